What follows belongs to an exercise in optimizing a design on an open flow for a short achievable clock period and few clock cycles; a production flow would make more cautious choices. At most, simulation tests tie the RTL to the original design; equivalence was not proved. Order is by start time. A run may have started before the one above it ended, and the first run may already hold edits. The series may have gaps, and a smaller design here may also do less where the tests do not look. Only the layout flow was run in run 2; the RTL was not checked for function there. Power and IR drop assume default switching activity.

**flow/run.sh**
```bash
#!/bin/bash
# synth_recipe.tcl (not shown) runs the flow's synth.tcl, then flattens the netlist and writes it again
# the make line also repeats each setting of config.mk as NAME=value (left out here)
make -C /OpenROAD-flow-scripts/flow DESIGN_CONFIG=/design/flow/config.mk WORK_HOME=/design/flow/orfs CLKGATE_MAP_FILE= SYNTH_SCRIPT=/design/flow/synth_recipe.tcl finish
```
**flow/design.v**
```verilog
`timescale 1ns / 1ps
module alu8(input [7:0] a, input [7:0] b, input [2:0] sel,
                    output [7:0] f, output ovf, output take_branch);
    reg [1:0] t_branch;
    reg oflow;
    reg [7:0] out;
    always @(*) begin
        out = 8'd0;
        oflow = 1'b0;
        t_branch = 2'b00;
        case (sel) 
            3'd0: begin      
                out = a + b;
                if ((a[7] == b[7]) && (a[7] != out[7])) begin
                    oflow = 1;
                end else begin
                    oflow = 0;
                end
            end
            3'd1: out = ~b;      
            3'd2: out = a & b;   
            3'd3: out = a | b;   
            3'd4: out = {a[7], a[7], a[6], a[5], a[4], a[3], a[2], a[1]};    
            3'd5: out = {a[6], a[5], a[4], a[3], a[2], a[1], a[0], 1'b0};    
            3'd6: begin              
                out = 8'd0;
                if (a == b) begin
                    t_branch = 2'b01;
                end else begin
                    t_branch = 2'b00;
                end
            end
            3'd7: begin              
                out = 8'd0;
                if (a != b) begin
                    t_branch = 2'b10;
                end else begin
                    t_branch = 2'b00;
                end
            end
        endcase
    end
    assign ovf = oflow & ~sel[2] & ~sel[1] & ~sel[0];
    assign take_branch = (t_branch[0] & sel[2] & sel[1] & ~sel[0]) |
                         (t_branch[1] & sel[2] & sel[1] &  sel[0]);
    assign f = out;
endmodule
`timescale 1ns / 1ps
module reg_file(input clk, input rst, input wr_en, 
    input [1:0] wr_addr, input [8:0] wr_data,
    input [1:0] rd0_addr, input [1:0] rd1_addr, 
    output [8:0] rd0_data, output [8:0] rd1_data);
    reg [8:0] reg0;
    reg [8:0] reg1;
    reg [8:0] reg2;
    reg [8:0] reg3;
    assign rd0_data = (rd0_addr[1] == 0) ? (rd0_addr[0] == 0 ? reg0 : reg1) : 
                                           (rd0_addr[0] == 0 ? reg2 : reg3);
    assign rd1_data = (rd1_addr[1] == 0) ? (rd1_addr[0] == 0 ? reg0 : reg1) :
                                           (rd1_addr[0] == 0 ? reg2 : reg3);
    always @(posedge rst, posedge clk) begin
        if (rst) begin
            reg0 <= 9'd0;
            reg1 <= 9'd0;
            reg2 <= 9'd0;
            reg3 <= 9'd0;
        end else if (wr_en) begin
            case (wr_addr)
                2'd0: reg0 <= wr_data;
                2'd1: reg1 <= wr_data;
                2'd2: reg2 <= wr_data;
                2'd3: reg3 <= wr_data;
            endcase
        end
    end
endmodule
`timescale 1ns / 1ps
module alu_regfile(input clk, input rst, input wr_en, 
                   input [1:0] wr_addr, input [8:0] wr_data,
                   input [1:0] rd0_addr, input [1:0] rd1_addr, 
                   input [7:0] instr_i, input [2:0] alu_op, 
                   input alu_s0, input alu_s1,
                   output [7:0] f, output ovf, output take_branch,
                   output [7:0] alu_in0, output [7:0] alu_in1,
		           output [8:0] ReadData1, output [8:0] ReadData2
    );
    wire [8:0] rd0_data;
    wire [8:0] rd1_data;
    reg [7:0] in0;
    reg [7:0] in1;
    assign alu_in0 = in0;
    assign alu_in1 = in1;
    assign ReadData1 = rd0_data;
    assign ReadData2 = rd1_data;
    reg_file regFile (.clk(clk), .rst(rst), .wr_en(wr_en), .wr_addr(wr_addr), .wr_data(wr_data), 
            .rd0_addr(rd0_addr), .rd1_addr(rd1_addr), .rd0_data(rd0_data), .rd1_data(rd1_data));
    always @(*) begin
        case (alu_s0) 
            0: in0 = rd0_data[7:0];
            1: in0 = 8'd0;
        endcase
        case (alu_s1)
            0: in1 = rd1_data[7:0];
            1: in1 = instr_i;
        endcase
    end
    alu8 alu (.a(alu_in0), .b(alu_in1), .sel(alu_op), .f(f), .ovf(ovf), .take_branch(take_branch));
endmodule
`timescale 1ns / 1ps
module data_memory(input clk, input rst, input we,
    input [7:0] a, input [8:0] d, output [8:0] spo);
    reg [8:0] mem [255:0];
    assign spo = mem[a];
    genvar i;
    generate
        for (i=0; i<256; i=i+1) begin : word
            always @(posedge rst, posedge clk) begin
                if (rst) begin
                    mem[i] <= 9'd0;
                end else if (we && (a == i)) begin
                    mem[i] <= d;
                end
            end
        end
    endgenerate
endmodule
`timescale 1ns / 1ps
module instr_decoder(input [15:0] instruction, output RegWrite, output RegDst, 
                     output [7:0] instr_i, output ALUSrc1, output ALUSrc2, output [2:0] ALUOp, 
                     output MemWrite, output [3:0] opcode, output MemToReg, 
                     output [1:0] rs_addr, output [1:0] rt_addr, output [1:0] rd_addr
    );
    reg [22:0] settings; 
    assign RegDst = settings[22];
    assign RegWrite = settings[21];
    assign instr_i = settings[20:13];
    assign ALUSrc1 = settings[12];
    assign ALUSrc2 = settings[11];
    assign ALUOp = settings[10:8];
    assign MemWrite = settings[7];
    assign MemToReg = settings[6];
    assign rs_addr = settings[5:4];
    assign rt_addr = settings[3:2];
    assign rd_addr = settings[1:0];
    assign opcode = instruction [15:12];
    always @(*) begin
        settings = 23'd0;
        case (instruction[15:12])
            4'b0000: begin
                settings[22:21] = 2'b01;
                settings[20:13] = instruction[7:0];
                settings[12:6] = 7'b01_000_01;
                settings[5:0] = {instruction[11:8], 2'b00};
            end
            4'b0001: begin
                settings[22:21] = 2'b00;
                settings[20:13] = instruction[7:0];
                settings[12:6] = 7'b01_000_10;
                settings[5:0] = {instruction[11:8], 2'b00};
            end
            4'b0010: begin
                settings[22:21] = 2'b11;
                settings[20:13] = 8'b0;
                settings[12:6] = 7'b00_000_00;
                settings[5:0] = instruction[11:6];
            end
            4'b0011: begin
                settings[22:21] = 2'b01;
                settings[20:13] = instruction[7:0];
                settings[12:6] = 7'b01_000_00;
                settings[5:0] = {instruction[11:8], 2'b00};
            end
            4'b0100: begin
                settings[22:21] = 2'b11;
                settings[20:13] = 8'b0;
                settings[12:6] = 7'b10_001_00;
                settings[5:0] = instruction[11:6];
            end
            4'b0101: begin
                settings[22:21] = 2'b11;
                settings[20:13] = 8'b0;
                settings[12:6] = 7'b00_010_00;
                settings[5:0] = instruction[11:6];
            end
            4'b0110: begin
                settings[22:21] = 2'b01;
                settings[20:13] = instruction[7:0];
                settings[12:6] = 7'b01_010_00;
                settings[5:0] = {instruction[11:8], 2'b00};
            end
            4'b0111: begin
                settings[22:21] = 2'b11;
                settings[20:13] = 8'b0;
                settings[12:6] = 7'b00_011_00;
                settings[5:0] = instruction[11:6];
            end
            4'b1000: begin
                settings[22:21] = 2'b01;
                settings[20:13] = instruction[7:0];
                settings[12:6] = 7'b01_011_00;
                settings[5:0] = {instruction[11:8], 2'b00};
            end
            4'b1001: begin
                settings[22:21] = 2'b01;
                settings[20:13] = instruction[7:0];
                settings[12:6] = 7'b01_100_00;
                settings[5:0] = {instruction[11:8], 2'b00};
            end
            4'b1010: begin
                settings[22:21] = 2'b01;
                settings[20:13] = instruction[7:0];
                settings[12:6] = 7'b01_101_00;
                settings[5:0] = {instruction[11:8], 2'b00};
            end
            4'b1011: begin
                settings[22:21] = 2'b00;
                settings[20:13] = instruction[7:0];
                settings[12:6] = 7'b00_110_00;
                settings[5:0] = {instruction[11:8], 2'b00};
            end
            4'b1100: begin
                settings[22:21] = 2'b00;
                settings[20:13] = instruction[7:0];
                settings[12:6] = 7'b00_111_00;
                settings[5:0] = {instruction[11:8], 2'b00};
            end
            4'b1101: begin
                settings[22:21] = 2'b01;
                settings[20:13] = 8'b0;
                settings[12:6] = 7'b10_010_00;
                settings[5:0] = instruction[11:6];
            end
        endcase
    end
endmodule
`timescale 1ns / 1ps
module programcounter(input clk, input rst, input [7:0] immediate, 
	     	      input take_branch, output [7:0] pc
	);
	reg [7:0] pcount; 
	assign pc = pcount;
	always @(posedge clk, posedge rst) begin
		if (rst) begin
			pcount <= 8'b0;
		end
		else if (take_branch) begin
			pcount <= pcount + immediate;
		end
		else begin
			pcount <= pcount + 1;
		end
	end
endmodule
`timescale 1ns / 1ps
module top (
		input wire clk,
		input wire rst,
		output wire [7:0] imem_addr,
		input wire [15:0] imem_data,
		output reg 	  tr_rf_we,
		output reg [1:0]  tr_rf_addr,
		output reg [8:0]  tr_rf_data,
		output reg 	  tr_dm_we,
		output reg [7:0]  tr_dm_addr,
		output reg [8:0]  tr_dm_data
	);
	wire [7:0] ALU_in1, ALU_in2;
	wire [7:0] ALU_out;
	wire [2:0] ALU_op;
	wire 	   ALU_ovf;
	wire 	   ALU_tb;
	wire [15:0] instruction;
	wire [3:0] opcode;
	wire [1:0] rs_addr;
	wire [1:0] rt_addr;
	wire [1:0] rd_addr;
	wire [7:0] immediate;
	wire RegDst;
	wire RegWrite;
	wire ALUSrc1;
	wire ALUSrc2;
	wire MemWrite;
	wire MemToReg;
	wire [1:0] rf_waddr;
	wire [8:0] rf_wdata;
	wire [8:0] rf_rdata1;
	wire [8:0] rf_rdata2;
	wire [8:0] data_mem_out;
	wire [7:0] pc;
	alu_regfile ALU_RegFile (
		.clk(clk), .rst(rst), .wr_en(RegWrite),
		.wr_addr(rf_waddr), .wr_data(rf_wdata), 
		.rd0_addr(rs_addr), .rd1_addr(rt_addr), .instr_i(immediate),
		.alu_op(ALU_op), .alu_s0(ALUSrc1), .alu_s1(ALUSrc2),
		.f(ALU_out), .ovf(ALU_ovf), .take_branch(ALU_tb),
		.alu_in0(ALU_in1), .alu_in1(ALU_in2), 
		.ReadData1(rf_rdata1), .ReadData2(rf_rdata2)
	);
	data_memory DataMem (
		.clk(clk), .rst(rst), .we(MemWrite),
		.a(ALU_out), .d(rf_rdata2), .spo(data_mem_out)
	);
	assign imem_addr = pc;
	assign instruction = imem_data;
	instr_decoder InstrDec (
		.instruction(instruction), .RegWrite(RegWrite), .RegDst(RegDst),
		.instr_i(immediate), 
		.ALUSrc1(ALUSrc1), .ALUSrc2(ALUSrc2), .ALUOp(ALU_op),
		.MemWrite(MemWrite), .opcode(opcode), .MemToReg(MemToReg),
		.rs_addr(rs_addr), .rt_addr(rt_addr), .rd_addr(rd_addr)
	);
	programcounter PCount (
		.clk(clk), .rst(rst),
		.immediate(immediate), .take_branch(ALU_tb), .pc(pc)
	);
	reg [8:0] WriteData;
	reg [1:0] WriteAddr;
	assign rf_wdata = WriteData;
	assign rf_waddr = WriteAddr;
	always @(*) begin
		case (MemToReg)
			1'b0: WriteData = {ALU_ovf, ALU_out};
			1'b1: WriteData = data_mem_out;
		endcase
	end
	always @(*) begin
		case (RegDst)
			1'b0: WriteAddr = rt_addr;
			1'b1: WriteAddr = rd_addr;
		endcase
	end
	always @(posedge clk, posedge rst) begin
		if (rst) begin
			tr_rf_we <= 1'b0;
			tr_rf_addr <= 2'd0;
			tr_rf_data <= 9'd0;
			tr_dm_we <= 1'b0;
			tr_dm_addr <= 8'd0;
			tr_dm_data <= 9'd0;
		end else begin
			tr_rf_we <= RegWrite;
			tr_rf_addr <= WriteAddr;
			tr_rf_data <= WriteData;
			tr_dm_we <= MemWrite;
			tr_dm_addr <= ALU_out;
			tr_dm_data <= rf_rdata2;
		end
	end
endmodule
```
**flow/constraint.sdc**
```tcl
create_clock -name core_clock -period 13.0 [get_ports {clk}]
set_input_delay 2.6000 -clock core_clock [delete_from_list [all_inputs] [get_ports {clk}]]
set_output_delay 2.6000 -clock core_clock [all_outputs]
set_load 0.01 [all_outputs]
```
**flow/config.mk**
```make
export PLATFORM = sky130hd
export DESIGN_NAME = top
export DESIGN_NICKNAME = top
export VERILOG_FILES = /design/flow/design.v
export SDC_FILE = /design/flow/constraint.sdc
export NUM_CORES = 4
export LEC_CHECK = 0
export CAP_MARGIN = 40
export CORE_MARGIN = 2
export CORE_UTILIZATION = 25
export SLEW_MARGIN = 20
```
==> results of run 1 <==
## state kept, by name (all words and copies together), names as in the netlist
name,cells
DataMem.mem,2304
ALU_RegFile.regFile.reg0,9
ALU_RegFile.regFile.reg1,9
ALU_RegFile.regFile.reg2,9
ALU_RegFile.regFile.reg3,9
tr_dm_data,9
tr_rf_data,9
PCount.pcount,8
tr_dm_addr,8
tr_rf_addr,2
tr_dm_we,1
tr_rf_we,1
## kinds of logic (layout without fill, tap and decap cells)
family	count (synthesis)	count (layout)
flops	2378	2378
xor+xnor	8	8
mux	159	159
compound gates	3952	3952
buf+inv	1051	2258
simple gates	4173	4173
other cells	0	326
fa+ha+maj	25	25
## critical path: cells and delay by family
family / cells / cell delay (ns)
AO/OA/AOI/OAI: 11 / 3.70
adder cells (fa/ha/maj): 1 / 0.34
buffers and inverters: 12 / 3.32
AND/OR/NAND/NOR: 7 / 2.45
## through the flow
step,total power [mW],cells,instance area (µm²),hold slack [ns],worst slack (ns)
5_1_grt,27.1,18700,139000,0.494,1.38
3_5_place_dp,17.7,18100,128000,0.463,0.826
6_report,27.6,19000,140000,0.473,1.38
2_1_floorplan,10.6,11700,108000,0.441,-22.65
4_1_cts,26.7,18600,138000,0.477,1.80
3_3_place_gp,17.5,17900,126000,0.453,0.104
## final cells by class
type / count / area (µm²) / area share (%)
clock buffers: 443 / 9030 / 6.47
multi-input cells: 8317 / 45600 / 32.6
clock inverters: 101 / 1240 / 0.888
diodes: 326 / 816 / 0.585
flip-flops and latches: 2378 / 59500 / 42.6
repair buffers: 1651 / 16000 / 11.5
inverters: 63 / 260 / 0.186
well taps: 5687 / 7120 / 5.10
## worst max path at each step
stage | startpoint | endpoint | slack, ns | cells past startpoint
2_1_floorplan | rst | ALU_RegFile.regFile.reg0[0] | -22.65 | 1
3_5_place_dp | imem_data[14] | ALU_RegFile.regFile.reg3[1] | 0.83 | 30
4_1_cts | imem_data[14] | ALU_RegFile.regFile.reg3[1] | 1.80 | 30
3_3_place_gp | imem_data[14] | ALU_RegFile.regFile.reg0[7] | 0.10 | 27
5_1_grt | imem_data[14] | ALU_RegFile.regFile.reg3[1] | 1.38 | 30
6_report | imem_data[14] | ALU_RegFile.regFile.reg3[1] | 1.38 | 31
## report_power, final
part	switching [mW]	internal (mW)	total [mW]
Combinational	8.50	1.81	10.3
Clock	3.98	5.17	9.15
Sequential	0.390	7.73	8.12
## metal layers
| layer | vias to the layer above | part of all wire (%) |
|---|---|---|
| met4 | 86 | 11 |
| li1 | 44200 | - |
| met2 | 11800 | 39 |
| met1 | 63000 | 37 |
| met3 | 3541 | 13 |
| met5 | - | 0.055 |
## cell usage in the layout, fill, tap and decap left out, types with 70 or more instances in the layout
master     synthesis  layout
buf_4             31    1290
nand2_2            3     130
nand2_1         3004    2867
o22ai_1           81      79
nand4_1          162     162
a22o_1           147     147
nor3_1           161     138
clkbuf_16          0     319
nand3_1          325     324
o21ai_0         2435    2423
buf_12             0     207
a21oi_1          203     195
mux2i_1          114     110
nor4_1            83      70
nor2_1           220     145
a31oi_1           81      75
a22oi_1          374     371
a32oi_1          117     116
diode_2            0     326
dfrtp_1         2378    2378
==> impl_results.md, run 1 <==
- Gr ovfl total: 0
- Arr. time, crit path: 12.53 ns
- Util after Layout: 32.6%
- Crit-path max FO: 38
- First-pass GRT wire length: 1450000 µm
- Clock slew at reported path FFs: 0.06 ns
- TritonCTS clock tree: done
- Count leader, synth: nand2_1
- P_leak: 58.8 nW
- Via/cell ratio: 6.46
- R2r endpoint: ALU_RegFile.regFile.reg3[1]
- R2R cell count: 27
- Root Buffer: clkbuf_16
- Outcome: finished clean
- Main combinational cell family by area after synthesis: compound AO/OA/AOI/OAI gates
- Final nets: 12800
- GP Congestion: 1.14
- Commonest cells post-synth: 3004 x nand2_1, 2435 x o21ai_0, 2378 x dfrtp_1
- Max Clk Rate: 86.0 MHz
- Yosys top cell area share: 55.3%
- IO Pins: 56
- Initial antenna violation count: 335
- Drt pass-1 iters: 8
- Ys Warns: 8
- Max Cap Viol: 0
- Synth Area in Compound Gates: 22.3%
- CP required: 13.90 ns
- CP peak stage delay: 0.84 ns
- Count of final hold-check violations: 0
- Drt wl/cell: 63.0 µm
- Synth area leaders: dfrtp_1 55%, o21ai_0 11%, nand2_1 10%
- WL final: 1200000 µm
- Routed vias: 123000
- Syn avg cell area: 9.16 µm²
- Post-Synth Simple-Gate Area: 16.5%
- Crit-path most repeated cell: buf_4
- P&R area growth vs syn: 29.7%
- Synth Cell Area: 108000 µm²
- Met2 usage: 70.5%
- Synth unique cells: 117
- #FFs+latches synth: 2378
- Met1 GRT Util: 63.8%
- Cell taking the most area after synthesis: dfrtp_1
- Ys flop type: dfrtp_1
- Crit path capture type: flop
- PortBufs: 55
- Full die area: 436000 µm²
- Clk sinks: 2378
- Hold buffers post-CTS: 0
- Share of layout cells above drive strength 1: 19.5%
- Skew final: 0.0845 ns
- Min-Delay Endpoint: DataMem.mem[119][4]
- Row cnt: 240
- Initial Util: 25.1%
- CTS buffer count: 312
- Max-Slew Margin vs Limit: 9.79%
- CTS Buffer Depth: 4
- Syn Nets: 11800
- PD cells: 198 nW/µm²
- Crit Reg-Reg Startpoint: ALU_RegFile.regFile.reg0[2]
- Actual slew at the worst max-slew pin: 1.35 ns
- Min cycle time layout: 11.62 ns
- CP max-delay cell: nor4_1
- Hold Crit Depth: 2
- Syn Inst Count: 11700
- Xor/xnor share of the synthesized area: 0.0651%
- Worst skew pair latency: 1.12 ns
- Register-to-register setup slack: 3.96 ns
- GRT Util Overall: 53.7%
- Tcrit/Tclk final: 89.4%
- Asr flop ratio synth: 100%
- DIE WIDTH: 660 µm
- HP Class: flop to flop
- Mux cell area share after synthesis: 1.57%
- Hold wc startpoint: DataMem.mem[119][4]
- Pin count of the biggest net entering global routing: 163
- Setup TNS: 0 ns
- Met3 GRT Util: 24.6%
- Sequential area share after synthesis: 55.3%
- DP HPWL: 913000 µm
- Routed Antenna Nets: 0
- Die height: 660 µm
- Core area: 428000 µm²
- Critical path class: primary input to flop
- Resized Gates After CTS: 0
- Setup bufs post-CTS: 0
- EDFF count, synth: 0
- Initial DRC count: 22100
- Final Max Tran Viols: 0
- Startpoint types: primary input
- Final setup viols: 0
- Synth Area in Adders: 0.305%
- Fillers: 44900
- Vias in the first global route: 106000
- Maximum VDD drop: 0.167 mV
- Unrepaired setup endpoints after global routing: no
- Gr busiest metal: met2
- Residual DRC count: 0
- H-tree lvl count: 5
Testbench counts, summed over its fixed seeds: cycles 57,457.
==> run 2, diff against run 1 <==
==> flow/design.v (replaced) <==
`timescale 1ns / 1ps
module top (
		input wire clk,
		input wire rst,
		output wire [7:0] imem_addr,
		input wire [15:0] imem_data,
		output reg 	  tr_rf_we,
		output reg [1:0]  tr_rf_addr,
		output reg [8:0]  tr_rf_data,
		output reg 	  tr_dm_we,
		output reg [7:0]  tr_dm_addr,
		output reg [8:0]  tr_dm_data
	);
	reg [7:0] pc;
	assign imem_addr = pc;
	wire [3:0] f_op   = imem_data[15:12];
	wire       f_br   = (f_op == 4'hB) | (f_op == 4'hC);
	wire       f_pred = f_br & imem_data[7];
	wire [7:0] f_pc1  = pc + 8'd1;
	wire [7:0] f_tgt  = pc + imem_data[7:0];
	reg        x_v;
	reg [15:0] x_ir;
	reg        x_pred;
	reg [7:0]  x_alt;
	wire [3:0] op  = x_ir[15:12];
	wire [1:0] rs  = x_ir[11:10];
	wire [1:0] rt  = x_ir[9:8];
	wire [1:0] rd  = x_ir[7:6];
	wire [7:0] imm = x_ir[7:0];
	reg [8:0] r0, r1, r2, r3;
	reg [8:0] rs_v, rt_v;
	always @(*) begin
		case (rs)
			2'd0: rs_v = r0;
			2'd1: rs_v = r1;
			2'd2: rs_v = r2;
			default: rs_v = r3;
		endcase
		case (rt)
			2'd0: rt_v = r0;
			2'd1: rt_v = r1;
			2'd2: rt_v = r2;
			default: rt_v = r3;
		endcase
	end
	wire [7:0] a = rs_v[7:0];
	wire [7:0] b = rt_v[7:0];
	wire [7:0] maddr = a + imm;
	reg  [8:0] mem [0:255];
	wire [8:0] l1 [0:63];
	wire [8:0] l2 [0:15];
	wire [8:0] l3 [0:3];
	genvar g;
	generate
		for (g = 0; g < 64; g = g + 1) begin : rd1
			assign l1[g] = maddr[1] ? (maddr[0] ? mem[4*g+3] : mem[4*g+2])
			                        : (maddr[0] ? mem[4*g+1] : mem[4*g]);
		end
		for (g = 0; g < 16; g = g + 1) begin : rd2
			assign l2[g] = maddr[3] ? (maddr[2] ? l1[4*g+3] : l1[4*g+2])
			                        : (maddr[2] ? l1[4*g+1] : l1[4*g]);
		end
		for (g = 0; g < 4; g = g + 1) begin : rd3
			assign l3[g] = maddr[5] ? (maddr[4] ? l2[4*g+3] : l2[4*g+2])
			                        : (maddr[4] ? l2[4*g+1] : l2[4*g]);
		end
	endgenerate
	wire [8:0] mrd = maddr[7] ? (maddr[6] ? l3[3] : l3[2])
	                          : (maddr[6] ? l3[1] : l3[0]);
	wire mwe = x_v & (op == 4'h1);
	generate
		for (g = 0; g < 256; g = g + 1) begin : word
			always @(posedge clk, posedge rst) begin
				if (rst)
					mem[g] <= 9'd0;
				else if (mwe && (maddr == g))
					mem[g] <= rt_v;
			end
		end
	endgenerate
	wire [7:0] addb = (op == 4'h2) ? b : imm;
	wire [7:0] sum  = a + addb;
	wire       ovf  = (a[7] == addb[7]) && (a[7] != sum[7]);
	reg [8:0] wdata;
	reg       wen;
	reg       use_rd;
	always @(*) begin
		wdata = 9'd0;
		wen = 1'b1;
		use_rd = 1'b0;
		case (op)
			4'h0: wdata = mrd;
			4'h1: wen = 1'b0;
			4'h2: begin wdata = {ovf, sum}; use_rd = 1'b1; end
			4'h3: wdata = {ovf, sum};
			4'h4: begin wdata = {1'b0, ~b}; use_rd = 1'b1; end
			4'h5: begin wdata = {1'b0, a & b}; use_rd = 1'b1; end
			4'h6: wdata = {1'b0, a & imm};
			4'h7: begin wdata = {1'b0, a | b}; use_rd = 1'b1; end
			4'h8: wdata = {1'b0, a | imm};
			4'h9: wdata = {1'b0, a[7], a[7:1]};
			4'hA: wdata = {1'b0, a[6:0], 1'b0};
			4'hD: wdata = 9'd0;
			default: wen = 1'b0;
		endcase
	end
	wire [1:0] waddr = use_rd ? rd : rt;
	wire       rwe   = x_v & wen;
	wire eq    = (a == b);
	wire x_br  = (op == 4'hB) | (op == 4'hC);
	wire taken = (op == 4'hB) ? eq : ~eq;
	wire x_mis = x_v & x_br & (taken ^ x_pred);
	always @(posedge clk, posedge rst) begin
		if (rst) begin
			pc <= 8'd0;
			x_v <= 1'b0;
			r0 <= 9'd0;
			r1 <= 9'd0;
			r2 <= 9'd0;
			r3 <= 9'd0;
			tr_rf_we <= 1'b0;
			tr_dm_we <= 1'b0;
		end else begin
			if (x_mis) begin
				pc <= x_alt;
				x_v <= 1'b0;
			end else begin
				pc <= f_pred ? f_tgt : f_pc1;
				x_v <= 1'b1;
			end
			if (rwe) begin
				case (waddr)
					2'd0: r0 <= wdata;
					2'd1: r1 <= wdata;
					2'd2: r2 <= wdata;
					default: r3 <= wdata;
				endcase
			end
			tr_rf_we <= rwe;
			tr_dm_we <= mwe;
		end
	end
	always @(posedge clk) begin
		x_ir <= imem_data;
		x_pred <= f_pred;
		x_alt <= f_pred ? f_pc1 : f_tgt;
		tr_rf_addr <= waddr;
		tr_rf_data <= wdata;
		tr_dm_addr <= maddr;
		tr_dm_data <= rt_v;
	end
endmodule
==> run 2 against run 1 <==
Net effect:
- still clean
- critical path depth shrank 18
- largest cell class unchanged
- sequential share of layout area rose by 7.2 points
- worst setup slack better by 4.8 ns
- power shrank 20%
- global-route usage shrank 40 points
- first-iteration DRC count down 71%
- die area down 2.1%
- register-to-register slack improved by 2.2 ns
- critical path type is now flop to flop
- routed wire length decreased by 75%
- cell count decreased by 21%
- worst hold slack worse by 0.012 ns
==> impl_results.md, run 2 <==
- IO Pins: 56 (unchanged)
- Pin count of the biggest net entering global routing: 170 (was 163)
- Final setup viols: 0 (unchanged)
- CP required: 13.78 ns (was 13.90 ns)
- Setup bufs post-CTS: 0 (unchanged)
- Full die area: 426000 µm² (was 436000 µm²)
- Final nets: 9257 (was 12800)
- Initial antenna violation count: 12 (was 335)
- Register-to-register setup slack: 6.14 ns (was 3.96 ns)
- Unrepaired setup endpoints after global routing: no (unchanged)
- Synth unique cells: 65 (was 117)
- Clock slew at reported path FFs: 0.07 ns (was 0.06 ns)
- Cell taking the most area after synthesis: dfrtp_1 (unchanged)
- Number of cells on the critical path: 13 (was 31)
- Ys Warns: 2 (was 8)
- CP bufs+invs: 4 (was 12)
- Drt pass-1 iters: 6 (was 8)
- PortBufs: 55 (unchanged)
- Synth area leaders: dfrtp_1 56%, mux4_2 15%, o21ai_0 10% (was dfrtp_1 55%, o21ai_0 11%, nand2_1 10%)
- PD cells: 183 nW/µm² (was 198 nW/µm²)
- Commonest cells post-synth: 2651 x nand2_1, 2351 x dfrtp_1, 2184 x o21ai_0 (was 3004 x nand2_1, 2435 x o21ai_0, 2378 x dfrtp_1)
- Outcome: finished clean (unchanged)
- Hold Crit Depth: 1 (was 2)
- Worst skew pair latency: 0.91 ns (was 1.12 ns)
- Placed Area: 112000 µm² (was 128000 µm²)
- #FFs+latches synth: 2404 (was 2378)
- Drt wl/cell: 19.9 µm (was 63.0 µm)
- DP HPWL: 181000 µm (was 913000 µm)
- Cells after DPL: 14500 (was 18100)
- Routed vias: 71300 (was 123000)
- Hold Slack: 0.461 ns (was 0.473 ns)
- Maximum VDD drop: 0.262 mV (was 0.167 mV)
- Syn Inst Count: 9525 (was 11700)
- Biggest regs: mem (2304), x_ir (16)
- Die height: 653 µm (was 660 µm)
- Final Max Tran Viols: 0 (unchanged)
- Final worst slack: 6.14 ns (was 1.38 ns)
- Setup TNS: 0 ns (unchanged)
- Clk sinks: 2404 (was 2378)
- HP Class: flop to flop (unchanged)
- Sequential area share after synthesis: 56.9% (was 55.3%)
- First-pass GRT wire length: 461000 µm (was 1450000 µm)
- Vias in the first global route: 69800 (was 106000)
- Count leader, synth: nand2_1 (unchanged)
- Arr. time, crit path: 7.63 ns (was 12.53 ns)
- Min cycle time layout: 6.86 ns (was 11.62 ns)
- CP cell instances: mux4_2 -> ha_4 -> inv_1 -> fa_4 -> buf_4 -> buf_4 -> mux4_2 -> and2_1 -> a2111oi_0 -> buf_4 -> o31ai_1 -> nand3_1 -> o31ai_1
- Most common cell after layout, fill and taps aside: nand2_1 (unchanged)
- Dpl ws: 6.30 ns (was 0.826 ns)
- Count of final hold-check violations: 0 (unchanged)
- Critical path class: flop to flop (was primary input to flop)
- Hold buffers post-CTS: 0 (unchanged)
- DIE WIDTH: 653 µm (was 660 µm)
- Initial Util: 25.1% (about the same)
- Ys flop type: dfrtp_1 (unchanged)
- Commonest non-fill, non-tap cells in the layout: 2650 x nand2_1, 2351 x dfrtp_1, 2183 x o21ai_0 (was 2867 x nand2_1, 2423 x o21ai_0, 2378 x dfrtp_1)
- Yosys top cell area share: 55.9% (was 55.3%)
- Skew final: 0.0444 ns (was 0.0845 ns)
- Top reg by flops: mem (was DataMem.mem)
- WL final: 298000 µm (was 1200000 µm)
- Max-Slew Margin vs Limit: 21.9% (was 9.79%)
- Overall Power: 22.0 mW (was 27.6 mW)
- CTS buffer count: 240 (was 312)
- CTS Buffer Depth: 3 (was 4)
- P&R area growth vs syn: 14.1% (was 29.7%)
- Routed Antenna Nets: 0 (unchanged)
- Initial DRC count: 6418 (was 22100)
- CP max-delay cell: fa_4 (was nor4_1)
- Max reg flops: 2304 (unchanged)
- Syn Nets: 9569 (was 11800)
- Crit path capture type: flop (unchanged)
- Tcrit/Tclk final: 52.7% (was 89.4%)
- Max Clk Rate: 146 MHz (was 86.0 MHz)
- R2R cell count: 13 (was 27)
- Startpoint types: flop (was primary input)
- TritonCTS clock tree: done (unchanged)
- Cell Count, Final, Fillers Out: 14900 (was 19000)
- Residual DRC count: 0 (unchanged)
- Fin area: 120000 µm² (was 140000 µm²)
- Gr ovfl total: 0 (unchanged)
- Row cnt: 238 (was 240)
- CP peak stage delay: 1.17 ns (was 0.84 ns)
- Via/cell ratio: 4.77 (was 6.46)
- Synth Cell Area: 105000 µm² (was 108000 µm²)
- H-tree lvl count: 4 (was 5)
- Root Buffer: clkbuf_16 (unchanged)
- Share of layout cells above drive strength 1: 13.9% (was 19.5%)
- Core area: 420000 µm² (was 428000 µm²)
- P_leak: 50.1 nW (was 58.8 nW)
- Actual slew at the worst max-slew pin: 1.17 ns (was 1.35 ns)
- Crit-path max FO: 54 (was 38)
- Max Cap Viol: 0 (unchanged)
- Worst path top cell family by delay: buffers and inverters (was compound AO/OA/AOI/OAI gates)
- Syn avg cell area: 11.1 µm² (was 9.16 µm²)
- Fillers: 43100 (was 44900)
- Resized Gates After CTS: 0 (unchanged)
- GP Congestion: 0.809 (was 1.14)
- Crit-path most repeated cell: buf_4 (unchanged)
- Asr flop ratio synth: 97.8% (was 100%)
- EDFF count, synth: 0 (unchanged)
- Util after Layout: 28.6% (was 32.6%)
- GRT Util Overall: 13.9% (was 53.7%)
## run 2: logic make-up (layout without fill, tap and decap cells)
logic type / Yosys count / after routing / share of synthesized area [%]
adder cells (fa/ha/maj): 28 / 28 / 0.349
other: 0 / 3 / 0
XOR/XNOR: 33 / 33 / 0.289
multiplexers: 829 / 829 / 16.1
flip-flops: 2404 / 2404 / 56.9
AO/OA/AOI/OAI: 2596 / 2596 / 12.9
buffers and inverters: 796 / 684 / 2.95
AND/OR/NAND/NOR: 2839 / 2839 / 10.5
## run 2: layout make-up
type	instances	area [µm²]	area share [%]
Sequential cell	2404	59900	49.9
Multi-Input combinational cell	6325	42700	35.5
Clock buffer	375	7150	5.96
Tap cell	5520	6910	5.75
Timing Repair Buffer	209	2400	2.00
Clock inverter	67	933	0.777
Inverter	33	135	0.112
Antenna cell	3	7.51	0.00625
## run 2: layer usage
layer	track usage [%]	part of all wire, %	routed length (µm)
met3	2.56	6.4	19000
met4	4.03	2.8	8410
met1	20.1	46	137000
met2	21.1	45	133000
met5	0	0	0
## run 2: where the power goes
group,internal [mW],total [mW],switching (mW)
Combinational,2.00,6.83,4.83
Sequential,7.81,8.00,0.196
Clock,4.08,7.13,3.06
## run 2: worst register-to-register path, cell delays in order, from the launching register on
cell and delay, ns:
dfxtp_1 0.69, mux4_2 0.46, ha_4 0.18, inv_1 0.06, fa_4 1.17, buf_4 0.68
buf_4 0.81, mux4_2 0.45, and2_1 0.14, a2111oi_0 0.07, buf_4 0.22, o31ai_1 0.75
nand3_1 0.64, o31ai_1 0.43
## run 2: path summary, 6_finish.rpt
| kind | from | endpoint |
|---|---|---|
| setup / recovery | x_ir[10] | r3[6] |
| max in group asynchronous | rst | mem[38][6] |
| hold reg to reg | x_alt[2] | pc[2] |
| setup reg to reg | x_ir[10] | r3[6] |
| min in group asynchronous | rst | pc[5] |
| hold / removal | x_alt[2] | pc[2] |
==> run 3, diff against run 2 <==
==> flow/design.v (replaced) <==
`timescale 1ns / 1ps
module top (
		input wire clk,
		input wire rst,
		output wire [7:0] imem_addr,
		input wire [15:0] imem_data,
		output reg 	  tr_rf_we,
		output reg [1:0]  tr_rf_addr,
		output reg [8:0]  tr_rf_data,
		output reg 	  tr_dm_we,
		output reg [7:0]  tr_dm_addr,
		output reg [8:0]  tr_dm_data
	);
	reg [8:0] r0, r1, r2, r3;
	reg [7:0] pc;
	assign imem_addr = pc;
	wire [3:0] f_op  = imem_data[15:12];
	wire [1:0] f_rs  = imem_data[11:10];
	wire [1:0] f_rt  = imem_data[9:8];
	wire [1:0] f_rd  = imem_data[7:6];
	wire [7:0] f_imm = imem_data[7:0];
	wire f_ld    = (f_op == 4'h0);
	wire f_st    = (f_op == 4'h1);
	wire f_rrr   = (f_op == 4'h2) | (f_op == 4'h4) | (f_op == 4'h5) | (f_op == 4'h7);
	wire f_wr    = ~f_st & (f_op != 4'hB) & (f_op != 4'hC) & (f_op != 4'hE) & (f_op != 4'hF);
	wire f_pred  = (f_op == 4'hC) | ((f_op == 4'hB) & f_imm[7]);
	wire [7:0] f_pc1 = pc + 8'd1;
	wire [7:0] f_tgt = pc + f_imm;
	reg        x_v;
	reg [15:0] x_ir;
	reg        x_pred;
	reg [7:0]  x_alt;
	reg [7:0]  x_addr;
	reg        x_ld, x_st, x_wr;
	reg [1:0]  x_dst;
	wire [3:0] op  = x_ir[15:12];
	wire [1:0] rs  = x_ir[11:10];
	wire [1:0] rt  = x_ir[9:8];
	wire [7:0] imm = x_ir[7:0];
	reg [8:0] rs_v, rt_v;
	always @(*) begin
		case (rs)
			2'd0: rs_v = r0;
			2'd1: rs_v = r1;
			2'd2: rs_v = r2;
			default: rs_v = r3;
		endcase
		case (rt)
			2'd0: rt_v = r0;
			2'd1: rt_v = r1;
			2'd2: rt_v = r2;
			default: rt_v = r3;
		endcase
	end
	wire [7:0] a = rs_v[7:0];
	wire [7:0] b = rt_v[7:0];
	wire [7:0] addb = (op == 4'h2) ? b : imm;
	wire [7:0] sum  = a + addb;
	wire       ovf  = (a[7] == addb[7]) && (a[7] != sum[7]);
	reg [8:0] alu_res;
	always @(*) begin
		case (op)
			4'h2, 4'h3: alu_res = {ovf, sum};
			4'h4: alu_res = {1'b0, ~b};
			4'h5: alu_res = {1'b0, a & b};
			4'h6: alu_res = {1'b0, a & imm};
			4'h7: alu_res = {1'b0, a | b};
			4'h8: alu_res = {1'b0, a | imm};
			4'h9: alu_res = {1'b0, a[7], a[7:1]};
			4'hA: alu_res = {1'b0, a[6:0], 1'b0};
			default: alu_res = 9'd0;
		endcase
	end
	reg        mem_clr;
	reg  [8:0] mem [0:255];
	wire [8:0] l1 [0:63];
	wire [8:0] l2 [0:15];
	wire [8:0] l3 [0:3];
	genvar g;
	generate
		for (g = 0; g < 64; g = g + 1) begin : rd1
			assign l1[g] = x_addr[1] ? (x_addr[0] ? mem[4*g+3] : mem[4*g+2])
			                         : (x_addr[0] ? mem[4*g+1] : mem[4*g]);
		end
		for (g = 0; g < 16; g = g + 1) begin : rd2
			assign l2[g] = x_addr[3] ? (x_addr[2] ? l1[4*g+3] : l1[4*g+2])
			                         : (x_addr[2] ? l1[4*g+1] : l1[4*g]);
		end
		for (g = 0; g < 4; g = g + 1) begin : rd3
			assign l3[g] = x_addr[5] ? (x_addr[4] ? l2[4*g+3] : l2[4*g+2])
			                         : (x_addr[4] ? l2[4*g+1] : l2[4*g]);
		end
	endgenerate
	wire [8:0] mrd = x_addr[7] ? (x_addr[6] ? l3[3] : l3[2])
	                           : (x_addr[6] ? l3[1] : l3[0]);
	wire mwe = x_v & x_st;
	generate
		for (g = 0; g < 256; g = g + 1) begin : word
			always @(posedge clk) begin
				if (mem_clr)
					mem[g] <= 9'd0;
				else if (mwe && (x_addr == g))
					mem[g] <= rt_v;
			end
		end
	endgenerate
	always @(posedge clk, posedge rst) begin
		if (rst)
			mem_clr <= 1'b1;
		else
			mem_clr <= 1'b0;
	end
	wire [8:0] wdata = x_ld ? mrd : alu_res;
	wire       rwe   = x_v & x_wr;
	wire eq    = (a == b);
	wire x_br  = (op == 4'hB) | (op == 4'hC);
	wire taken = (op == 4'hB) ? eq : ~eq;
	wire x_mis = x_v & x_br & (taken ^ x_pred);
	reg [8:0] f_base_rf;
	always @(*) begin
		case (f_rs)
			2'd0: f_base_rf = r0;
			2'd1: f_base_rf = r1;
			2'd2: f_base_rf = r2;
			default: f_base_rf = r3;
		endcase
	end
	wire       f_fwd   = x_v & x_wr & (x_dst == f_rs);
	wire [7:0] f_base  = f_fwd ? alu_res[7:0] : f_base_rf[7:0];
	wire [7:0] f_addr  = f_base + f_imm;
	wire       f_stall = f_fwd & x_ld & (f_ld | f_st);
	always @(posedge clk, posedge rst) begin
		if (rst) begin
			pc <= 8'd0;
			x_v <= 1'b0;
			r0 <= 9'd0;
			r1 <= 9'd0;
			r2 <= 9'd0;
			r3 <= 9'd0;
			tr_rf_we <= 1'b0;
			tr_dm_we <= 1'b0;
		end else begin
			if (x_mis) begin
				pc <= x_alt;
				x_v <= 1'b0;
			end else if (f_stall) begin
				x_v <= 1'b0;
			end else begin
				pc <= f_pred ? f_tgt : f_pc1;
				x_v <= 1'b1;
			end
			if (rwe) begin
				case (x_dst)
					2'd0: r0 <= wdata;
					2'd1: r1 <= wdata;
					2'd2: r2 <= wdata;
					default: r3 <= wdata;
				endcase
			end
			tr_rf_we <= rwe;
			tr_dm_we <= mwe;
		end
	end
	always @(posedge clk) begin
		x_ir <= imem_data;
		x_pred <= f_pred;
		x_alt <= f_pred ? f_pc1 : f_tgt;
		x_addr <= f_addr;
		x_ld <= f_ld;
		x_st <= f_st;
		x_wr <= f_wr;
		x_dst <= f_rrr ? f_rd : f_rt;
		tr_rf_addr <= x_dst;
		tr_rf_data <= wdata;
		tr_dm_addr <= x_addr;
		tr_dm_data <= rt_v;
	end
endmodule
==> flow/flow/run.sh (new file) <==
#!/bin/bash
# The standard layout, with timing repair aimed at a setup slack of
# SETUP_SLACK_MARGIN ns instead of 0, so that repair keeps improving paths
# well below the 13 ns clock period.
set -euo pipefail
bash standard.sh SETUP_SLACK_MARGIN=8.5 finish > standard.log 2>&1
==> flow/standard.sh (new file) <==
#!/bin/bash
# synth_recipe.tcl (not shown) runs the flow's synth.tcl, then flattens the netlist and writes it again
# the make line also repeats each setting of config.mk as NAME=value (left out here)
make -C /OpenROAD-flow-scripts/flow DESIGN_CONFIG=/design/flow/config.mk WORK_HOME=/design/flow/orfs CLKGATE_MAP_FILE= SYNTH_SCRIPT=/design/flow/synth_recipe.tcl "${@:-finish}"
--- a/flow/config.mk
+++ b/flow/config.mk
@@ -7,5 +7,6 @@
 export LEC_CHECK = 0
+export ABC_CLOCK_PERIOD_IN_PS = 4000
 export CAP_MARGIN = 40
 export CORE_MARGIN = 2
-export CORE_UTILIZATION = 25
+export CORE_UTILIZATION = 40
 export SLEW_MARGIN = 20
removed: flow/run.sh
==> run 3 against run 2 <==
Net effect:
- synthesized cell count increased by 28%
- fmax increased by 47%
- routed wire length increased by 40%
- synthesized area decreased by 0.53%
- cell count increased by 4.5%
- power decreased by 7.1%
- count of clock-buffer cells in the layout decreased by 13
- sequential power decreased by 3.5%
- largest cell class is now multi-input gates
==> impl_results.md, run 3 <==
- Synth area leaders: dfxtp_1 45%, mux4_2 14%, nand2_1 13% (was dfrtp_1 56%, mux4_2 15%, o21ai_0 10%)
- Clock slew at reported path FFs: 0.06 ns (was 0.07 ns)
- Setup TNS: 0 ns (unchanged)
- TritonCTS clock tree: done (unchanged)
- Top reg by flops: mem (unchanged)
- DIE WIDTH: 516 µm (was 653 µm)
- Crit-path most repeated cell: buf_4 (unchanged)
- Syn Nets: 12300 (was 9569)
- CTS Buffer Depth: 3 (unchanged)
- Most common cell after layout, fill and taps aside: nand2_1 (unchanged)
- Skew final: 0.0512 ns (was 0.0444 ns)
- Final worst slack: 8.34 ns (was 6.14 ns)
- Initial Util: 40.3% (was 25.1%)
- Main combinational cell family by area after synthesis: simple AND/OR/NAND/NOR gates (was multiplexers)
- Actual slew at the worst max-slew pin: 1.33 ns (was 1.17 ns)
- Ys Warns: 2 (unchanged)
- Gr ovfl total: 0 (unchanged)
- CP max-delay cell: dfxtp_4 (was fa_4)
- Via/cell ratio: 5.95 (was 4.77)
- Startpoint types: flop (unchanged)
- Maximum VDD drop: 0.201 mV (was 0.262 mV)
- WL final: 415000 µm (was 298000 µm)
- DP HPWL: 250000 µm (was 181000 µm)
- CP required: 13.83 ns (was 13.78 ns)
- Worst skew pair latency: 0.90 ns (was 0.91 ns)
- Cell taking the most area after synthesis: dfxtp_1 (was dfrtp_1)
- Final setup viols: 0 (unchanged)
- Root Buffer: clkbuf_16 (unchanged)
- CP peak stage delay: 0.73 ns (was 1.17 ns)
- Xor/xnor share of the synthesized area: 0.309% (was 0.289%)
- Routed vias: 92900 (was 71300)
- Critical path class: flop to flop (unchanged)
- CTS buffer count: 241 (was 240)
- Dpl ws: 6.78 ns (was 6.30 ns)
- Initial antenna violation count: 24 (was 12)
- Crit-path max FO: 24 (was 54)
- Synth Area in Compound Gates: 13.1% (was 12.9%)
- Min cycle time layout: 4.66 ns (was 6.86 ns)
- Post-Synth Simple-Gate Area: 19.9% (was 10.5%)
- Drt wl/cell: 26.6 µm (was 19.9 µm)
- Commonest non-fill, non-tap cells in the layout: 3659 x nand2_1, 2360 x dfxtp_1, 2247 x a21oi_1 (was 2650 x nand2_1, 2351 x dfrtp_1, 2183 x o21ai_0)
- Clk sinks: 2418 (was 2404)
- Hold buffers post-CTS: 0 (unchanged)
- Sequential area share after synthesis: 46.5% (was 56.9%)
- Syn avg cell area: 8.56 µm² (was 11.1 µm²)
- Util after Layout: 45.2% (was 28.6%)
- GRT Util Overall: 30.1% (was 13.9%)
- Commonest cells post-synth: 3671 x nand2_1, 2370 x dfxtp_1, 2250 x a21oi_1 (was 2651 x nand2_1, 2351 x dfrtp_1, 2184 x o21ai_0)
- H-tree lvl count: 4 (unchanged)
- Row cnt: 187 (was 238)
- Area of the multi-input gates: 52500 µm² (was 42700 µm²)
- Core area: 260000 µm² (was 420000 µm²)
- Max Clk Rate: 215 MHz (was 146 MHz)
- Share of layout cells above drive strength 1: 12.8% (was 13.9%)
- Vias in the first global route: 86800 (was 69800)
- Die height: 516 µm (was 653 µm)
- Arr. time, crit path: 5.49 ns (was 7.63 ns)
- First-pass GRT wire length: 595000 µm (was 461000 µm)
- Ys flop type: dfxtp_1 (was dfrtp_1)
- Outcome: finished clean (unchanged)
- Tcrit/Tclk final: 35.8% (was 52.7%)
- HP Class: flop to flop (unchanged)
- Max reg flops: 2304 (unchanged)
- Mux cell area share after synthesis: 16.0% (was 16.1%)
- Worst setup startpoint: x_addr[3] (was x_ir[10])
- Hold Slack: 0.441 ns (was 0.461 ns)
- Final nets: 11900 (was 9257)
- Crit path capture type: flop (unchanged)
- Synth unique cells: 87 (was 65)
- Final Max Tran Viols: 0 (unchanged)
- Biggest regs: mem (2304), x_ir (16) (unchanged)
- Full die area: 266000 µm² (was 426000 µm²)
- Sequential cell area: 48700 µm² (was 59900 µm²)
- Count leader, synth: nand2_1 (unchanged)
- Initial DRC count: 12300 (was 6418)
- Unrepaired setup endpoints after global routing: yes (was no)
- CP cell instances: buf_4 -> buf_6 -> and2_1 -> buf_4 -> nand2_2 -> buf_4 -> nor2_1 -> nand2_1 -> a21oi_1 (was mux4_2 -> ha_4 -> inv_1 -> fa_4 -> buf_4 -> buf_4 -> mux4_2 -> and2_1 -> a2111oi_0 -> buf_4 -> o31ai_1 -> nand3_1 -> o31ai_1)
- #FFs+latches synth: 2418 (was 2404)
- EDFF count, synth: 0 (unchanged)
- Synth Cell Area: 105000 µm² (about the same)
- Synth Area in Adders: 0.320% (was 0.349%)
- GP Congestion: 0.964 (was 0.809)
- PD cells: 174 nW/µm² (was 183 nW/µm²)
- P&R area growth vs syn: 12.1% (was 14.1%)
- Residual DRC count: 0 (unchanged)
- P_leak: 38.5 nW (was 50.1 nW)
- Max Cap Viol: 0 (unchanged)
- Register-to-register setup slack: 8.34 ns (was 6.14 ns)
- Drt pass-1 iters: 7 (was 6)
- Syn Inst Count: 12200 (was 9525)
- PortBufs: 55 (unchanged)
- Fillers: 24700 (was 43100)
- R2R cell count: 9 (was 13)
- Pin count of the biggest net entering global routing: 239 (was 170)
- Asr flop ratio synth: 1.99% (was 97.8%)
- Critical path endpoint: mem[205][1] (was r3[6])
- Routed Antenna Nets: 0 (unchanged)
- IO Pins: 56 (unchanged)
- Max-Slew Margin vs Limit: 11.3% (was 21.9%)
- Count of final hold-check violations: 0 (unchanged)
- R2r endpoint: mem[205][1] (was r3[6])
- Yosys top cell area share: 45.3% (was 55.9%)
- Crit Reg-Reg Startpoint: x_addr[3] (was x_ir[10])
[run 3: where the power goes]
part,switching [mW],internal (mW),total [mW]
logic,3.89,1.54,5.43
clock network,3.09,4.16,7.25
registers,0.188,7.53,7.72
total,7.17,13.2,20.4
[run 3: repair_timing]
action                                  4_1_cts  5_1_grt
cloned                                        4        5
hold endpoints to repair                      0        0
pin swaps                                     0        4
setup buffers                                15       11
resized for setup                            74       54
endpoints found under the setup margin      114      110
[run 3: worst min-delay path by stage]
stage                         start             to  slack [ns]  cells past startpoint
after floorplan           x_addr[1]  tr_dm_addr[1]        0.33                      0
after global placement     x_dst[0]  tr_rf_addr[0]        0.42                      0
after detailed placement   x_dst[0]  tr_rf_addr[0]        0.43                      0
after CTS                  x_dst[0]  tr_rf_addr[0]        0.44                      0
after global routing       x_dst[0]  tr_rf_addr[0]        0.45                      0
final                      x_alt[1]          pc[1]        0.44                      2
[run 3: stage by stage]
stage               power (mW)  instance area (µm²)  instances
finish                    20.4               117000      15600
global route              20.8               117000      15600
CTS                       20.1               117000      15600
detailed placement        12.8               108000      15100
global placement          12.7               108000      15100
floorplan                 10.8               105000      12200
[run 3: critical path, delay by kind of cell (launching register included)]
family | cells | cell delay (ns)
AND/OR/NAND/NOR | 4 | 1.61
buffers and inverters | 4 | 1.96
AO/OA/AOI/OAI | 1 | 0.15
flip-flops | 1 | 0.73
[run 3: logic make-up (layout without fill, tap and decap cells)]
logic type | count (synthesis) | in the layout
and+or+nand+nor | 5354 | 5354
muxes | 878 | 878
xor gates and xnor gates | 37 | 37
other | 1 | 12
buffers and inverters | 929 | 787
adders and majority gates | 25 | 25
AOI/OAI and AO/OA | 2595 | 2595
DFF | 2418 | 2418
[run 3: area by class of cell]
type | count | share of cell area [%]
Inverter | 41 | 0.199
Timing Repair Buffer | 298 | 2.92
Multi-Input combinational cell | 8890 | 44.7
Tap cell | 3496 | 3.73
Clock buffer | 362 | 6.12
Sequential cell | 2418 | 41.5
Antenna cell | 11 | 0.0234
Clock inverter | 86 | 0.849
[run 3: metal layers]
layer	track usage [%]	vias up	wire, µm
met5	0.110	-	88
met4	17.6	14	27800
met3	9.54	1271	53400
met2	44.2	5611	176000
met1	38.7	45100	157000
li1	-	40900	-
Testbench counts for the RTL of run 3, summed over its fixed seeds: cycles 59,091.
==> run 4, diff against run 3 <==
==> flow/design.v (replaced) <==
`timescale 1ns / 1ps
module top (
		input wire clk,
		input wire rst,
		output wire [7:0] imem_addr,
		input wire [15:0] imem_data,
		output reg 	  tr_rf_we,
		output reg [1:0]  tr_rf_addr,
		output reg [8:0]  tr_rf_data,
		output reg 	  tr_dm_we,
		output reg [7:0]  tr_dm_addr,
		output reg [8:0]  tr_dm_data
	);
	function [7:0] add8;
		input [7:0] x, y;
		reg [7:0] g0, p0, g1, p1, g2, p2, g3;
		begin
			g0 = x & y;
			p0 = x ^ y;
			g1 = g0 | (p0 & {g0[6:0], 1'b0});
			p1 = p0 & {p0[6:0], 1'b0};
			g2 = g1 | (p1 & {g1[5:0], 2'b0});
			p2 = p1 & {p1[5:0], 2'b0};
			g3 = g2 | (p2 & {g2[3:0], 4'b0});
			add8 = p0 ^ {g3[6:0], 1'b0};
		end
	endfunction
	reg [8:0] r0, r1, r2, r3;
	reg [7:0] pc;
	assign imem_addr = pc;
	wire [3:0] f_op  = imem_data[15:12];
	wire [1:0] f_rs  = imem_data[11:10];
	wire [1:0] f_rt  = imem_data[9:8];
	wire [1:0] f_rd  = imem_data[7:6];
	wire [7:0] f_imm = imem_data[7:0];
	wire f_ld     = (f_op == 4'h0);
	wire f_st     = (f_op == 4'h1);
	wire f_rrr    = (f_op == 4'h2) | (f_op == 4'h4) | (f_op == 4'h5) | (f_op == 4'h7);
	wire f_beq    = (f_op == 4'hB);
	wire f_bne    = (f_op == 4'hC);
	wire f_wr     = ~f_st & ~f_beq & ~f_bne & (f_op != 4'hE) & (f_op != 4'hF);
	wire f_useimm = (f_op == 4'h3) | (f_op == 4'h6) | (f_op == 4'h8);
	reg        x_v;
	reg [3:0]  x_alo;     
	reg [15:0] x_dlo;     
	reg        x_c4;      
	reg [3:0]  x_bhi;     
	reg [3:0]  x_ihi;     
	reg [7:0]  x_a;       
	reg [8:0]  x_b;       
	reg [7:0]  x_opb;     
	reg        x_ld, x_st, x_wr;
	reg        k_add, k_not, k_and, k_or, k_sra, k_sll;
	reg [1:0]  x_dst;
	wire [7:0] sum = add8(x_a, x_opb);
	wire       ovf = (x_a[7] == x_opb[7]) && (x_a[7] != sum[7]);
	wire [7:0] lres = ({8{k_not}} & ~x_opb)
	                | ({8{k_and}} & (x_a & x_opb))
	                | ({8{k_or}}  & (x_a | x_opb))
	                | ({8{k_sra}} & {x_a[7], x_a[7:1]})
	                | ({8{k_sll}} & {x_a[6:0], 1'b0});
	wire [8:0] alu_res = k_add ? {ovf, sum} : {1'b0, lres};
	wire [3:0]  x_ahi = x_bhi + x_ihi + {3'b000, x_c4};
	wire [7:0]  maddr = {x_ahi, x_alo};
	wire [15:0] x_dhi = 16'd1 << x_ahi;
	reg        mem_clr;
	reg  [8:0] mem [0:255];
	wire [8:0] grp [0:15];
	genvar g, h;
	generate
		for (g = 0; g < 16; g = g + 1) begin : rdg
			wire [8:0] t [0:15];
			for (h = 0; h < 16; h = h + 1) begin : rdw
				assign t[h] = {9{x_dlo[h]}} & mem[16*g+h];
			end
			assign grp[g] = {9{x_dhi[g]}} &
				(((t[0] | t[1]) | (t[2] | t[3])) | ((t[4] | t[5]) | (t[6] | t[7])) |
				 ((t[8] | t[9]) | (t[10] | t[11])) | ((t[12] | t[13]) | (t[14] | t[15])));
		end
	endgenerate
	wire [8:0] mrd = ((grp[0] | grp[1]) | (grp[2] | grp[3])) | ((grp[4] | grp[5]) | (grp[6] | grp[7])) |
	                 ((grp[8] | grp[9]) | (grp[10] | grp[11])) | ((grp[12] | grp[13]) | (grp[14] | grp[15]));
	wire mwe = x_v & x_st;
	generate
		for (g = 0; g < 256; g = g + 1) begin : word
			always @(posedge clk) begin
				if (mem_clr)
					mem[g] <= 9'd0;
				else if (mwe && x_dlo[g % 16] && x_dhi[g / 16])
					mem[g] <= x_b;
			end
		end
	endgenerate
	always @(posedge clk, posedge rst) begin
		if (rst)
			mem_clr <= 1'b1;
		else
			mem_clr <= 1'b0;
	end
	wire [8:0] wdata = x_ld ? mrd : alu_res;
	wire       rwe   = x_v & x_wr;
	reg [8:0] rf_s, rf_t;
	always @(*) begin
		case (f_rs)
			2'd0: rf_s = r0;
			2'd1: rf_s = r1;
			2'd2: rf_s = r2;
			default: rf_s = r3;
		endcase
		case (f_rt)
			2'd0: rf_t = r0;
			2'd1: rf_t = r1;
			2'd2: rf_t = r2;
			default: rf_t = r3;
		endcase
	end
	wire       fwd_s = rwe & (x_dst == f_rs);
	wire       fwd_t = rwe & (x_dst == f_rt);
	wire [8:0] f_s   = fwd_s ? wdata : rf_s;
	wire [8:0] f_t   = fwd_t ? wdata : rf_t;
	wire e01, e02, e03, e12, e13, e23;
	wire [3:0] ea;
	brcmp cmp (.r0(r0[7:0]), .r1(r1[7:0]), .r2(r2[7:0]), .r3(r3[7:0]),
	           .a(x_a), .b(x_opb), .k_add(k_add), .lres(lres),
	           .e01(e01), .e02(e02), .e03(e03), .e12(e12), .e13(e13), .e23(e23), .ea(ea));
	reg e_rf;
	always @(*) begin
		case ({f_rs, f_rt})
			4'b0001, 4'b0100: e_rf = e01;
			4'b0010, 4'b1000: e_rf = e02;
			4'b0011, 4'b1100: e_rf = e03;
			4'b0110, 4'b1001: e_rf = e12;
			4'b0111, 4'b1101: e_rf = e13;
			4'b1011, 4'b1110: e_rf = e23;
			default: e_rf = 1'b1;
		endcase
	end
	wire       f_same    = (f_rs == f_rt);
	wire       f_eq_rf   = f_same | (~fwd_s & ~fwd_t & e_rf);
	wire [1:0] f_ea_idx  = fwd_s ? f_rt : f_rs;
	wire [3:0] f_sel_ea  = {4{~f_same & (fwd_s | fwd_t)}} & (4'd1 << f_ea_idx);
	wire [7:0] f_pc1 = pc + 8'd1;
	wire [7:0] f_tgt = add8(pc, f_imm);
	wire [7:0] f_base = fwd_s ? alu_res[7:0] : rf_s[7:0];
	wire [4:0] f_alo  = {1'b0, f_base[3:0]} + {1'b0, f_imm[3:0]};
	wire f_stall = x_v & x_ld & ((fwd_s & (f_ld | f_st | f_beq | f_bne)) |
	                             (fwd_t & (f_beq | f_bne)));
	wire [7:0] f_pc_eq = f_stall ? pc : (f_beq ? f_tgt : f_pc1);
	wire [7:0] f_pc_ne = f_stall ? pc : (f_bne ? f_tgt : f_pc1);
	wire [7:0] f_pc_next;
	pcsel psel (.ea(ea), .sel_ea(f_sel_ea), .eq_rf(f_eq_rf),
	            .pc_eq(f_pc_eq), .pc_ne(f_pc_ne), .pc_next(f_pc_next));
	always @(posedge clk, posedge rst) begin
		if (rst) begin
			pc <= 8'd0;
			x_v <= 1'b0;
			r0 <= 9'd0;
			r1 <= 9'd0;
			r2 <= 9'd0;
			r3 <= 9'd0;
			tr_rf_we <= 1'b0;
			tr_dm_we <= 1'b0;
		end else begin
			pc <= f_pc_next;
			x_v <= ~f_stall;
			if (rwe) begin
				case (x_dst)
					2'd0: r0 <= wdata;
					2'd1: r1 <= wdata;
					2'd2: r2 <= wdata;
					default: r3 <= wdata;
				endcase
			end
			tr_rf_we <= rwe;
			tr_dm_we <= mwe;
		end
	end
	always @(posedge clk) begin
		x_alo <= f_alo[3:0];
		x_dlo <= 16'd1 << f_alo[3:0];
		x_c4 <= f_alo[4];
		x_bhi <= f_base[7:4];
		x_ihi <= f_imm[7:4];
		x_a <= f_s[7:0];
		x_b <= f_t;
		x_opb <= f_useimm ? f_imm : f_t[7:0];
		x_ld <= f_ld;
		x_st <= f_st;
		x_wr <= f_wr;
		k_add <= (f_op == 4'h2) | (f_op == 4'h3);
		k_not <= (f_op == 4'h4);
		k_and <= (f_op == 4'h5) | (f_op == 4'h6);
		k_or  <= (f_op == 4'h7) | (f_op == 4'h8);
		k_sra <= (f_op == 4'h9);
		k_sll <= (f_op == 4'hA);
		x_dst <= f_rrr ? f_rd : f_rt;
		tr_rf_addr <= x_dst;
		tr_rf_data <= wdata;
		tr_dm_addr <= maddr;
		tr_dm_data <= x_b;
	end
endmodule
module brcmp (
		input wire [7:0] r0, r1, r2, r3,
		input wire [7:0] a, b, lres,
		input wire k_add,
		output wire e01, e02, e03, e12, e13, e23,
		output wire [3:0] ea
	);
	function sum_eq;
		input [7:0] x, y, k;
		reg [7:0] c;
		begin
			c = {(x[6:0] & y[6:0]) | ((x[6:0] | y[6:0]) & ~k[6:0]), 1'b0};
			sum_eq = ~|(x ^ y ^ k ^ c);
		end
	endfunction
	assign e01 = (r0 == r1);
	assign e02 = (r0 == r2);
	assign e03 = (r0 == r3);
	assign e12 = (r1 == r2);
	assign e13 = (r1 == r3);
	assign e23 = (r2 == r3);
	assign ea = k_add ? {sum_eq(a, b, r3), sum_eq(a, b, r2), sum_eq(a, b, r1), sum_eq(a, b, r0)}
	                  : {lres == r3, lres == r2, lres == r1, lres == r0};
endmodule
module pcsel (
		input wire [3:0] ea, sel_ea,
		input wire eq_rf,
		input wire [7:0] pc_eq, pc_ne,
		output wire [7:0] pc_next
	);
	wire eq = eq_rf | (|(ea & sel_ea));
	assign pc_next = eq ? pc_eq : pc_ne;
endmodule
--- a/flow/flow/run.sh
+++ b/flow/flow/run.sh
@@ -5,2 +5,2 @@
 set -euo pipefail
-bash standard.sh SETUP_SLACK_MARGIN=8.5 finish > standard.log 2>&1
+bash standard.sh SETUP_SLACK_MARGIN=9.5 finish > standard.log 2>&1
--- a/flow/config.mk
+++ b/flow/config.mk
@@ -7,6 +7,10 @@
 export LEC_CHECK = 0
-export ABC_CLOCK_PERIOD_IN_PS = 4000
+export ABC_CLOCK_PERIOD_IN_PS = 1500
 export CAP_MARGIN = 40
 export CORE_MARGIN = 2
-export CORE_UTILIZATION = 40
+export CORE_UTILIZATION = 50
+export CTS_CLUSTER_DIAMETER = 60
+export CTS_CLUSTER_SIZE = 20
 export SLEW_MARGIN = 20
+export SYNTH_HIERARCHICAL = 1
+export SYNTH_MINIMUM_KEEP_SIZE = 0
==> run 4 against run 3 <==
Net effect:
- critical path depth shrank 8
- worst hold slack lost 0.10 ns
- combinational power grew 23%
- non-clock buffer count grew 241
- die area shrank 22%
- sequential share of layout area grew 0.51 points
- fmax grew 15%
- synthesized area shrank 2.7%
- via count grew 11%
- design area is essentially flat
- sequential cell count grew 27
==> impl_results.md, run 4 <==
- Outcome: finished clean (unchanged)
- GRT Util Overall: 42.3% (was 30.1%)
- Pin count of the biggest net entering global routing: 179 (was 239)
- Hold Slack: 0.338 ns (was 0.441 ns)
- Commonest non-fill, non-tap cells in the layout: 4951 x nand2_1, 2351 x dfxtp_1, 2328 x a21oi_1 (was 3659 x nand2_1, 2360 x dfxtp_1, 2247 x a21oi_1)
- Cell taking the most area after synthesis: dfxtp_1 (unchanged)
- Asr flop ratio synth: 1.96% (was 1.99%)
- Clk sinks: 2445 (was 2418)
- Clock slew at reported path FFs: 0.08 ns (was 0.06 ns)
- Final setup viols: 0 (unchanged)
- Sequential area share after synthesis: 48.3% (was 46.5%)
- Placed Area: 105000 µm² (was 108000 µm²)
- Full die area: 207000 µm² (was 266000 µm²)
- Initial antenna violation count: 20 (was 24)
- Syn Inst Count: 13100 (was 12200)
- Maximum VDD drop: 0.213 mV (was 0.201 mV)
- Met2 WL: 193000 µm (was 176000 µm)
- Final Max Tran Viols: 0 (unchanged)
- Cells after DPL: 15200 (was 15100)
- Count of final hold-check violations: 0 (unchanged)
- Max Cap Viol: 0 (unchanged)
- Final worst slack: 8.94 ns (was 8.34 ns)
- Initial DRC count: 15200 (was 12300)
- Gr ovfl total: 0 (unchanged)
- Cell Count, Final, Fillers Out: 15700 (was 15600)
- Crit path capture type: output pin (was flop)
- Setup TNS: 0 ns (unchanged)
- IO Pins: 56 (unchanged)
- CP max-delay cell: dfrtp_2 (was dfxtp_4)
- Startpoint types: flop (unchanged)
- Syn Nets: 13200 (was 12300)
- First-pass GRT wire length: 658000 µm (was 595000 µm)
- Routed Antenna Nets: 0 (unchanged)
- Top reg by flops: mem (unchanged)
- Dpl ws: 7.41 ns (was 6.78 ns)
- TritonCTS clock tree: done (unchanged)
- Min cycle time layout: 4.06 ns (was 4.66 ns)
- Share of layout cells above drive strength 1: 10.8% (was 12.8%)
- P&R area growth vs syn: 15.3% (was 12.1%)
- Vias in the first global route: 93000 (was 86800)
- Ys Warns: 9 (was 2)
- Drt pass-1 iters: 9 (was 7)
- Unrepaired setup endpoints after global routing: yes (unchanged)
- Commonest cells post-synth: 4991 x nand2_1, 2397 x dfxtp_1, 2349 x a21oi_1 (was 3671 x nand2_1, 2370 x dfxtp_1, 2250 x a21oi_1)
- Worst path top cell family by delay: flip-flops (was buffers and inverters)
- Via/cell ratio: 6.55 (was 5.95)
- Syn avg cell area: 7.76 µm² (was 8.56 µm²)
- Tcrit/Tclk final: 31.2% (was 35.8%)
- Worst skew pair latency: 0.91 ns (was 0.90 ns)
- H-tree lvl count: 4 (unchanged)
- CP required: 10.40 ns (was 13.83 ns)
- Synth unique cells: 74 (was 87)
- Most common cell after layout, fill and taps aside: nand2_1 (unchanged)
- PortBufs: 55 (unchanged)
- WL final: 465000 µm (was 415000 µm)
- Die height: 455 µm (was 516 µm)
- PD cells: 181 nW/µm² (was 174 nW/µm²)
- EDFF count, synth: 0 (unchanged)
- DIE WIDTH: 455 µm (was 516 µm)
- Max Used Layer: met5 (unchanged)
- Met1 WL: 177000 µm (was 157000 µm)
- Fin area: 118000 µm² (was 117000 µm²)
- Max Clk Rate: 246 MHz (was 215 MHz)
- HP Class: flop to flop (unchanged)
- Drt wl/cell: 29.6 µm (was 26.6 µm)
- Synth Cell Area: 102000 µm² (was 105000 µm²)
- CP cell instances: buf_6 (was buf_4 -> buf_6 -> and2_1 -> buf_4 -> nand2_2 -> buf_4 -> nor2_1 -> nand2_1 -> a21oi_1)
- Yosys top cell area share: 47.1% (was 45.3%)
- Max reg flops: 2304 (unchanged)
- Core area: 202000 µm² (was 260000 µm²)
- Synth area leaders: dfxtp_1 47%, nand2_1 18%, a21oi_1 12% (was dfxtp_1 45%, mux4_2 14%, nand2_1 13%)
- Initial Util: 50.4% (was 40.3%)
- Sequential cell area: 49300 µm² (was 48700 µm²)
- Fillers: 18300 (was 24700)
- Max-Slew Margin vs Limit: 18.5% (was 11.3%)
- Row cnt: 165 (was 187)
- CP peak stage delay: 0.45 ns (was 0.73 ns)
- CP bufs+invs: 1 (was 4)
- DP HPWL: 272000 µm (was 250000 µm)
- Area of the multi-input gates: 51600 µm² (was 52500 µm²)
- Routed vias: 103000 (was 92900)
- CTS buffer count: 177 (was 241)
- Arr. time, crit path: 1.46 ns (was 5.49 ns)
- GP Congestion: 0.933 (was 0.964)
- #FFs+latches synth: 2445 (was 2418)
- Metal3 WL: 62300 µm (was 53400 µm)
- Count leader, synth: nand2_1 (unchanged)
- Actual slew at the worst max-slew pin: 1.22 ns (was 1.33 ns)
- Critical path class: flop to output pin (was flop to flop)
- Crit-path max FO: 2 (was 24)
- CTS Buffer Depth: 3 (unchanged)
- Residual DRC count: 0 (unchanged)
- Final nets: 13000 (was 11900)
- Ys flop type: dfxtp_1 (unchanged)
- P_leak: 37.3 nW (was 38.5 nW)
- Biggest regs: mem (2304), x_dlo (16) (was mem (2304), x_ir (16))
- Root Buffer: clkbuf_16 (unchanged)
- Skew final: 0.0483 ns (was 0.0512 ns)
-- run 4: cell families (layout without fill, tap and decap cells) --
logic type | count (synthesis) | count (layout) | share of synthesized area [%]
AO/OA/AOI/OAI | 3765 | 3765 | 23.2
XOR/XNOR | 138 | 138 | 1.23
adder cells (fa/ha/maj) | 63 | 63 | 1.02
buffers and inverters | 1018 | 925 | 3.87
flip-flops | 2445 | 2445 | 48.3
multiplexers | 53 | 53 | 0.777
other | 1 | 19 | 0.00368
AND/OR/NAND/NOR | 5640 | 5640 | 21.6
-- run 4: layout make-up --
type,instances,share of cell area [%]
diodes,18,0.0383
clock buffers,206,4.09
clock inverters,114,1.27
inverters,66,0.216
multi-input cells,9660,43.9
flip-flops and latches,2445,42.0
well taps,2672,2.84
repair buffers,539,5.67
-- run 4: timing repair --
action	4_1_cts	5_1_grt
setup buffers	130	49
endpoints found under the setup margin	2249	1516
pin swaps	107	84
gates resized for setup	686	295
gates cloned	22	9
hold buffers	0	0
-- run 4: path summary, 6_finish.rpt --
kind | startpoint | end | slack, ns | cells after the start
worst min-delay path | x_alo[1] | tr_dm_addr[1] | 0.34 | 0
min in group asynchronous | rst | x_v | 2.29 | 3
max in group asynchronous | rst | r2[5] | 10.18 | 3
worst max-delay path | pc[1] | imem_addr[1] | 8.94 | 1
worst min register to register | x_alo[1] | tr_dm_addr[1] | 0.34 | 0
worst max register to register | x_bhi[0] | r3[0] | 9.22 | 15
-- run 4: through the flow --
stage	utilization, %	total power, mW
after floorplan	-	10.9
after global placement	51.5	13.3
after detailed placement	51.9	13.3
after CTS	57.1	20.4
after global routing	58.1	21.5
final	58.1	21.2
-- run 4: power by group --
part | internal (mW) | switching (mW)
registers | 7.67 | 0.685
clock network | 3.10 | 3.12
logic | 1.96 | 4.71
-- run 4: routing by layer --
| layer | track usage (%) | vias to the layer above |
|---|---|---|
| li1 | - | 44700 |
| met1 | 56.3 | 49500 |
| met2 | 60.9 | 7177 |
| met3 | 12.0 | 1609 |
| met4 | 25.2 | 22 |
| met5 | 0 | - |
-- run 4: Yosys stat by module, one instance, submodules excluded --
module	flops+latches	copies in the design	cell area (µm²)	cells inside
top	2445	1	99600	12900
brcmp	0	1	2210	252
pcsel	0	1	111	11
Testbench counts for the RTL of run 4, summed over its fixed seeds: cycles 58,269.
==> run 5, diff against run 4 <==
--- a/flow/config.mk
+++ b/flow/config.mk
@@ -10,3 +10,3 @@
 export CORE_MARGIN = 2
-export CORE_UTILIZATION = 50
+export CORE_UTILIZATION = 40
 export CTS_CLUSTER_DIAMETER = 60
==> run 5 against run 4 <==
Net effect:
- worst hold slack worse by 0.011 ns
- clock power down 2%
- synthesized cell count unchanged
- sequential share of layout area down 0.46 points
- power up 0.52%
- critical endpoint is now tr_dm_addr[5]
- still clean on timing, DRC and antenna
- combinational power up 4.9%
==> impl_results.md, run 5 <==
- Via/cell ratio: 6.18 (was 6.55)
- Synth area leaders: dfxtp_1 47%, nand2_1 18%, a21oi_1 12% (unchanged)
- Drt pass-1 iters: 6 (was 9)
- Fin area: 119000 µm² (was 118000 µm²)
- Biggest regs: mem (2304), x_dlo (16) (unchanged)
- Actual slew at the worst max-slew pin: 1.33 ns (was 1.22 ns)
- P&R area growth vs syn: 16.6% (was 15.3%)
- Initial Util: 40.2% (was 50.4%)
- Count leader, synth: nand2_1 (unchanged)
- First-pass GRT wire length: 657000 µm (was 658000 µm)
- GRT Util Overall: 34.1% (was 42.3%)
- Share of layout cells above drive strength 1: 11.1% (was 10.8%)
- DIE WIDTH: 509 µm (was 455 µm)
- CP bufs+invs: 1 (unchanged)
- Core area: 254000 µm² (was 202000 µm²)
- Max reg flops: 2304 (unchanged)
- Pin count of the biggest net entering global routing: 210 (was 179)
- Gr ovfl total: 0 (unchanged)
- H-tree lvl count: 4 (unchanged)
- Cells after DPL: 15800 (was 15200)
- #FFs+latches synth: 2445 (unchanged)
- CTS buffer count: 176 (was 177)
- Syn Nets: 13200 (unchanged)
- Unrepaired setup endpoints after global routing: yes (unchanged)
- Fillers: 24600 (was 18300)
- Final nets: 13000 (about the same)
- Ys Warns: 9 (unchanged)
- Routed Antenna Nets: 0 (unchanged)
- Clk sinks: 2445 (unchanged)
- Sequential cell area: 49300 µm² (about the same)
- Commonest non-fill, non-tap cells in the layout: 4967 x nand2_1, 2348 x dfxtp_1, 2326 x a21oi_1 (was 4951 x nand2_1, 2351 x dfxtp_1, 2328 x a21oi_1)
- Maximum VDD drop: 0.189 mV (was 0.213 mV)
- PD cells: 180 nW/µm² (was 181 nW/µm²)
- Top reg by flops: mem (unchanged)
- Synth Cell Area: 102000 µm² (unchanged)
- Outcome: finished clean (unchanged)
- Asr flop ratio synth: 1.96% (unchanged)
- Cell taking the most area after synthesis: dfxtp_1 (unchanged)
- Worst path top cell family by delay: flip-flops (unchanged)
- Setup TNS: 0 ns (unchanged)
- Arr. time, crit path: 1.46 ns (about the same)
- Count of final hold-check violations: 0 (unchanged)
- Worst skew pair latency: 0.91 ns (about the same)
- Sequential area share after synthesis: 48.3% (unchanged)
- Clock slew at reported path FFs: 0.09 ns (was 0.08 ns)
- Vias in the first global route: 89600 (was 93000)
- DP HPWL: 262000 µm (was 272000 µm)
- WL final: 466000 µm (was 465000 µm)
- CTS Buffer Depth: 3 (unchanged)
- Initial DRC count: 15900 (was 15200)
- Yosys top cell area share: 47.1% (unchanged)
- CP max-delay cell: dfxtp_4 (was dfrtp_2)
- Syn Inst Count: 13100 (unchanged)
- CP required: 10.40 ns (about the same)
- Syn avg cell area: 7.76 µm² (unchanged)
- Final Max Tran Viols: 0 (unchanged)
- Drt wl/cell: 28.3 µm (was 29.6 µm)
- Tcrit/Tclk final: 31.2% (about the same)
- Max Clk Rate: 246 MHz (about the same)
- TritonCTS clock tree: done (unchanged)
- Ys flop type: dfxtp_1 (unchanged)
- Critical path class: flop to output pin (unchanged)
- Startpoint types: flop (unchanged)
- CP cell instances: buf_6 (unchanged)
- Commonest cells post-synth: 4991 x nand2_1, 2397 x dfxtp_1, 2349 x a21oi_1 (unchanged)
- Die height: 509 µm (was 455 µm)
- Area of the multi-input gates: 51700 µm² (was 51600 µm²)
- Most common cell after layout, fill and taps aside: nand2_1 (unchanged)
- PortBufs: 55 (unchanged)
- GP Congestion: 0.933 (about the same)
- Final setup viols: 0 (unchanged)
- CP peak stage delay: 0.43 ns (was 0.45 ns)
- Min cycle time layout: 4.06 ns (about the same)
- EDFF count, synth: 0 (unchanged)
- Max Cap Viol: 0 (unchanged)
- Cell Count, Final, Fillers Out: 16400 (was 15700)
- Full die area: 259000 µm² (was 207000 µm²)
- Skew final: 0.0504 ns (was 0.0483 ns)
- IO Pins: 56 (unchanged)
- Root Buffer: clkbuf_16 (unchanged)
- Max-Slew Margin vs Limit: 11.2% (was 18.5%)
- Placed Area: 106000 µm² (was 105000 µm²)
- Initial antenna violation count: 30 (was 20)
- Row cnt: 185 (was 165)
- Crit-path max FO: 1 (was 2)
- P_leak: 37.4 nW (was 37.3 nW)
- Residual DRC count: 0 (unchanged)
- Synth unique cells: 74 (unchanged)
- Routed vias: 102000 (was 103000)
- HP Class: flop to flop (unchanged)
- Crit path capture type: output pin (unchanged)
[run 5: changes by cell type in the layout (fill, tap and decap cells not counted), sizes merged, moves of 4 or more]
cell,change
buf,+31
bufinv,-6
clkbuf,-5
clkinv,-5
diode,-6
inv,+4
[run 5: path summary, 6_finish.rpt]
check	startpoint	slack (ns)	endpoint	cells after the start
worst max-delay path	tr_dm_addr[5]	8.94	tr_dm_addr[5]	1
worst min-delay path	x_alo[2]	0.33	tr_dm_addr[2]	0
worst max register to register	x_ihi[0]	9.22	r3[7]	16
worst min register to register	x_alo[2]	0.33	tr_dm_addr[2]	0
max in group asynchronous	rst	10.20	pc[0]	3
min in group asynchronous	rst	2.27	pc[7]	3
[run 5: repair_timing]
| item | 4_1_cts | 5_1_grt |
|---|---|---|
| gates resized for setup | 648 | 367 |
| pin swaps | 112 | 119 |
| cloned | 26 | 9 |
| setup endpoints to repair | 2290 | 1982 |
| buffers inserted | 144 | 73 |
| hold buffers | 0 | 0 |
[run 5: Yosys stat by module, one instance, submodules excluded]
module	flops+latches	times used
brcmp	0	1
pcsel	0	1
top	2445	1
[run 5: routing by layer]
layer,track usage [%],up-vias,part of all wire (%)
li1,-,44800,-
met1,46.1,48300,38
met2,48.6,7023,41
met3,9.01,1442,13
met4,20.5,28,6.9
met5,0,-,0.090
[run 5: cell families (layout without fill, tap and decap cells)]
group | Yosys count | in the layout | synth area share, %
flops | 2445 | 2445 | 48.3
other cells | 1 | 13 | 0.00368
fa+ha+maj | 63 | 63 | 1.02
mux | 53 | 53 | 0.777
simple gates | 5640 | 5641 | 21.6
compound gates | 3765 | 3766 | 23.2
buf+inv | 1018 | 951 | 3.87
xor+xnor | 138 | 138 | 1.23
[run 5: per-stage QoR]
step	hold slack, ns	util [%]	power, mW	setup WS [ns]
3_3_place_gp	0.312	41.3	13.2	7.18
3_5_place_dp	0.312	41.7	13.3	7.54
5_1_grt	0.329	46.8	21.6	8.94
4_1_cts	0.327	45.7	20.4	8.91
6_report	0.327	46.8	21.4	8.94
2_1_floorplan	0.310	-	10.9	8.41
[run 5: final cells by class]
type | count | area share [%]
multi-input cells | 9662 | 43.5
flip-flops and latches | 2445 | 41.5
repair buffers | 572 | 6.10
clock buffers | 203 | 3.97
well taps | 3366 | 3.54
clock inverters | 110 | 1.12
inverters | 66 | 0.214
diodes | 12 | 0.0253
[run 5: power by group]
group	internal (mW)	switching (mW)
Sequential	7.68	0.617
Clock	2.94	3.13
Combinational	2.07	4.93
==> run 6, diff against run 5 <==
--- a/flow/config.mk
+++ b/flow/config.mk
@@ -10,3 +10,3 @@
 export CORE_MARGIN = 2
-export CORE_UTILIZATION = 40
+export CORE_UTILIZATION = 60
 export CTS_CLUSTER_DIAMETER = 60
==> run 6 against run 5 <==
Net effect:
- sequential power rose by 2%
- highest routed layer unchanged
- largest power group unchanged
- via count up 3.0%
- largest cell class unchanged
- routed wire length decreased by 3.0%
- synthesized area stayed put
- critical path type unchanged
- design area is 2.5% lower
- still clean on timing, DRC and antenna
- die area is 33% lower
- critical path depth is the same
==> impl_results.md, run 6 <==
- Full die area: 173000 µm² (was 259000 µm²)
- Gr ovfl total: 0 (unchanged)
- TritonCTS clock tree: done (unchanged)
- DIE WIDTH: 416 µm (was 509 µm)
- Core area: 169000 µm² (was 254000 µm²)
- Cell taking the most area after synthesis: dfxtp_1 (unchanged)
- IO Pins: 56 (unchanged)
- Metal3 WL: 72100 µm (was 61400 µm)
- Worst skew pair latency: 0.90 ns (was 0.91 ns)
- Final nets: 12900 (was 13000)
- Worst path top cell family by delay: flip-flops (unchanged)
- Met1 WL: 156000 µm (was 179000 µm)
- Cell Count, Final, Fillers Out: 15200 (was 16400)
- #FFs+latches synth: 2445 (unchanged)
- Syn Nets: 13200 (unchanged)
- P&R area growth vs syn: 13.7% (was 16.6%)
- Drt wl/cell: 29.7 µm (was 28.3 µm)
- First-pass GRT wire length: 643000 µm (was 657000 µm)
- Ys Warns: 9 (unchanged)
- Fillers: 14000 (was 24600)
- Register-to-register setup slack: 9.19 ns (was 9.22 ns)
- Max Cap Viol: 0 (unchanged)
- Setup TNS: 0 ns (unchanged)
- Routed vias: 105000 (was 102000)
- Most common cell after layout, fill and taps aside: nand2_1 (unchanged)
- Unrepaired setup endpoints after global routing: yes (unchanged)
- Crit Reg-Reg Startpoint: x_dlo[1] (was x_ihi[0])
- Top reg by flops: mem (unchanged)
- Synth area leaders: dfxtp_1 47%, nand2_1 18%, a21oi_1 12% (unchanged)
- Syn Inst Count: 13100 (unchanged)
- Arr. time, crit path: 1.43 ns (was 1.46 ns)
- Outcome: finished clean (unchanged)
- Hold wc startpoint: x_alo[2] (unchanged)
- Asr flop ratio synth: 1.96% (unchanged)
- Root Buffer: clkbuf_16 (unchanged)
- CTS buffer count: 164 (was 176)
- CP max-delay cell: dfrtp_2 (was dfxtp_4)
- Commonest non-fill, non-tap cells in the layout: 4941 x nand2_1, 2347 x dfxtp_1, 2329 x a21oi_1 (was 4967 x nand2_1, 2348 x dfxtp_1, 2326 x a21oi_1)
- Hold Slack: 0.341 ns (was 0.327 ns)
- EDFF count, synth: 0 (unchanged)
- Skew final: 0.0528 ns (was 0.0504 ns)
- Final Max Tran Viols: 0 (unchanged)
- Vias in the first global route: 94800 (was 89600)
- Residual DRC count: 0 (unchanged)
- Initial DRC count: 18300 (was 15900)
- Worst setup startpoint: pc[4] (was tr_dm_addr[5])
- PortBufs: 55 (unchanged)
- Max reg flops: 2304 (unchanged)
- GP Congestion: 0.970 (was 0.933)
- Clk sinks: 2445 (unchanged)
- Sequential area share after synthesis: 48.3% (unchanged)
- Row cnt: 151 (was 185)
- Tcrit/Tclk final: 31.0% (was 31.2%)
- WL final: 452000 µm (was 466000 µm)
- CP cell instances: buf_6 (unchanged)
- Sequential cell area: 49300 µm² (about the same)
- CTS Buffer Depth: 3 (unchanged)
- Synth Cell Area: 102000 µm² (unchanged)
- Share of layout cells above drive strength 1: 10.3% (was 11.1%)
- Commonest cells post-synth: 4991 x nand2_1, 2397 x dfxtp_1, 2349 x a21oi_1 (unchanged)
- Max Clk Rate: 248 MHz (was 246 MHz)
- Crit-path max FO: 2 (was 1)
- CP peak stage delay: 0.44 ns (was 0.43 ns)
- Drt pass-1 iters: 9 (was 6)
- PD cells: 178 nW/µm² (was 180 nW/µm²)
- Startpoint types: flop (unchanged)
- HP Class: flop to flop (unchanged)
- Clock slew at reported path FFs: 0.08 ns (was 0.09 ns)
- Util after Layout: 68.5% (was 46.8%)
- Initial antenna violation count: 28 (was 30)
- Initial Util: 60.3% (was 40.2%)
- Area of the multi-input gates: 51400 µm² (was 51700 µm²)
- CP required: 10.40 ns (about the same)
- DP HPWL: 260000 µm (was 262000 µm)
- Maximum VDD drop: 0.185 mV (was 0.189 mV)
- Count of final hold-check violations: 0 (unchanged)
- Actual slew at the worst max-slew pin: 1.22 ns (was 1.33 ns)
- Die height: 416 µm (was 509 µm)
- Max-Slew Margin vs Limit: 18.4% (was 11.2%)
- Pin count of the biggest net entering global routing: 240 (was 210)
- Syn avg cell area: 7.76 µm² (unchanged)
- Critical path class: flop to output pin (unchanged)
- Max Used Layer: met5 (unchanged)
- H-tree lvl count: 4 (unchanged)
- Count leader, synth: nand2_1 (unchanged)
- Yosys top cell area share: 47.1% (unchanged)
- Routed Antenna Nets: 0 (unchanged)
- Cells after DPL: 14700 (was 15800)
- Synth unique cells: 74 (unchanged)
- Overall Power: 20.6 mW (was 21.4 mW)
- Met2 WL: 183000 µm (was 193000 µm)
- P_leak: 36.8 nW (was 37.4 nW)
- Ys flop type: dfxtp_1 (unchanged)
- Crit path capture type: output pin (unchanged)
- Final setup viols: 0 (unchanged)
- Via/cell ratio: 6.88 (was 6.18)
- GRT Util Overall: 49.6% (was 34.1%)
- CP bufs+invs: 1 (unchanged)
- Biggest regs: mem (2304), x_dlo (16) (unchanged)
- Min cycle time layout: 4.03 ns (was 4.06 ns)
[run 6: final cells by class]
cell class | count | share of cell area (%)
multi-input cells | 9661 | 44.4
flip-flops and latches | 2445 | 42.6
repair buffers | 527 | 5.72
clock buffers | 200 | 3.87
well taps | 2218 | 2.40
clock inverters | 82 | 0.773
inverters | 66 | 0.231
diodes | 15 | 0.0324
repair inverters | 1 | 0.00756
[run 6: power breakdown]
group	switching [mW]	total [mW]	internal, mW
clock	2.91	5.57	2.66
combinational	4.66	6.60	1.94
sequential	0.746	8.42	7.67
total	8.31	20.6	12.3
[run 6: modules after synthesis (local to each module, per instance)]
module,cells inside,flip-flops and latches,times used
top,12900,2445,1
pcsel,11,0,1
brcmp,252,0,1
[run 6: through the flow]
stage / area (µm²) / worst slack [ns]
2_1_floorplan: 102000 / 8.41
3_5_place_dp: 104000 / 7.17
4_1_cts: 114000 / 8.94
3_3_place_gp: 103000 / 6.91
6_report: 116000 / 8.97
5_1_grt: 116000 / 8.95
[run 6: cell families after synthesis]
family,count (synthesis),share of synthesized area [%]
other,1,0.00368
DFF,2445,48.3
buffers and inverters,1018,3.87
muxes,53,0.777
and+or+nand+nor,5640,21.6
adders and majority gates,63,1.02
xor gates and xnor gates,138,1.23
AOI/OAI and AO/OA,3765,23.2
[run 6: timing repair]
action	4_1_cts	5_1_grt
gates cloned	26	4
hold buffers	0	0
gates resized for setup	627	289
endpoints found under the setup margin	2159	1381
pin swaps	98	66
buffers inserted	136	43
[run 6: per-layer routing]
layer  GRT usage (%)  vias up
li1                -    44600
met1            62.5    49300
met2            69.3     8591
met3            17.4     2175
met4            37.7       24
met5           0.639        -
[run 6: worst reg2reg max path: cells and delay by family, from the launching register on]
family                 cells  cell delay, ns
DFF                        1            0.53
buffers and inverters      1            0.47
AOI/OAI and AO/OA          3            1.16
and+or+nand+nor            3            1.54
[run 6: path summary, 6_finish.rpt]
| path | depth (start not counted) | endpoint |
|---|---|---|
| max | 1 | imem_addr[4] |
| min | 0 | tr_dm_addr[2] |
| max in group asynchronous | 3 | pc[3] |
| max reg2reg | 7 | r1[0] |
| min reg2reg | 0 | tr_dm_addr[2] |
| min in group asynchronous | 3 | tr_rf_we |
==> run 7, diff against run 6 <==
--- a/flow/config.mk
+++ b/flow/config.mk
@@ -10,5 +10,5 @@
 export CORE_MARGIN = 2
-export CORE_UTILIZATION = 60
+export CORE_UTILIZATION = 50
 export CTS_CLUSTER_DIAMETER = 60
-export CTS_CLUSTER_SIZE = 20
+export CTS_CLUSTER_SIZE = 40
 export SLEW_MARGIN = 20
==> run 7 against run 6 <==
Net effect:
- first-iteration DRC count is 13% lower
- register-to-register slack got worse by 0.13 ns
- count of clock-buffer cells in the layout is 9 lower
- highest routed layer unchanged
- critical path depth unchanged
- clock skew grew 0.015 ns
- largest cell class unchanged
- worst hold slack got worse by 0.00065 ns
- largest power group unchanged
- fmax shrank 0.79%
- still clean
- critical endpoint is now imem_addr[1]
==> impl_results.md, run 7 <==
- IO Pins: 56 (unchanged)
- Syn Nets: 13200 (unchanged)
- Gr ovfl total: 0 (unchanged)
- Drt wl/cell: 29.3 µm (was 29.7 µm)
- CP cell instances: buf_6 (unchanged)
- Maximum VDD drop: 0.223 mV (was 0.185 mV)
- CP peak stage delay: 0.45 ns (was 0.44 ns)
- Synth unique cells: 74 (unchanged)
- Met3 GRT Util: 12.1% (was 17.4%)
- #FFs+latches synth: 2445 (unchanged)
- Full die area: 207000 µm² (was 173000 µm²)
- P&R area growth vs syn: 15.7% (was 13.7%)
- Share of power burned in registers: 39.4% (was 40.9%)
- CP max-delay cell: dfrtp_2 (unchanged)
- Startpoint types: flop (unchanged)
- Cell taking the most area after synthesis: dfxtp_1 (unchanged)
- Worst skew pair latency: 0.91 ns (was 0.90 ns)
- Min cycle time layout: 4.06 ns (was 4.03 ns)
- Routed Antenna Nets: 0 (unchanged)
- P_leak: 37.4 nW (was 36.8 nW)
- Via/cell ratio: 6.51 (was 6.88)
- Biggest regs: mem (2304), x_dlo (16) (unchanged)
- Synth area leaders: dfxtp_1 47%, nand2_1 18%, a21oi_1 12% (unchanged)
- First-pass GRT wire length: 657000 µm (was 643000 µm)
- Initial Util: 50.4% (was 60.3%)
- Post-Synth Simple-Gate Area: 21.6% (unchanged)
- Combinational share of power: 31.8% (was 32.1%)
- Crit path capture type: output pin (unchanged)
- DIE WIDTH: 455 µm (was 416 µm)
- Hold Slack: 0.341 ns (about the same)
- Main combinational cell family by area after synthesis: compound AO/OA/AOI/OAI gates (unchanged)
- Final nets: 13000 (was 12900)
- Clock slew at reported path FFs: 0.10 ns (was 0.08 ns)
- Count of final hold-check violations: 0 (unchanged)
- Synth Area in Adders: 1.02% (unchanged)
- DP HPWL: 272000 µm (was 260000 µm)
- Tcrit/Tclk final: 31.2% (was 31.0%)
- Number of cells on the critical path: 1 (unchanged)
- Switch Pwr: 8.59 mW (was 8.31 mW)
- Ys flop type: dfxtp_1 (unchanged)
- Overall Power: 21.2 mW (was 20.6 mW)
- Met1 GRT Util: 56.1% (was 62.5%)
- Met2 usage: 60.8% (was 69.3%)
- Ys Warns: 9 (unchanged)
- Unrepaired setup endpoints after global routing: yes (unchanged)
- Root Buffer: clkbuf_16 (unchanged)
- Mux cell area share after synthesis: 0.777% (unchanged)
- Crit-path max FO: 2 (unchanged)
- Register-to-register setup slack: 9.06 ns (was 9.19 ns)
- Top reg by flops: mem (unchanged)
- Outcome: finished clean (unchanged)
- Setup TNS: 0 ns (unchanged)
- Critical path class: flop to output pin (unchanged)
- Xor/xnor share of the synthesized area: 1.23% (unchanged)
- Asr flop ratio synth: 1.96% (unchanged)
- Worst path top cell family by delay: flip-flops (unchanged)
- PortBufs: 55 (unchanged)
- Worst setup startpoint: pc[1] (was pc[4])
- Clock power share: 28.8% (was 27.0%)
- Arr. time, crit path: 1.46 ns (was 1.43 ns)
- Initial DRC count: 16000 (was 18300)
- CTS Buffer Depth: 3 (unchanged)
- Internal: 12.6 mW (was 12.3 mW)
- Vias in the first global route: 92900 (was 94800)
- Share of layout cells above drive strength 1: 11.5% (was 10.3%)
- Actual slew at the worst max-slew pin: 1.15 ns (was 1.22 ns)
- Gr busiest metal: met2 (unchanged)
- EDFF count, synth: 0 (unchanged)
- Crit Reg-Reg Startpoint: x_dlo[5] (was x_dlo[1])
- Final setup viols: 0 (unchanged)
- Pin count of the biggest net entering global routing: 179 (was 240)
- R2R cell count: 9 (was 7)
- Critical path endpoint: imem_addr[1] (was imem_addr[4])
- H-tree lvl count: 4 (unchanged)
- Routed vias: 102000 (was 105000)
- Synth Cell Area: 102000 µm² (unchanged)
- Syn avg cell area: 7.76 µm² (unchanged)
- Max Cap Viol: 0 (unchanged)
- Initial antenna violation count: 22 (was 28)
- CP required: 10.40 ns (about the same)
- Core area: 202000 µm² (was 169000 µm²)
- Max-Slew Margin vs Limit: 23.2% (was 18.4%)
- Commonest cells post-synth: 4991 x nand2_1, 2397 x dfxtp_1, 2349 x a21oi_1 (unchanged)
- Max reg flops: 2304 (unchanged)
- Most common cell after layout, fill and taps aside: nand2_1 (unchanged)
- Syn Inst Count: 13100 (unchanged)
- Final Max Tran Viols: 0 (unchanged)
- Row cnt: 165 (was 151)
- Die height: 455 µm (was 416 µm)
- CP bufs+invs: 1 (unchanged)
- GP Congestion: 0.933 (was 0.970)
- Hold buffers post-CTS: 0 (unchanged)
- Yosys top cell area share: 47.1% (unchanged)
- Residual DRC count: 0 (unchanged)
- PD cells: 180 nW/µm² (was 178 nW/µm²)
- WL final: 462000 µm (was 452000 µm)
- Skew final: 0.0674 ns (was 0.0528 ns)
- HP Class: flop to flop (unchanged)
- Sequential area share after synthesis: 48.3% (unchanged)
- Drt pass-1 iters: 9 (unchanged)
- Clk sinks: 2445 (unchanged)
- Commonest non-fill, non-tap cells in the layout: 4946 x nand2_1, 2350 x dfxtp_1, 2325 x a21oi_1 (was 4941 x nand2_1, 2347 x dfxtp_1, 2329 x a21oi_1)
- Max Clk Rate: 246 MHz (was 248 MHz)
- CTS buffer count: 171 (was 164)
- Count leader, synth: nand2_1 (unchanged)
- R2r endpoint: r3[0] (was r1[0])
- TritonCTS clock tree: done (unchanged)
- GRT Util Overall: 42.2% (was 49.6%)
- Synth Area in Compound Gates: 23.2% (unchanged)
- Sw frac: 40.5% (was 40.4%)
-- run 7: changes by cell type in the layout (fill, tap and decap cells not counted), sizes merged --
cell and delta:
a21oi -1, buf +42, clkbuf -1, clkinvlp -3, bufbuf -2, dlygate4sd2 +1, bufinv +3, inv +27
diode -4, clkinv +14, clkdlybuf4s15 -6
-- run 7: worst min-delay path by stage --
| stage | from | end | slack (ns) | cells past startpoint |
|---|---|---|---|---|
| 5_1_grt | x_alo[1] | tr_dm_addr[1] | 0.34 | 0 |
| 3_5_place_dp | x_alo[0] | tr_dm_addr[0] | 0.33 | 0 |
| 4_1_cts | x_alo[1] | tr_dm_addr[1] | 0.34 | 0 |
| 2_1_floorplan | x_alo[0] | tr_dm_addr[0] | 0.31 | 0 |
| 3_3_place_gp | x_alo[2] | tr_dm_addr[2] | 0.32 | 0 |
| 6_report | x_alo[1] | tr_dm_addr[1] | 0.34 | 0 |
-- run 7: kinds of logic after synthesis --
kind of cell,count (synthesis)
AO/OA/AOI/OAI,3765
adder cells (fa/ha/maj),63
AND/OR/NAND/NOR,5640
flip-flops,2445
other,1
multiplexers,53
XOR/XNOR,138
buffers and inverters,1018
-- run 7: what timing repair did --
| action | CTS | global route |
|---|---|---|
| setup endpoints to repair | 2285 | 1380 |
| cloned | 21 | 9 |
| endpoints found under the hold margin | 0 | 0 |
| resized for setup | 739 | 332 |
| setup buffers | 145 | 68 |
| pin swaps | 120 | 92 |
-- run 7: power by group through the flow --
stage | registers, mW | logic, mW | clock network (mW)
3_5_place_dp | 8.62 | 4.73 | 0
5_1_grt | 8.35 | 6.75 | 6.38
4_1_cts | 8.31 | 5.95 | 6.10
2_1_floorplan | 7.98 | 2.97 | 0
6_report | 8.35 | 6.73 | 6.10
3_3_place_gp | 8.72 | 4.54 | 0
-- run 7: per-stage QoR --
step	utilization (%)	instances	cell area, µm²	setup WS, ns
finish	58.3	15700	118000	8.94
global placement	51.5	15100	104000	7.33
detailed placement	51.9	15200	105000	7.41
floorplan	-	13100	102000	8.41
CTS	57.1	15600	116000	8.91
global route	58.3	15700	118000	8.92
-- run 7: cell type report --
cell class                      count  area (µm²)
Clock inverter                    124        1640
Sequential cell                  2445       49300
Inverter                           66         264
Tap cell                         2672        3340
Clock buffer                      191        4530
Timing Repair Buffer              570        6980
Multi-Input combinational cell   9660       51800
Fill cell                       18200       84400
Antenna cell                       11        27.5
-- run 7: Yosys stat by module, one instance, submodules excluded --
| module | times used | flip-flops and latches | cells |
|---|---|---|---|
| pcsel | 1 | 0 | 11 |
| top | 1 | 2445 | 12900 |
| brcmp | 1 | 0 | 252 |
-- run 7: layer usage --
metal / part of all wire [%] / wire, µm
met3: 13 / 61500
met4: 7.0 / 32400
met5: 0.034 / 158
met2: 42 / 192000
met1: 38 / 176000
==> run 8, diff against run 7 <==
--- a/flow/design.v
+++ b/flow/design.v
@@ -28,3 +28,4 @@
 	reg [8:0] r0, r1, r2, r3;
-	reg [7:0] pc;
+	reg [7:0] pc, pc_n;
+	wire [7:0] pc_i = ~pc_n;
 	assign imem_addr = pc;
@@ -141,4 +142,4 @@
 	wire [3:0] f_sel_ea  = {4{~f_same & (fwd_s | fwd_t)}} & (4'd1 << f_ea_idx);
-	wire [7:0] f_pc1 = pc + 8'd1;
-	wire [7:0] f_tgt = add8(pc, f_imm);
+	wire [7:0] f_pc1 = pc_i + 8'd1;
+	wire [7:0] f_tgt = add8(pc_i, f_imm);
 	wire [7:0] f_base = fwd_s ? alu_res[7:0] : rf_s[7:0];
@@ -147,4 +148,4 @@
 	                             (fwd_t & (f_beq | f_bne)));
-	wire [7:0] f_pc_eq = f_stall ? pc : (f_beq ? f_tgt : f_pc1);
-	wire [7:0] f_pc_ne = f_stall ? pc : (f_bne ? f_tgt : f_pc1);
+	wire [7:0] f_pc_eq = f_stall ? pc_i : (f_beq ? f_tgt : f_pc1);
+	wire [7:0] f_pc_ne = f_stall ? pc_i : (f_bne ? f_tgt : f_pc1);
 	wire [7:0] f_pc_next;
@@ -155,2 +156,3 @@
 			pc <= 8'd0;
+			pc_n <= 8'hff;
 			x_v <= 1'b0;
@@ -164,2 +166,3 @@
 			pc <= f_pc_next;
+			pc_n <= ~f_pc_next;
 			x_v <= ~f_stall;
--- a/flow/config.mk
+++ b/flow/config.mk
@@ -12,3 +12,3 @@
 export CTS_CLUSTER_DIAMETER = 60
-export CTS_CLUSTER_SIZE = 40
+export CTS_CLUSTER_SIZE = 20
 export SLEW_MARGIN = 20
==> run 8 against run 7 <==
Net effect:
- synthesized cell count increased by 1.1%
- clock skew fell by 0.024 ns
- sequential share of layout area down 0.27 points
- routed wire length is 2.2% higher
- via count is 0.81% higher
- count of clock-buffer cells in the layout is 10 higher
- utilization grew 0.078 points
- largest power group unchanged
- highest routed layer unchanged
==> impl_results.md, run 8 <==
- Drt pass-1 iters: 9 (unchanged)
- Most common cell after layout, fill and taps aside: nand2_1 (unchanged)
- CTS buffer count: 181 (was 171)
- EDFF count, synth: 0 (unchanged)
- Maximum VDD drop: 0.171 mV (was 0.223 mV)
- Count of final hold-check violations: 0 (unchanged)
- GP Congestion: 0.962 (was 0.933)
- Initial antenna violation count: 20 (was 22)
- Asr flop ratio synth: 2.28% (was 1.96%)
- Min-Delay Endpoint: tr_dm_addr[2] (was tr_dm_addr[1])
- Root Buffer: clkbuf_16 (unchanged)
- TritonCTS clock tree: done (unchanged)
- Syn avg cell area: 7.72 µm² (was 7.76 µm²)
- Clock slew at reported path FFs: 0.08 ns (was 0.10 ns)
- Hold buffers post-CTS: 0 (unchanged)
- Startpoint types: flop (unchanged)
- Met3 GRT Util: 12.4% (was 12.1%)
- Hold Slack: 0.328 ns (was 0.341 ns)
- Worst skew pair latency: 0.90 ns (was 0.91 ns)
- Synth unique cells: 78 (was 74)
- Vias in the first global route: 92800 (was 92900)
- Die height: 457 µm (was 455 µm)
- Crit Reg-Reg Startpoint: x_c4 (was x_dlo[5])
- Initial Util: 50.2% (was 50.4%)
- HP Class: flop to flop (unchanged)
- Final setup viols: 0 (unchanged)
- Hold Crit Depth: 0 (unchanged)
- Tcrit/Tclk final: 30.8% (was 31.2%)
- Setup TNS: 0 ns (unchanged)
- Drt wl/cell: 29.6 µm (was 29.3 µm)
- Sequential area share after synthesis: 48.2% (was 48.3%)
- Gr busiest metal: met2 (unchanged)
- CTS Buffer Depth: 3 (unchanged)
- H-tree lvl count: 4 (unchanged)
- R2r endpoint: r3[1] (was r3[0])
- Cell Count, Final, Fillers Out: 15900 (was 15700)
- PD cells: 184 nW/µm² (was 180 nW/µm²)
- Final Max Tran Viols: 0 (unchanged)
- WL final: 472000 µm (was 462000 µm)
- P&R area growth vs syn: 16.3% (was 15.7%)
- Routed Antenna Nets: 0 (unchanged)
- Via/cell ratio: 6.49 (was 6.51)
- PortBufs: 55 (unchanged)
- Skew final: 0.0430 ns (was 0.0674 ns)
- IO Pins: 56 (unchanged)
- Fin area: 119000 µm² (was 118000 µm²)
- Overall Power: 22.0 mW (was 21.2 mW)
- Max reg flops: 2304 (unchanged)
- Ys Warns: 9 (unchanged)
- Initial DRC count: 15900 (was 16000)
- Commonest cells post-synth: 5071 x nand2_1, 2397 x dfxtp_1, 2340 x a21oi_1 (was 4991 x nand2_1, 2397 x dfxtp_1, 2349 x a21oi_1)
- Outcome: finished clean (unchanged)
- Ys flop type: dfxtp_1 (unchanged)
- Syn Nets: 13400 (was 13200)
- Clk sinks: 2453 (was 2445)
- Arr. time, crit path: 1.40 ns (was 1.46 ns)
- Row cnt: 166 (was 165)
- Max-Slew Margin vs Limit: 19.3% (was 23.2%)
- Routed vias: 103000 (was 102000)
- Actual slew at the worst max-slew pin: 1.21 ns (was 1.15 ns)
- Count leader, synth: nand2_1 (unchanged)
- Placed Area: 105000 µm² (about the same)
- Crit-path max FO: 1 (was 2)
- Met1 GRT Util: 56.3% (was 56.1%)
- Min cycle time layout: 4.00 ns (was 4.06 ns)
- Commonest non-fill, non-tap cells in the layout: 4961 x nand2_1, 2350 x dfxtp_1, 2327 x a21oi_1 (was 4946 x nand2_1, 2350 x dfxtp_1, 2325 x a21oi_1)
- Synth Cell Area: 102000 µm² (about the same)
- CP bufs+invs: 1 (unchanged)
- Max Clk Rate: 250 MHz (was 246 MHz)
- Synth area leaders: dfxtp_1 47%, nand2_1 19%, a21oi_1 11% (was dfxtp_1 47%, nand2_1 18%, a21oi_1 12%)
- CP required: 10.40 ns (about the same)
- Unrepaired setup endpoints after global routing: yes (unchanged)
- Residual DRC count: 0 (unchanged)
- Syn Inst Count: 13300 (was 13100)
- Cells after DPL: 15300 (was 15200)
- Pin count of the biggest net entering global routing: 219 (was 179)
- Register-to-register setup slack: 9.09 ns (was 9.06 ns)
- Met2 usage: 61.4% (was 60.8%)
- GRT Util Overall: 42.8% (was 42.2%)
- Worst path top cell family by delay: flip-flops (unchanged)
- Final nets: 13200 (was 13000)
- CP peak stage delay: 0.39 ns (was 0.45 ns)
- DP HPWL: 270000 µm (was 272000 µm)
- DIE WIDTH: 457 µm (was 455 µm)
- Top reg by flops: mem (unchanged)
- Hold wc startpoint: x_alo[2] (was x_alo[1])
- #FFs+latches synth: 2453 (was 2445)
- Core area: 204000 µm² (was 202000 µm²)
- Critical path class: flop to output pin (unchanged)
- Max Cap Viol: 0 (unchanged)
- Share of layout cells above drive strength 1: 11.8% (was 11.5%)
- P_leak: 37.8 nW (was 37.4 nW)
- CP max-delay cell: dfrtp_1 (was dfrtp_2)
- Biggest regs: mem (2304), x_dlo (16) (unchanged)
- First-pass GRT wire length: 662000 µm (was 657000 µm)
- Cell taking the most area after synthesis: dfxtp_1 (unchanged)
- Gr ovfl total: 0 (unchanged)
- Yosys top cell area share: 46.8% (was 47.1%)
- R2R cell count: 14 (was 9)
- Full die area: 209000 µm² (was 207000 µm²)
- Crit path capture type: output pin (unchanged)
- CP cell instances: buf_2 (was buf_6)
## run 8: cell count changes after synthesis, sizes merged, moves of 9 or more
| cell | previous run | this run |
|---|---|---|
| a21oi | 2349 | 2340 |
| a221oi | 525 | 365 |
| a22o | 548 | 377 |
| a22oi | 141 | 449 |
| and3 | 36 | 26 |
| and4 | 6 | 30 |
| buf | 160 | 189 |
| clkbuf | 792 | 768 |
| inv | 66 | 83 |
| nand2 | 4992 | 5072 |
| nand4 | 162 | 141 |
| nor2 | 303 | 316 |
| nor3 | 29 | 69 |
| o22ai | 9 | 46 |
## run 8: Yosys stat by module (local to each module, per instance)
module  cells  cell area (µm²)
brcmp     252             2210
top     13000           100000
pcsel      11              111
## run 8: cells by family after synthesis
family	count (synthesis)	synth area share (%)
xor+xnor	138	1.22
buf+inv	1040	3.97
flops	2453	48.2
fa+ha+maj	63	1.01
simple gates	5761	22.1
other cells	1	0.00366
mux	46	0.687
compound gates	3769	22.8
## run 8: worst max-delay path by stage
stage / start / endpoint / slack [ns] / cells after the start
after CTS: pc[7] / imem_addr[7] / 8.95 / 1
after floorplan: imem_data[11] / x_dlo[2] / 8.43 / 12
after global routing: x_dlo[1] / r3[4] / 8.88 / 9
after detailed placement: imem_data[13] / pc[7] / 7.16 / 10
after global placement: imem_data[9] / pc[1] / 7.10 / 10
final: pc[2] / imem_addr[2] / 9.00 / 1
## run 8: per-layer routing
layer / share of wire [%] / wire (µm) / vias up
met5: 0.061 / 290 / -
met4: 7.4 / 34800 / 8
met3: 14 / 63900 / 1579
met2: 41 / 195000 / 7130
met1: 38 / 178000 / 49500
li1: - / - / 45100
## run 8: report_power, final
group	internal, mW	switching, mW
combinational	2.21	5.09
sequential	7.72	0.637
clock	3.15	3.15
total	13.1	8.88
## run 8: area by class of cell
class | count | area [µm²]
fill | 18400 | 85000
multi-input combinational | 9779 | 52000
sequential | 2453 | 49500
timing repair buffer | 574 | 7390
clock buffer | 201 | 4790
tap | 2688 | 3360
clock inverter | 126 | 1640
inverter | 83 | 322
antenna | 18 | 45.0
timing repair inverter | 2 | 15.0
## run 8: what timing repair did
action / 4_1_cts / 5_1_grt
buffers inserted: 136 / 89
cloned: 36 / 11
setup endpoints to repair: 2443 / 1537
pin swaps: 92 / 103
gates resized for setup: 670 / 441
## run 8: metrics by stage
step                setup WS, ns  utilization, %
CTS                         8.95            56.9
global route                8.88            58.3
finish                      9.00            58.4
detailed placement          7.16            51.6
floorplan                   8.43               -
global placement            7.10            51.3
Testbench counts for the RTL of run 8, summed over its fixed seeds: cycles 58,269.

[static timing again, ports no longer ideal]
No port has a modelled driver above. Below, the same layouts with a new extraction and two added sets of constraints.
Step 1 assumes that a clkbuf_16 drives the clock port and a buf_2 every other input.
Step 2 moves the port delays by t, midway between the first and last clock arrival at a register: inputs arrive t later, outputs are due t later. That takes back most of the time a late clock gives input paths.
Three values: ideal, step 1, step 2; two values: the first two.
| run | shift t [ns] | setup slack, ns | hold WS [ns] | worst setup path after step 2 | slew at the worst register clock pin (ns) |
|---|---|---|---|---|---|
| run 1 | 1.185 | 1.375 / 1.460 / 0.274 | 0.473 / 0.473 / 0.473 | input to register | 0.07 / 0.07 |
| run 2 | 0.979 | 6.144 / 6.144 / 6.144 | 0.461 / 0.461 / 0.461 | register to register | 0.07 / 0.07 |
| run 3 | 0.988 | 8.340 / 8.340 / 7.748 | 0.441 / 0.441 / 0.441 | input to register | 0.07 / 0.07 |
| run 4 | 0.972 | 8.940 / 8.854 / 8.188 | 0.338 / 0.338 / 0.338 | input to register | 0.09 / 0.09 |
| run 5 | 0.993 | 8.943 / 8.832 / 8.173 | 0.327 / 0.327 / 0.327 | input to register | 0.09 / 0.09 |
| run 6 | 0.951 | 8.971 / 8.885 / 8.084 | 0.341 / 0.341 / 0.341 | input to register | 0.09 / 0.09 |
| run 7 | 0.977 | 8.939 / 8.835 / 8.195 | 0.341 / 0.341 / 0.341 | input to register | 0.10 / 0.10 |
| run 8 | 0.968 | 9.001 / 8.909 / 8.153 | 0.328 / 0.328 / 0.328 | input to register | 0.09 / 0.09 |
After both steps every run listed still meets setup and hold. The setup slack of run 1, which loses most, moves by +0.085 ns with the drivers and by -1.101 ns with both steps.
